Source: an optimization exercise on an open RTL-to-GDS flow (aim: small area). Production flows keep margins and buffers that such runs may drop.
In this exercise RTL edits were held to simulation tests only and were not proved equivalent to the original.
Runs are listed by start time; runs that overlapped did not see each other's results, and the first one shown may already differ from the original design.
Not every run is shown, and edits may drop behaviour that the tests do not exercise.

### config.mk
export PLATFORM = sky130hd
export DESIGN_NAME = lcd114_test
export DESIGN_NICKNAME = lcd114_test
export VERILOG_FILES = /design/flow/design.v
export SDC_FILE = /design/flow/constraint.sdc
export NUM_CORES = 4
export LEC_CHECK = 0
export CAP_MARGIN = 20
export CORE_MARGIN = 2
export CORE_UTILIZATION = 40
export SLEW_MARGIN = 20
### constraint.sdc
create_clock -name core_clock -period 11.0 [get_ports {clk}]
set_input_delay 2.2000 -clock core_clock [delete_from_list [all_inputs] [get_ports {clk}]]
set_output_delay 2.2000 -clock core_clock [all_outputs]
set_load 0.01 [all_outputs]
### design.v
`timescale 1ps/1ps
module lcd114_test(
	input clk,  
	input resetn,
	output lcd_resetn,
	output lcd_cs,
	output lcd_rs,
	output lcd_data
);
localparam MAX_CMDS = 69;
wire [8:0] init_cmd[MAX_CMDS:0];
assign init_cmd[ 0] = 9'h036;
assign init_cmd[ 1] = 9'h170;
assign init_cmd[ 2] = 9'h03A;
assign init_cmd[ 3] = 9'h105;
assign init_cmd[ 4] = 9'h0B2;
assign init_cmd[ 5] = 9'h10C;
assign init_cmd[ 6] = 9'h10C;
assign init_cmd[ 7] = 9'h100;
assign init_cmd[ 8] = 9'h133;
assign init_cmd[ 9] = 9'h133;
assign init_cmd[10] = 9'h0B7;
assign init_cmd[11] = 9'h135;
assign init_cmd[12] = 9'h0BB;
assign init_cmd[13] = 9'h119;
assign init_cmd[14] = 9'h0C0;
assign init_cmd[15] = 9'h12C;
assign init_cmd[16] = 9'h0C2;
assign init_cmd[17] = 9'h101;
assign init_cmd[18] = 9'h0C3;
assign init_cmd[19] = 9'h112;
assign init_cmd[20] = 9'h0C4;
assign init_cmd[21] = 9'h120;
assign init_cmd[22] = 9'h0C6;
assign init_cmd[23] = 9'h10F;
assign init_cmd[24] = 9'h0D0;
assign init_cmd[25] = 9'h1A4;
assign init_cmd[26] = 9'h1A1;
assign init_cmd[27] = 9'h0E0;
assign init_cmd[28] = 9'h1D0;
assign init_cmd[29] = 9'h104;
assign init_cmd[30] = 9'h10D;
assign init_cmd[31] = 9'h111;
assign init_cmd[32] = 9'h113;
assign init_cmd[33] = 9'h12B;
assign init_cmd[34] = 9'h13F;
assign init_cmd[35] = 9'h154;
assign init_cmd[36] = 9'h14C;
assign init_cmd[37] = 9'h118;
assign init_cmd[38] = 9'h10D;
assign init_cmd[39] = 9'h10B;
assign init_cmd[40] = 9'h11F;
assign init_cmd[41] = 9'h123;
assign init_cmd[42] = 9'h0E1;
assign init_cmd[43] = 9'h1D0;
assign init_cmd[44] = 9'h104;
assign init_cmd[45] = 9'h10C;
assign init_cmd[46] = 9'h111;
assign init_cmd[47] = 9'h113;
assign init_cmd[48] = 9'h12C;
assign init_cmd[49] = 9'h13F;
assign init_cmd[50] = 9'h144;
assign init_cmd[51] = 9'h151;
assign init_cmd[52] = 9'h12F;
assign init_cmd[53] = 9'h11F;
assign init_cmd[54] = 9'h11F;
assign init_cmd[55] = 9'h120;
assign init_cmd[56] = 9'h123;
assign init_cmd[57] = 9'h021;
assign init_cmd[58] = 9'h029;
assign init_cmd[59] = 9'h02A;  
assign init_cmd[60] = 9'h100;
assign init_cmd[61] = 9'h128;
assign init_cmd[62] = 9'h101;
assign init_cmd[63] = 9'h117;
assign init_cmd[64] = 9'h02B;  
assign init_cmd[65] = 9'h100;
assign init_cmd[66] = 9'h135;
assign init_cmd[67] = 9'h100;
assign init_cmd[68] = 9'h1BB;
assign init_cmd[69] = 9'h02C;  
localparam INIT_RESET   = 4'b0000;  
localparam INIT_PREPARE = 4'b0001;  
localparam INIT_WAKEUP  = 4'b0010;  
localparam INIT_SNOOZE  = 4'b0011;  
localparam INIT_WORKING = 4'b0100;  
localparam INIT_DONE    = 4'b0101;  
localparam CNT_100MS = 32'd27;
localparam CNT_120MS = 32'd32;
localparam CNT_200MS = 32'd54;
reg [ 3:0] init_state;
reg [ 6:0] cmd_index;
reg [31:0] clk_cnt;
reg [ 4:0] bit_loop;
reg [15:0] pixel_cnt;
reg lcd_cs_r;
reg lcd_rs_r;
reg lcd_reset_r;
reg [7:0] spi_data;
assign lcd_resetn = lcd_reset_r;
assign lcd_cs     = lcd_cs_r;
assign lcd_rs     = lcd_rs_r;
assign lcd_data   = spi_data[7];  
localparam integer SCALE = 6;
wire [8:0] pixel_x = pixel_cnt % 240;
wire [8:0] pixel_y = pixel_cnt / 240;
localparam ORIGIN_X = 80;
localparam ORIGIN_Y = 80;
wire [9:0] rel_x = pixel_x - ORIGIN_X;
wire [9:0] rel_y = pixel_y - ORIGIN_Y;
wire [2:0] font_col = rel_x / SCALE;
wire [2:0] font_row = rel_y / SCALE;
wire draw_area = (rel_x < 8 * SCALE) && (rel_y < 8 * SCALE);
reg [7:0] font_A_row;
always @(*) begin
    case (font_row)
    3'd0: font_A_row = 8'b00011000;
    3'd1: font_A_row = 8'b00100100;
    3'd2: font_A_row = 8'b01000010;
    3'd3: font_A_row = 8'b01111110;
    3'd4: font_A_row = 8'b01000010;
    3'd5: font_A_row = 8'b01000010;
    3'd6: font_A_row = 8'b01000010;
    default: font_A_row = 8'b00000000;
    endcase
end
wire font_pixel_on = font_A_row[7 - font_col];
wire [15:0] pixel = (draw_area && font_pixel_on) ? 16'h001F : 16'hFFFF;
always@(posedge clk or negedge resetn) begin
	if (~resetn) begin
		clk_cnt <= 0;
		cmd_index <= 0;
		init_state <= INIT_RESET;
		lcd_cs_r <= 1;
		lcd_rs_r <= 1;
		lcd_reset_r <= 0;
		spi_data <= 8'hFF;
		bit_loop <= 0;
		pixel_cnt <= 0;
	end else begin
		case (init_state)
			INIT_RESET : begin
				if (clk_cnt == CNT_100MS) begin
					clk_cnt <= 0;
					init_state <= INIT_PREPARE;
					lcd_reset_r <= 1;
				end else begin
					clk_cnt <= clk_cnt + 1;
				end
			end
			INIT_PREPARE : begin
				if (clk_cnt == CNT_200MS) begin
					clk_cnt <= 0;
					init_state <= INIT_WAKEUP;
				end else begin
					clk_cnt <= clk_cnt + 1;
				end
			end
			INIT_WAKEUP : begin
				if (bit_loop == 0) begin
					lcd_cs_r <= 0;
					lcd_rs_r <= 0;
					spi_data <= 8'h11;  
					bit_loop <= bit_loop + 1;
				end else if (bit_loop == 8) begin
					lcd_cs_r <= 1;
					lcd_rs_r <= 1;
					bit_loop <= 0;
					init_state <= INIT_SNOOZE;
				end else begin
					spi_data <= { spi_data[6:0], 1'b1 };
					bit_loop <= bit_loop + 1;
				end
			end
			INIT_SNOOZE : begin
				if (clk_cnt == CNT_120MS) begin
					clk_cnt <= 0;
					init_state <= INIT_WORKING;
				end else begin
					clk_cnt <= clk_cnt + 1;
				end
			end
			INIT_WORKING : begin
				if (cmd_index == MAX_CMDS + 1) begin
					init_state <= INIT_DONE;
				end else begin
					if (bit_loop == 0) begin
						lcd_cs_r <= 0;
						lcd_rs_r <= init_cmd[cmd_index][8];
						spi_data <= init_cmd[cmd_index][7:0];
						bit_loop <= bit_loop + 1;
					end else if (bit_loop == 8) begin
						lcd_cs_r <= 1;
						lcd_rs_r <= 1;
						bit_loop <= 0;
						cmd_index <= cmd_index + 1;  
					end else begin
						spi_data <= { spi_data[6:0], 1'b1 };
						bit_loop <= bit_loop + 1;
					end
				end
			end
			INIT_DONE : begin
				if (pixel_cnt == 32400) begin
					;  
				end else begin
					if (bit_loop == 0) begin
						lcd_cs_r <= 0;
						lcd_rs_r <= 1;
						spi_data <= pixel[15:8];
						bit_loop <= bit_loop + 1;
					end else if (bit_loop == 8) begin
						spi_data <= pixel[7:0];
						bit_loop <= bit_loop + 1;
					end else if (bit_loop == 16) begin
						lcd_cs_r <= 1;
						lcd_rs_r <= 1;
						bit_loop <= 0;
						pixel_cnt <= pixel_cnt + 1;  
					end else begin
						spi_data <= { spi_data[6:0], 1'b1 };
						bit_loop <= bit_loop + 1;
					end
				end
			end
		endcase
	end
end
endmodule
### run.sh
#!/bin/bash
# synth_recipe.tcl (not shown) runs the flow's synth.tcl, then flattens the netlist and writes it again
# the make line also repeats each setting of config.mk as NAME=value (left out here)
make -C /OpenROAD-flow-scripts/flow DESIGN_CONFIG=/design/flow/config.mk WORK_HOME=/design/flow/orfs CLKGATE_MAP_FILE= SYNTH_SCRIPT=/design/flow/synth_recipe.tcl finish
==> results of run 1 <==
## through the flow
stage          hold slack [ps]  setup WS, ps  instance area [µm²]
2_1_floorplan              447          2470                 8600
3_5_place_dp               451           816                 8750
4_1_cts                    471           716                 9060
3_3_place_gp               453          1020                 8750
5_1_grt                    485          29.1                 9080
6_report                   468           742                 9080
## placed cells by master, fill, tap and decap left out, types with 8 or more instances in the layout
cell type    n
or2_2        8
nor2_1     123
and2_1      12
a21oi_1     70
o21ai_1     13
a211oi_1    14
o22ai_1      9
buf_4       14
nand4_1     26
o21ai_0     57
a31oi_1     20
ha_1        22
o32ai_1      8
dfstp_2     10
inv_1       33
xor2_1      12
o2111ai_1   14
nor3_1      42
nand3_1     56
mux2i_1     12
xnor2_1     52
a21o_1      18
nor2b_1     13
o31ai_1     14
and3_1      22
o21a_1      11
clkbuf_16    9
nand2b_1    16
nor4_1      21
dfrtp_1     63
nand2_1    120
o211ai_1    18
or3_1       16
## timing repair
action	4_1_cts	5_1_grt
resized for setup	0	3
buffers inserted	0	2
endpoints found under the hold margin	0	0
endpoints found under the setup margin	0	8
## cell families (layout without fill, tap and decap cells)
group,after synthesis,after routing
buffers and inverters,110,70
adders and majority gates,22,22
DFF,74,74
muxes,17,17
and+or+nand+nor,514,514
xor gates and xnor gates,65,65
AOI/OAI and AO/OA,364,364
## state kept, by name, summed over array words and instances, names as in the netlist
| register | cells |
|---|---|
| clk_cnt | 32 |
| spi_data | 8 |
| cmd_index | 7 |
| pixel_cnt | 16 |
| lcd_cs_r | 1 |
| bit_loop | 5 |
| lcd_reset_r | 1 |
| init_state | 3 |
| lcd_rs_r | 1 |
## final timing paths
check	end	slack (ps)	cells past startpoint
worst max-delay path	spi_data[5]	740	36
worst min-delay path	lcd_reset_r	470	1
worst max register to register	spi_data[5]	740	36
worst min register to register	lcd_reset_r	470	1
max in group asynchronous	pixel_cnt[14]	8310	1
min in group asynchronous	pixel_cnt[13]	2000	1
## layer usage
layer / routed length [µm] / global-route usage [%] / part of all wire (%) / vias to the layer above
met1: 11700 / 31.6 / 49 / 4101
met2: 10200 / 31.5 / 43 / 329
li1: - / - / - / 4276
met5: 0 / 0 / 0 / -
met3: 1460 / 2.61 / 6.1 / 40
met4: 459 / 6.50 / 1.9 / 0
## area by class of cell
cell class,instances,area (µm²)
clock buffers,11,243
clock inverters,5,63.8
fillers,2170,12000
inverters,36,135
multi-input cells,982,6290
flip-flops and latches,74,1870
well taps,275,344
repair buffers,18,145
==> impl_metrics.yaml, run 1 <==
detailed_routing:
  drtPass1Iterations: 5
  drt-initial-drc-count: 946
  viasPerCell: 6.24
  drc: 0
  drtAntennaViolNets: 0
  wl_per_cell_um: 17.0
  route.vias.total: 8746
  wl_um: 23800
synthesis:
  synth.area.top_cells: "dfrtp_1, nor2_1, xnor2_1, nand2_1, a21oi_1"
  ys_ff_latch: 74
  synth_top_family_by_area: "compound AO/OA/AOI/OAI gates"
  synth-edff-count: 0
  avgSynthCellArea_um2: 7.37
  synthMuxAreaShare_pct: 2.10
  synth_compound_area_share_pct: 30.8
  yosysMostFrequentCell: "nor2_1"
  yosys.area_share.adder_pct: 3.20
  synthCells: 1166
  yosys.area_share.xor_xnor_pct: 6.71
  ys.flop_type: "dfrtp_1"
  synth_cell_types: 102
  yosysWarningCount: 1
  synthArstFlopShare_pct: 100
  synth_top_area_cell: "dfrtp_1"
  synth_nets: 1190
  synthSimpleGateAreaFrac_pct: 30.3
  synthDominantCellAreaShare_pct: 18.6
  syn_area_um2: 8600
  yosysSeqAreaShare_pct: 21.7
  synth_commonest_cells: "nor2_1, nand2_1, a21oi_1"
placement:
  place_congestion: 0.938
  io_buffers: 5
  place_inst: 1383
  dp_hpwl_um: 17300
die:
  dieArea_um2: 22700
  start_util_pct: 40.8
  num_io_pins: 6
  die_h_um: 151
  die_w_um: 151
  rows: 53
  core-area_um2: 21100
critical_path:
  startpoint_type: "register"
  path_class: "reg -> reg"
  crit_top_cell: "nor2_1"
  critPathTopFamily: "compound AO/OA/AOI/OAI gates"
  crit_arrival_ps: 10500
  cp_slowest_cell: "dfrtp_1"
  cp-startpoint: "pixel_cnt[12]"
  path_max_fanout: 20
  endpoint_kind: "register"
  slowest_delay_ps: 680
  cp.required_ps: 11240
  worst-path-buf-inv: 2
  reg2reg_from: "pixel_cnt[12]"
grt:
  grt_overflow: 0
  grt_pass1_vias: 7775
  grt_pass1_wl_um: 39600
  grt_antenna_before_repair: 0
  grt_max_degree: 75
  grt.total_usage_pct: 21.1
timing:
  timing.setup.tns_ps: 0
  finalHoldViolations: 0
  maxSlewHeadroom_pct: 35.5
  final.min_clock_period_ps: 10260
  clock_skew_ps: 7.40
  worst-slew-pin-transition_ps: 958
  setup_viol: 0
  drv_slew: 0
  clock.fmax_ghz: 0.0975
  grt_setup_unrepaired: "false"
  period_share_pct: 93.3
cells_and_area:
  fin_cells: 1401
  areaGrowthSynthToFinish_pct: 5.66
  fin_nets: 1145
  final_core_util_pct: 43.1
  drive_above_1_share_pct: 8.70
  antenna_cells_inserted: 0
flow_run:
  cap_viol_max_count: 0
status:
  status: "timing/DRC/antenna clean"
hold_path:
  min_path_type: "reg -> reg"
  min_from: "lcd_reset_r"
cts:
  cts_max_path_buffers: 2
  cts_tree: "done"
  cts_hold_buf: 0
  cts.htree.levels: 3
  clock_latency_ps: 340
  clock-root-buffer: "clkbuf_16"
  clock_sinks: 74
  cts_buffers: 9
  path_clk_slew_ps: 60
Power of run 1 is not shown: the default activity estimate is doubtful for this run.
==> run 2: changes to the inputs <==
==> design.v (replaced) <==
module lcd114_test(
	input clk,
	input resetn,
	output lcd_resetn,
	output lcd_cs,
	output lcd_rs,
	output lcd_data
);
reg [4:0] b;
reg [2:0] lx;
reg [5:0] gx;
reg [2:0] ly;
reg [4:0] gy;
wire init   = (gx < 6'd18) || (gx == 6'd18 && lx < 3'd4);
wire b8     = (b == 5'd8);
wire b17    = (b == 5'd17);
wire x_last = (gx == 6'd58) && (lx == 3'd3);
wire y_last = (gy == 5'd25) && (ly == 3'd0);
wire stop   = !init && b17 && x_last && y_last;
wire x_inc  = init ? b8 : b17;
wire y_inc  = !init && b17 && x_last;
always @(posedge clk or negedge resetn) begin
	if (~resetn) begin
		b  <= 5'd0;
		lx <= 3'd4;
		gx <= 6'd4;
		ly <= 3'd4;
		gy <= 5'd2;
	end else if (!stop) begin
		if (init)
			b <= b8 ? 5'd0 : b + 5'd1;
		else
			b <= b17 ? 5'd1 : b + 5'd1;
		if (x_inc) begin
			if (x_last) begin
				lx <= 3'd4;
				gx <= 6'd18;
			end else if (lx == 3'd5) begin
				lx <= 3'd0;
				gx <= gx + 6'd1;
			end else
				lx <= lx + 3'd1;
		end
		if (y_inc) begin
			if (ly == 3'd5) begin
				ly <= 3'd0;
				gy <= gy + 5'd1;
			end else
				ly <= ly + 3'd1;
		end
	end
end
reg [8:0] tb;
always @(*) begin
	case ({gx, lx})
		{6'd7,3'd0}: tb = 9'h036;
		{6'd7,3'd1}: tb = 9'h170;
		{6'd7,3'd2}: tb = 9'h03a;
		{6'd7,3'd3}: tb = 9'h105;
		{6'd7,3'd4}: tb = 9'h0b2;
		{6'd7,3'd5}: tb = 9'h10c;
		{6'd8,3'd0}: tb = 9'h10c;
		{6'd8,3'd1}: tb = 9'h100;
		{6'd8,3'd2}: tb = 9'h133;
		{6'd8,3'd3}: tb = 9'h133;
		{6'd8,3'd4}: tb = 9'h0b7;
		{6'd8,3'd5}: tb = 9'h135;
		{6'd9,3'd0}: tb = 9'h0bb;
		{6'd9,3'd1}: tb = 9'h119;
		{6'd9,3'd2}: tb = 9'h0c0;
		{6'd9,3'd3}: tb = 9'h12c;
		{6'd9,3'd4}: tb = 9'h0c2;
		{6'd9,3'd5}: tb = 9'h101;
		{6'd10,3'd0}: tb = 9'h0c3;
		{6'd10,3'd1}: tb = 9'h112;
		{6'd10,3'd2}: tb = 9'h0c4;
		{6'd10,3'd3}: tb = 9'h120;
		{6'd10,3'd4}: tb = 9'h0c6;
		{6'd10,3'd5}: tb = 9'h10f;
		{6'd11,3'd0}: tb = 9'h0d0;
		{6'd11,3'd1}: tb = 9'h1a4;
		{6'd11,3'd2}: tb = 9'h1a1;
		{6'd11,3'd3}: tb = 9'h0e0;
		{6'd11,3'd4}: tb = 9'h1d0;
		{6'd11,3'd5}: tb = 9'h104;
		{6'd12,3'd0}: tb = 9'h10d;
		{6'd12,3'd1}: tb = 9'h111;
		{6'd12,3'd2}: tb = 9'h113;
		{6'd12,3'd3}: tb = 9'h12b;
		{6'd12,3'd4}: tb = 9'h13f;
		{6'd12,3'd5}: tb = 9'h154;
		{6'd13,3'd0}: tb = 9'h14c;
		{6'd13,3'd1}: tb = 9'h118;
		{6'd13,3'd2}: tb = 9'h10d;
		{6'd13,3'd3}: tb = 9'h10b;
		{6'd13,3'd4}: tb = 9'h11f;
		{6'd13,3'd5}: tb = 9'h123;
		{6'd14,3'd0}: tb = 9'h0e1;
		{6'd14,3'd1}: tb = 9'h1d0;
		{6'd14,3'd2}: tb = 9'h104;
		{6'd14,3'd3}: tb = 9'h10c;
		{6'd14,3'd4}: tb = 9'h111;
		{6'd14,3'd5}: tb = 9'h113;
		{6'd15,3'd0}: tb = 9'h12c;
		{6'd15,3'd1}: tb = 9'h13f;
		{6'd15,3'd2}: tb = 9'h144;
		{6'd15,3'd3}: tb = 9'h151;
		{6'd15,3'd4}: tb = 9'h12f;
		{6'd15,3'd5}: tb = 9'h11f;
		{6'd16,3'd0}: tb = 9'h11f;
		{6'd16,3'd1}: tb = 9'h120;
		{6'd16,3'd2}: tb = 9'h123;
		{6'd16,3'd3}: tb = 9'h021;
		{6'd16,3'd4}: tb = 9'h029;
		{6'd16,3'd5}: tb = 9'h02a;
		{6'd17,3'd0}: tb = 9'h100;
		{6'd17,3'd1}: tb = 9'h128;
		{6'd17,3'd2}: tb = 9'h101;
		{6'd17,3'd3}: tb = 9'h117;
		{6'd17,3'd4}: tb = 9'h02b;
		{6'd17,3'd5}: tb = 9'h100;
		{6'd18,3'd0}: tb = 9'h135;
		{6'd18,3'd1}: tb = 9'h100;
		{6'd18,3'd2}: tb = 9'h1bb;
		{6'd18,3'd3}: tb = 9'h02c;
		default: tb = 9'h1ff;
	endcase
end
reg [7:0] font_row;
always @(*) begin
	case (gy[2:0])
	3'd0: font_row = 8'b00011000;
	3'd1: font_row = 8'b00100100;
	3'd2: font_row = 8'b01000010;
	3'd3: font_row = 8'b01111110;
	3'd4: font_row = 8'b01000010;
	3'd5: font_row = 8'b01000010;
	3'd6: font_row = 8'b01000010;
	default: font_row = 8'b00000000;
	endcase
end
wire on = (gx[5:3] == 3'b100) && (gy[4:3] == 2'b10) && font_row[~gx[2:0]];
wire table_slot = (gx >= 6'd7);                            
wire rst_low    = (gx < 6'd5) || (gx == 6'd5 && (lx == 3'd0 || (lx == 3'd1 && b == 5'd0)));
wire wake_a     = (gx == 6'd6) && (lx == 3'd1) && (b >= 5'd3);   
wire wake_b     = (gx == 6'd6) && (lx == 3'd2) && (b <= 5'd1);   
wire [7:0] wake = 8'h11;
wire [2:0] bi   = b[3] ? 3'd0 : ~b[2:0];                    
reg r_rst, r_cs, r_rs, r_data;
always @(*) begin
	r_rst = 1'b1; r_cs = 1'b1; r_rs = 1'b1; r_data = 1'b1;
	if (init) begin
		if (table_slot) begin
			r_cs   = b[3];
			r_rs   = tb[8] | b[3];
			r_data = tb[bi];
		end else if (wake_a) begin
			r_cs = 1'b0; r_rs = 1'b0; r_data = wake[3'd2 - b[2:0]];
		end else if (wake_b) begin
			r_cs = 1'b0; r_rs = 1'b0; r_data = wake[3'd1 - b[2:0]];
		end else
			r_rst = !rst_low;
	end else begin
		r_cs   = b17 || (b == 5'd0);
		r_data = (b != 5'd0) && ((b >= 5'd12) || !on);
	end
end
assign lcd_resetn = r_rst;
assign lcd_cs     = r_cs;
assign lcd_rs     = r_rs;
assign lcd_data   = r_data;
endmodule
--- a/config.mk
+++ b/config.mk
@@ -6,6 +6,8 @@
 export NUM_CORES = 4
 export LEC_CHECK = 0
+export ABC_AREA = 1
 export CAP_MARGIN = 20
 export CORE_MARGIN = 2
-export CORE_UTILIZATION = 40
+export CORE_UTILIZATION = 60
+export CTS_BUF_LIST = sky130_fd_sc_hd__clkbuf_2 sky130_fd_sc_hd__clkbuf_4 sky130_fd_sc_hd__clkbuf_8
 export SLEW_MARGIN = 20
==> run 2 against run 1 <==
Against the previous run:
- wire length is 61% lower
- hold slack better by 30 ps
- still clean on timing, DRC and antenna
- core utilization is 21 points higher
- sequential cell count is 52 lower
- critical path depth is 21 lower
- clock skew is 2.7 ps lower
- synthesized area is 67% lower
- non-clock buffer count is 13 lower
- cell area is 67% lower
- global-route usage is 16 points higher
- sequential share of layout area is 1.8 points lower
==> impl_metrics.yaml, run 2 <==
critical_path:
  regToRegSetupSlack_ps: 7580
  cp.required_ps: 8800
  reg2reg_from: "gx[0]"
  crit_top_cell: "nand2_1"
  r2r.worst_path.cells: 13
  cp_cell_sequence: "inv_1, nor2_1, nand3_1, nand2_1, inv_1, nand2_1, nand2_1, nand2_1, a21oi_1, a21oi_1, nand2_1, nand3_1, nand2_1, nand2_1, clkdlybuf4s50_1"
  cp_slowest_cell: "dfrtp_1"
  slowest_delay_ps: 1030
  startpoint_type: "register"
  path_class: "reg -> out"
  endpoint_kind: "output pin"
  path_max_fanout: 32
  r2r_end: "gx[5]"
  crit_arrival_ps: 3500
cells_and_area:
  mostFrequentLayoutCells: "nand2_1, nor2_1, inv_1, nand3_1, a21oi_1"
  antenna_cells_inserted: 0
  drive_above_1_share_pct: 5.18
  fill_cells: 418
  regMostFlops: "gx"
  fin_nets: 511
  top_regs: "gx (6), b (5), gy (5)"
  fin_cells: 537
  areaGrowthSynthToFinish_pct: 3.27
  final_common_cell: "nand2_1"
  seqCellArea_um2: 556
  multi_input_area_um2: 2020
  largest_reg_flops: 6
grt:
  grt_max_degree: 33
  grt_antenna_before_repair: 0
  grt_pass1_vias: 3153
  grt_overflow: 0
  grt_pass1_wl_um: 15100
  grt.total_usage_pct: 36.7
hold_path:
  holdPathEnd: "ly[2]"
  holdPathStages: 1
  min_path_type: "reg -> reg"
  min_from: "ly[2]"
cts:
  cts_setup_buffers: 0
  clock_latency_ps: 260
  cts_max_path_buffers: 2
  path_clk_slew_ps: 80
  ctsResizeCount: 0
  clock_sinks: 22
  cts_hold_buf: 0
  cts_tree: "done"
  clock-root-buffer: "clkbuf_8"
  cts_buffers: 3
  cts.htree.levels: 1
synthesis:
  avgSynthCellArea_um2: 5.90
  ys_ff_latch: 22
  yosysSeqAreaShare_pct: 19.3
  yosysWarningCount: 1
  ys.flop_type: "dfrtp_1"
  syn_area_um2: 2870
  yosysMostFrequentCell: "nand2_1"
  synth_nets: 514
  synthDominantCellAreaShare_pct: 18.6
  synthCells: 487
  synth_cell_types: 41
  synth-edff-count: 0
  synthArstFlopShare_pct: 100
  synth_commonest_cells: "nand2_1, nor2_1, inv_1, nand3_1, a21oi_1"
  synth.area.top_cells: "nand2_1, dfrtp_1, ha_1, nand3_1, nor2_1"
  synth_top_area_cell: "nand2_1"
timing:
  maxSlewHeadroom_pct: 30.8
  setup_viol: 0
  drv_slew: 0
  finalHoldViolations: 0
  final.min_clock_period_ps: 5700
  clock.fmax_ghz: 0.175
  period_share_pct: 51.8
  worst-slew-pin-transition_ps: 1040
  clock_skew_ps: 4.66
  timing.setup.tns_ps: 0
  grt_setup_unrepaired: "false"
die:
  die_h_um: 73.2
  start_util_pct: 61.6
  rows: 25
  core-area_um2: 4660
  num_io_pins: 6
  die_w_um: 73.2
  dieArea_um2: 5360
flow_run:
  cap_viol_max_count: 0
detailed_routing:
  drt-initial-drc-count: 523
  wl_per_cell_um: 17.1
  drtAntennaViolNets: 0
  drc: 0
  wl_um: 9170
  route.vias.total: 3313
  viasPerCell: 6.17
  drtPass1Iterations: 5
placement:
  io_buffers: 5
  place_inst: 533
  place_congestion: 1.03
  dp_hpwl_um: 7010
status:
  status: "timing/DRC/antenna clean"
## run 2: cell types whose count changed after synthesis, moves of 18 or more
cell,change
and3_1,-22
xnor2_1,-52
a21oi_1,-36
clkbuf_1,-45
nor2_1,-59
dfrtp_1,-46
a21o_1,-18
inv_1,+22
nor4_1,-20
nand2_1,+22
nor3_1,-39
nand4_1,-22
o21ai_0,-28
## run 2: through the flow
step | area, µm² | worst slack, ps | hold WS [ps] | util, %
2_1_floorplan | 2870 | 6940 | 470 | -
3_5_place_dp | 2920 | 5720 | 486 | 62.6
3_3_place_gp | 2920 | 5710 | 480 | 62.6
5_1_grt | 2970 | 4980 | 506 | 63.6
4_1_cts | 2970 | 5430 | 496 | 63.7
6_report | 2970 | 5300 | 498 | 63.6
## run 2: cell families after synthesis
kind of cell             synth area share (%)
multiplexers                            0.349
flip-flops                               19.3
XOR/XNOR                                0.915
AO/OA/AOI/OAI                            16.5
AND/OR/NAND/NOR                          41.7
adder cells (fa/ha/maj)                  10.9
buffers and inverters                    10.4
## run 2: worst max path at each step
stage	depth (start not counted)	startpoint	endpoint	slack, ps
finish	15	gx[1]	lcd_data	5300
global placement	15	gx[1]	lcd_data	5710
floorplan	14	lx[1]	lcd_data	6940
global route	15	gx[1]	lcd_data	4980
detailed placement	15	gx[1]	lcd_data	5720
CTS	15	gx[1]	lcd_data	5430
## run 2: layout make-up
cell class | count | share of cell area [%]
timing repair buffer | 5 | 1.52
sequential | 22 | 18.7
tap | 54 | 2.28
inverter | 59 | 7.55
clock buffer | 4 | 1.86
multi-input combinational | 393 | 68.1
## run 2: worst max-delay path: cells and delay by family (launching register included)
family,cells,cell delay (ps)
buf+inv,3,1110
compound gates,2,190
flops,1,1030
simple gates,10,900
## run 2: routing by layer
metal | GRT usage [%] | routed length (µm)
met5 | 0 | 0
met4 | 24.1 | 630
met3 | 3.45 | 627
met2 | 60.0 | 4320
met1 | 46.0 | 3590
Power of run 2 is not shown: the default activity estimate is doubtful for this run.
==> run 3: changes to the inputs <==
==> design.v (replaced) <==
module lcd114_test(
	input clk,
	input resetn,
	output lcd_resetn,
	output lcd_cs,
	output lcd_rs,
	output lcd_data
);
reg [4:0] b;
reg [2:0] lx;
reg [5:0] gx;
reg [2:0] ly;
reg [4:0] gy;
wire init   = (gy == 5'd2) && ly == 3'b011;          
wire x_last = ({gx, lx} == {6'd58, 3'b011});                
wire x_end  = ({gx, lx} == {6'd14, 3'b010});                 
wire y_last = (gy == 5'd25) && (ly == 3'b000);       
wire wrap_b = init ? (b[3] || x_end) : b[4];          
wire stop   = !init && x_last && y_last;
wire x_inc  = wrap_b && !stop;
always @(posedge clk or negedge resetn) begin
	if (~resetn) begin
		b  <= 5'd0;
		{gx, lx} <= {6'd0, 3'b010};
		gy <= 5'd2;
		ly <= 3'b011;
	end else begin
		if (x_inc)
			b <= 5'd0;
		else if (!wrap_b)
			b <= b + 5'd1;
		if (x_inc) begin
			if (x_last || x_end) begin
				gx <= 6'd18;
				lx <= 3'b100;
				ly <= (ly[2] && ly[0]) ? 3'd0 : ly + 3'd1;
				if (ly[2] && ly[0])
					gy <= gy + 5'd1;
			end else begin
				lx <= (lx[2] && lx[0]) ? 3'd0 : lx + 3'd1;
				if (lx[2] && lx[0])
					gx <= gx + 6'd1;
			end
		end
	end
end
reg [5:0] cls;
reg [8:0] tb;
always @(*) begin
	case ({gx, lx})
		{6'd0, 3'b010}: begin cls = 6'b100000; tb = 9'bx; end
		{6'd0, 3'b011}: begin cls = 6'b100000; tb = 9'bx; end
		{6'd0, 3'b100}: begin cls = 6'b100000; tb = 9'bx; end
		{6'd0, 3'b101}: begin cls = 6'b010000; tb = 9'bx; end
		{6'd1, 3'b000}: begin cls = 6'b000000; tb = 9'bx; end
		{6'd1, 3'b001}: begin cls = 6'b000000; tb = 9'bx; end
		{6'd1, 3'b010}: begin cls = 6'b000000; tb = 9'bx; end
		{6'd1, 3'b011}: begin cls = 6'b000000; tb = 9'bx; end
		{6'd1, 3'b100}: begin cls = 6'b000000; tb = 9'bx; end
		{6'd1, 3'b101}: begin cls = 6'b001000; tb = 9'bx; end
		{6'd2, 3'b000}: begin cls = 6'b000100; tb = 9'bx; end
		{6'd2, 3'b001}: begin cls = 6'b000000; tb = 9'bx; end
		{6'd2, 3'b010}: begin cls = 6'b000000; tb = 9'bx; end
		{6'd2, 3'b011}: begin cls = 6'b000000; tb = 9'bx; end
		{6'd2, 3'b100}: begin cls = 6'b000010; tb = 9'h036; end
		{6'd2, 3'b101}: begin cls = 6'b000010; tb = 9'h170; end
		{6'd3, 3'b000}: begin cls = 6'b000010; tb = 9'h03a; end
		{6'd3, 3'b001}: begin cls = 6'b000010; tb = 9'h105; end
		{6'd3, 3'b010}: begin cls = 6'b000010; tb = 9'h0b2; end
		{6'd3, 3'b011}: begin cls = 6'b000010; tb = 9'h10c; end
		{6'd3, 3'b100}: begin cls = 6'b000010; tb = 9'h10c; end
		{6'd3, 3'b101}: begin cls = 6'b000010; tb = 9'h100; end
		{6'd4, 3'b000}: begin cls = 6'b000010; tb = 9'h133; end
		{6'd4, 3'b001}: begin cls = 6'b000010; tb = 9'h133; end
		{6'd4, 3'b010}: begin cls = 6'b000010; tb = 9'h0b7; end
		{6'd4, 3'b011}: begin cls = 6'b000010; tb = 9'h135; end
		{6'd4, 3'b100}: begin cls = 6'b000010; tb = 9'h0bb; end
		{6'd4, 3'b101}: begin cls = 6'b000010; tb = 9'h119; end
		{6'd5, 3'b000}: begin cls = 6'b000010; tb = 9'h0c0; end
		{6'd5, 3'b001}: begin cls = 6'b000010; tb = 9'h12c; end
		{6'd5, 3'b010}: begin cls = 6'b000010; tb = 9'h0c2; end
		{6'd5, 3'b011}: begin cls = 6'b000010; tb = 9'h101; end
		{6'd5, 3'b100}: begin cls = 6'b000010; tb = 9'h0c3; end
		{6'd5, 3'b101}: begin cls = 6'b000010; tb = 9'h112; end
		{6'd6, 3'b000}: begin cls = 6'b000010; tb = 9'h0c4; end
		{6'd6, 3'b001}: begin cls = 6'b000010; tb = 9'h120; end
		{6'd6, 3'b010}: begin cls = 6'b000010; tb = 9'h0c6; end
		{6'd6, 3'b011}: begin cls = 6'b000010; tb = 9'h10f; end
		{6'd6, 3'b100}: begin cls = 6'b000010; tb = 9'h0d0; end
		{6'd6, 3'b101}: begin cls = 6'b000010; tb = 9'h1a4; end
		{6'd7, 3'b000}: begin cls = 6'b000010; tb = 9'h1a1; end
		{6'd7, 3'b001}: begin cls = 6'b000010; tb = 9'h0e0; end
		{6'd7, 3'b010}: begin cls = 6'b000010; tb = 9'h1d0; end
		{6'd7, 3'b011}: begin cls = 6'b000010; tb = 9'h104; end
		{6'd7, 3'b100}: begin cls = 6'b000010; tb = 9'h10d; end
		{6'd7, 3'b101}: begin cls = 6'b000010; tb = 9'h111; end
		{6'd8, 3'b000}: begin cls = 6'b000010; tb = 9'h113; end
		{6'd8, 3'b001}: begin cls = 6'b000010; tb = 9'h12b; end
		{6'd8, 3'b010}: begin cls = 6'b000010; tb = 9'h13f; end
		{6'd8, 3'b011}: begin cls = 6'b000010; tb = 9'h154; end
		{6'd8, 3'b100}: begin cls = 6'b000010; tb = 9'h14c; end
		{6'd8, 3'b101}: begin cls = 6'b000010; tb = 9'h118; end
		{6'd9, 3'b000}: begin cls = 6'b000010; tb = 9'h10d; end
		{6'd9, 3'b001}: begin cls = 6'b000010; tb = 9'h10b; end
		{6'd9, 3'b010}: begin cls = 6'b000010; tb = 9'h11f; end
		{6'd9, 3'b011}: begin cls = 6'b000010; tb = 9'h123; end
		{6'd9, 3'b100}: begin cls = 6'b000010; tb = 9'h0e1; end
		{6'd9, 3'b101}: begin cls = 6'b000010; tb = 9'h1d0; end
		{6'd10, 3'b000}: begin cls = 6'b000010; tb = 9'h104; end
		{6'd10, 3'b001}: begin cls = 6'b000010; tb = 9'h10c; end
		{6'd10, 3'b010}: begin cls = 6'b000010; tb = 9'h111; end
		{6'd10, 3'b011}: begin cls = 6'b000010; tb = 9'h113; end
		{6'd10, 3'b100}: begin cls = 6'b000010; tb = 9'h12c; end
		{6'd10, 3'b101}: begin cls = 6'b000010; tb = 9'h13f; end
		{6'd11, 3'b000}: begin cls = 6'b000010; tb = 9'h144; end
		{6'd11, 3'b001}: begin cls = 6'b000010; tb = 9'h151; end
		{6'd11, 3'b010}: begin cls = 6'b000010; tb = 9'h12f; end
		{6'd11, 3'b011}: begin cls = 6'b000010; tb = 9'h11f; end
		{6'd11, 3'b100}: begin cls = 6'b000010; tb = 9'h11f; end
		{6'd11, 3'b101}: begin cls = 6'b000010; tb = 9'h120; end
		{6'd12, 3'b000}: begin cls = 6'b000010; tb = 9'h123; end
		{6'd12, 3'b001}: begin cls = 6'b000010; tb = 9'h021; end
		{6'd12, 3'b010}: begin cls = 6'b000010; tb = 9'h029; end
		{6'd12, 3'b011}: begin cls = 6'b000010; tb = 9'h02a; end
		{6'd12, 3'b100}: begin cls = 6'b000010; tb = 9'h100; end
		{6'd12, 3'b101}: begin cls = 6'b000010; tb = 9'h128; end
		{6'd13, 3'b000}: begin cls = 6'b000010; tb = 9'h101; end
		{6'd13, 3'b001}: begin cls = 6'b000010; tb = 9'h117; end
		{6'd13, 3'b010}: begin cls = 6'b000010; tb = 9'h02b; end
		{6'd13, 3'b011}: begin cls = 6'b000010; tb = 9'h100; end
		{6'd13, 3'b100}: begin cls = 6'b000010; tb = 9'h135; end
		{6'd13, 3'b101}: begin cls = 6'b000010; tb = 9'h100; end
		{6'd14, 3'b000}: begin cls = 6'b000010; tb = 9'h1bb; end
		{6'd14, 3'b001}: begin cls = 6'b000010; tb = 9'h02c; end
		{6'd14, 3'b010}: begin cls = 6'b000001; tb = 9'bx; end
		default: begin cls = 6'bxxxxxx; tb = 9'bx; end
	endcase
end
wire rst_a  = cls[5];    
wire rst_b  = cls[4];    
wire wake_a = cls[3];    
wire wake_b = cls[2];    
wire tbl    = cls[1];    
wire last   = cls[0];    
wire [2:0] bi = b[3] ? 3'd0 : ~b[2:0];                
wire [7:0] wake = 8'h11;
reg i_rst, i_cs, i_rs, i_data;
always @(*) begin
	i_rst = 1'b1; i_cs = 1'b1; i_rs = 1'b1; i_data = 1'b1;
	if (tbl) begin
		i_cs   = b[3];
		i_rs   = tb[8] | b[3];
		i_data = tb[bi];
	end else if (last) begin
		i_data = 1'b0;
	end else if (wake_a && b >= 5'd3) begin
		i_cs = 1'b0; i_rs = 1'b0; i_data = wake[3'd2 - b[2:0]];
	end else if (wake_b && b <= 5'd1) begin
		i_cs = 1'b0; i_rs = 1'b0; i_data = wake[3'd1 - b[2:0]];
	end else
		i_rst = !(rst_a || (rst_b && b == 5'd0));
end
reg [7:0] font_row;
always @(*) begin
	case (gy[2:0])
	3'd0: font_row = 8'b00011000;
	3'd1: font_row = 8'b00100100;
	3'd2: font_row = 8'b01000010;
	3'd3: font_row = 8'b01111110;
	3'd4: font_row = 8'b01000010;
	3'd5: font_row = 8'b01000010;
	3'd6: font_row = 8'b01000010;
	default: font_row = 8'b00000000;
	endcase
end
wire on = (gx[5:3] == 3'b100) && (gy[4:3] == 2'b10) && font_row[~gx[2:0]];
wire f_data = b[4] || (b[3] && (b[2] || (b[1] && b[0]))) || !on;
assign lcd_resetn = init ? i_rst  : 1'b1;
assign lcd_cs     = init ? i_cs   : b[4];
assign lcd_rs     = init ? i_rs   : 1'b1;
assign lcd_data   = init ? i_data : f_data;
endmodule
==> flow/run.sh (new file) <==
#!/bin/bash
# Own layout flow: the standard ORFS layout, except that synthesis maps
# the logic with an area-oriented ABC script (flow/area.abc) and leaves out
# Yosys's extract_fa half/full-adder extraction. Everything else (the Yosys
# steps before and after ABC, flattening, renaming, register mapping, and
# all OpenROAD steps) is the standard flow, run through standard.sh.
set -euo pipefail
W=$(pwd)
export MY_ABC_SCRIPT="$W/flow/area.abc"
export MY_NO_FA=1
bash "$W/standard.sh" "SYNTH_SCRIPT=$W/flow/synth.tcl" finish > "$W/flow_make.log" 2>&1
==> flow/area.abc (new file) <==
strash
&get -n
&deepsyn -T 60
&put
dch -f
map -a
topo
==> flow/synth.tcl (new file) <==
# synth_recipe.tcl with two changes: abc runs flow/area.abc instead of the
# ABC script ORFS picks, and extract_fa is skipped.
proc synth {args} { yosys synth -nofsm -noshare {*}$args }
proc abc {args} {
  set i [lsearch -exact $args -script]
  if {$i >= 0} { lset args [expr {$i + 1}] $::env(MY_ABC_SCRIPT) }
  yosys abc {*}$args
}
if {[info exists ::env(MY_NO_FA)] && $::env(MY_NO_FA)} { proc extract_fa {args} {} }
source $::env(SCRIPTS_DIR)/synth.tcl
# left out here: clear keep_hierarchy, flatten, clean up, hide names made inside functions, write 1_2_yosys.v
==> standard.sh (new file) <==
#!/bin/bash
# synth_recipe.tcl (not shown) runs the flow's synth.tcl, then flattens the netlist and writes it again
# the make line also repeats each setting of config.mk as NAME=value (left out here)
make -C /OpenROAD-flow-scripts/flow DESIGN_CONFIG=/design/flow/config.mk WORK_HOME=/design/flow/orfs CLKGATE_MAP_FILE= SYNTH_SCRIPT=/design/flow/synth_recipe.tcl "${@:-finish}"
--- a/config.mk
+++ b/config.mk
@@ -6,8 +6,7 @@
 export NUM_CORES = 4
 export LEC_CHECK = 0
-export ABC_AREA = 1
 export CAP_MARGIN = 20
 export CORE_MARGIN = 2
 export CORE_UTILIZATION = 60
-export CTS_BUF_LIST = sky130_fd_sc_hd__clkbuf_2 sky130_fd_sc_hd__clkbuf_4 sky130_fd_sc_hd__clkbuf_8
+export CTS_BUF_LIST = sky130_fd_sc_hd__clkbuf_8
 export SLEW_MARGIN = 20
removed: run.sh
==> run 3 against run 2 <==
Against the previous run:
- fmax decreased by 2.2%
- hold slack worse by 23 ps
- via count shrank 29%
- synthesized cell count fell by 38%
- final cell count decreased by 36%
- wire length shrank 32%
- synthesized area fell by 35%
- register-to-register slack got worse by 290 ps
- largest cell class unchanged
==> impl_metrics.yaml, run 3 <==
placement:
  place_congestion: 1.11
  io_buffers: 5
  dp_hpwl_um: 4650
status:
  status: "timing/DRC/antenna clean"
timing:
  clock_skew_ps: 7.85
  period_share_pct: 53.0
  clock.fmax_ghz: 0.172
  finalHoldViolations: 0
  grt_setup_unrepaired: "false"
  final.min_clock_period_ps: 5830
  timing.setup.tns_ps: 0
  setup_viol: 0
  drv_slew: 0
  maxSlewHeadroom_pct: 48.6
  worst-slew-pin-transition_ps: 768
detailed_routing:
  routed.top_layer: "met4"
  drtPass1Iterations: 5
  wl_met1_um: 2320
  viasPerCell: 6.85
  drc: 0
  drtAntennaViolNets: 0
  drt-initial-drc-count: 276
  wl_um: 6240
  wl_met2_um: 2880
  wl_met3_um: 690
  wl_per_cell_um: 18.2
  route.vias.total: 2344
cells_and_area:
  final_common_cell: "nor2_1"
  regMostFlops: "gx"
  mostFrequentLayoutCells: "nor2_1, clkinv_1, nand2_1, o21ai_0, a21oi_1"
  final_core_util_pct: 67.0
  areaGrowthSynthToFinish_pct: 7.56
  top_regs: "gx (6), b (5), gy (5)"
  fin_nets: 312
  antenna_cells_inserted: 0
  drive_above_1_share_pct: 3.88
  largest_reg_flops: 6
die:
  dieArea_um2: 3580
  rows: 20
  die_w_um: 59.8
  start_util_pct: 62.3
  num_io_pins: 6
  core-area_um2: 3000
  die_h_um: 59.8
critical_path:
  path_max_fanout: 12
  r2r_end: "gx[5]"
  cp_slowest_cell: "dfrtp_1"
  cp.required_ps: 8800
  startpoint_type: "register"
  crit_arrival_ps: 3630
  path_class: "reg -> out"
  cp_cell_sequence: "clkinv_1, nor2_1, clkinv_1, o22ai_1, o21ai_0, nand2_1, o311ai_0, nand4_1, a31oi_1, o22ai_1, a41oi_1, clkdlybuf4s50_1"
  reg2reg_from: "gx[0]"
  slowest_delay_ps: 560
  endpoint_kind: "output pin"
  regToRegSetupSlack_ps: 7290
  r2r.worst_path.cells: 15
flow_run:
  cap_viol_max_count: 0
hold_path:
  holdPathStages: 2
  min_path_type: "reg -> reg"
  min_from: "ly[1]"
  holdPathEnd: "ly[1]"
cts:
  cts.htree.levels: 1
  ctsResizeCount: 0
  path_clk_slew_ps: 70
  cts_buffers: 3
  cts_max_path_buffers: 2
  cts_tree: "done"
  clock_sinks: 22
  clock_latency_ps: 270
  clock-root-buffer: "clkbuf_8"
  cts_hold_buf: 0
  cts_setup_buffers: 0
synthesis:
  avgSynthCellArea_um2: 6.23
  synth_cell_types: 28
  yosysMostFrequentCell: "nor2_1"
  ys.flop_type: "dfrtp_1"
  yosysSeqAreaShare_pct: 29.7
  synthArstFlopShare_pct: 100
  synth.area.top_cells: "dfrtp_1, nor2_1, clkinv_1, nand2_1, dfstp_2"
  synth_commonest_cells: "nor2_1, clkinv_1, nand2_1"
  yosysWarningCount: 1
  synthDominantCellAreaShare_pct: 24.1
  synth-edff-count: 0
  synth_top_area_cell: "dfrtp_1"
  synthCells: 300
  syn_area_um2: 1870
  synth_nets: 302
  ys_ff_latch: 22
grt:
  grt_max_degree: 23
  grt_pass1_vias: 2135
  grt_pass1_wl_um: 10100
  grt_overflow: 0
  grt.total_usage_pct: 37.5
  grt_antenna_before_repair: 0
==> run 3: cell types whose count changed in the layout (fill, tap and decap cells not counted), moves of 6 or more <==
cell,before,now
nand4_1,4,10
inv_1,55,0
clkinv_1,0,48
o21ai_0,29,20
nand3_1,55,17
ha_1,25,0
a21oi_1,34,20
nand2_1,142,46
==> run 3: cell type report <==
cell class,instances,area [µm²]
multi-input cells,230,1130
fillers,269,992
flip-flops and latches,22,556
inverters,48,180
clock buffers,4,55.1
repair buffers,5,45.0
well taps,33,41.3
==> run 3: worst max-delay path, delay by kind of cell (launching register included) <==
family,cells,cell delay (ps)
flip-flops,1,560
buffers and inverters,3,1230
AND/OR/NAND/NOR,3,540
AO/OA/AOI/OAI,6,1020
==> run 3: kinds of logic after synthesis <==
| group | after synthesis | synth area share, % |
|---|---|---|
| flip-flops | 22 | 29.7 |
| AO/OA/AOI/OAI | 74 | 24.6 |
| XOR/XNOR | 3 | 1.41 |
| buffers and inverters | 48 | 9.64 |
| AND/OR/NAND/NOR | 153 | 34.6 |
==> run 3: worst max path at each step <==
| stage | start | end | slack, ps | cells past startpoint |
|---|---|---|---|---|
| after floorplan | lx[1] | lcd_data | 6660 | 11 |
| after global placement | gx[1] | lcd_data | 5560 | 12 |
| after detailed placement | lx[1] | lcd_data | 5620 | 12 |
| after CTS | lx[1] | lcd_data | 5350 | 12 |
| after global routing | lx[1] | lcd_data | 5000 | 12 |
| final | gx[1] | lcd_data | 5170 | 12 |
==> run 3: per-stage QoR <==
stage | cells | setup WS, ps | area, µm² | hold slack [ps]
after global routing | 342 | 5000 | 2010 | 505
after detailed placement | 338 | 5620 | 1960 | 469
after floorplan | 300 | 6660 | 1870 | 449
final | 342 | 5170 | 2010 | 476
after global placement | 338 | 5560 | 1960 | 463
after CTS | 342 | 5350 | 2020 | 480
==> run 3: per-layer routing <==
layer | up-vias | GRT usage, %
met5 | - | 0
met4 | 0 | 18.1
met3 | 43 | 4.55
met2 | 191 | 60.2
met1 | 1035 | 50.1
li1 | 1075 | -
Power of run 3 is not shown: the default activity estimate is doubtful for this run.
==> run 4: changes to the inputs <==
==> flow/run.sh (replaced) <==
#!/bin/bash
# Own layout flow: the standard ORFS layout (standard.sh) with three changes:
#  - synthesis maps the logic with an area-oriented ABC script (flow/area.abc)
#    and skips Yosys's extract_fa half/full-adder extraction (flow/synth.tcl);
#    all other synthesis steps, register mapping, flattening and renaming are
#    the standard ones;
#  - the port buffers that buffer_ports inserts on every input and output are
#    sky130_fd_sc_hd__buf_1;
#  - clock tree synthesis uses sky130_fd_sc_hd__clkbuf_8 buffers, one sink
#    cluster for up to 32 flip-flops, and no dummy loads.
# Each tool's full output is in the ORFS logs under orfs/logs/; make's own
# output is in flow_make.log.
set -euo pipefail
W=$(pwd)
export MY_ABC_SCRIPT="$W/flow/area.abc"
export MY_NO_FA=1
bash "$W/standard.sh" \
  "SYNTH_SCRIPT=$W/flow/synth.tcl" \
  "BUFFER_PORTS_ARGS=-buffer_cell sky130_fd_sc_hd__buf_1" \
  "CTS_ARGS=-sink_clustering_enable -repair_clock_nets -sink_clustering_size 32 -buf_list sky130_fd_sc_hd__clkbuf_8 -root_buf sky130_fd_sc_hd__clkbuf_8 -dont_use_dummy_load" \
  finish > "$W/flow_make.log" 2>&1
--- a/config.mk
+++ b/config.mk
@@ -9,4 +9,3 @@
 export CORE_MARGIN = 2
 export CORE_UTILIZATION = 60
-export CTS_BUF_LIST = sky130_fd_sc_hd__clkbuf_8
 export SLEW_MARGIN = 20
==> run 4 against run 3 <==
Against the previous run:
- wire length increased by 5.1%
- worst setup slack improved by 440 ps
- highest routed layer unchanged
- global-route usage up 3.1 points
- cell area is 1.4% lower
- clock-buffer cell count decreased by 1
- core utilization decreased by 0.96 points
- sequential cell count is the same
- non-clock buffer count up 1
- clock skew up 2.7 ps
- critical path depth unchanged
- via count is 2.0% higher
==> impl_metrics.yaml, run 4 <==
status:
  status: "timing/DRC/antenna clean"
critical_path:
  regToRegSetupSlack_ps: 7070
  cp-startpoint: "lx[1]"
  endpoint_kind: "output pin"
  path_max_fanout: 8
  cp_cell_sequence: "clkinv_1, nor2_1, clkinv_1, nor2_1, clkinv_1, nand3_1, nand3_1, o21ai_0, o221ai_1, o22ai_1, a41oi_1, buf_1"
  worstSetupEndpoint: "lcd_data"
  crit_top_cell: "clkinv_1"
  path_class: "reg -> out"
  crit_arrival_ps: 3190
  startpoint_type: "register"
  r2r_end: "gx[5]"
  reg2reg_from: "gx[2]"
  slowest_delay_ps: 620
  r2r.worst_path.cells: 15
  cp_slowest_cell: "dfstp_2"
  cp.required_ps: 8800
timing:
  grt_setup_unrepaired: "false"
  drv_slew: 0
  maxSlewHeadroom_pct: 51.9
  final.min_clock_period_ps: 5390
  timing.setup.tns_ps: 0
  worst-slew-pin-transition_ps: 719
  clock_skew_ps: 10.6
  worst_hold_slack_ps: 493
  period_share_pct: 49.0
  clock.fmax_ghz: 0.186
  setup_viol: 0
  finalHoldViolations: 0
placement:
  dp_hpwl_um: 4830
  placed_cell_area_um2: 1940
  io_buffers: 5
  place_congestion: 1.14
synthesis:
  synthCells: 300
  synth-edff-count: 0
  syn_area_um2: 1870
  yosysMostFrequentCell: "nor2_1"
  synth_nets: 302
  synth_cell_types: 28
  synth_commonest_cells: "nor2_1, clkinv_1, nand2_1"
  synth.area.top_cells: "dfrtp_1, nor2_1, clkinv_1, nand2_1, dfstp_2"
  ys.flop_type: "dfrtp_1"
  avgSynthCellArea_um2: 6.23
  ys_ff_latch: 22
  synth_top_area_cell: "dfrtp_1"
  yosysSeqAreaShare_pct: 29.7
  synthArstFlopShare_pct: 100
  yosysWarningCount: 1
  synthDominantCellAreaShare_pct: 24.1
cts:
  ctsResizeCount: 0
  clock_sinks: 22
  cts_hold_buf: 0
  cts_tree: "done"
  cts.htree.levels: 1
  clock-root-buffer: "clkbuf_8"
  cts_max_path_buffers: 2
  cts_setup_buffers: 0
  cts_buffers: 3
  clock_latency_ps: 270
  path_clk_slew_ps: 80
grt:
  grt_pass1_wl_um: 10700
  grt_pass1_vias: 2335
  grt_overflow: 0
  grt_antenna_before_repair: 0
  grt.total_usage_pct: 40.6
  grt_max_degree: 15
cells_and_area:
  fin_area_um2: 1980
  areaGrowthSynthToFinish_pct: 6.02
  top_regs: "gx (6), b (5), gy (5)"
  largest_reg_flops: 6
  final_core_util_pct: 66.0
  final_common_cell: "nor2_1"
  drive_above_1_share_pct: 3.56
  antenna_cells_inserted: 0
  regMostFlops: "gx"
  fin_nets: 313
  mostFrequentLayoutCells: "nor2_1, clkinv_1, nand2_1, o21ai_0, a21oi_1"
die:
  num_io_pins: 6
  dieArea_um2: 3580
  core-area_um2: 3000
  die_h_um: 59.8
  die_w_um: 59.8
  rows: 20
  start_util_pct: 62.3
hold_path:
  min_path_type: "reg -> reg"
  holdPathStages: 2
flow_run:
  cap_viol_max_count: 0
detailed_routing:
  drtPass1Iterations: 7
  viasPerCell: 6.99
  wl_per_cell_um: 19.2
  drtAntennaViolNets: 0
  drt-initial-drc-count: 285
  wl_um: 6550
  route.vias.total: 2392
  drc: 0
## run 4: cell count changes in the layout (fill, tap and decap cells not counted)
cell             before  now
buf_6                 0    1
clkbuf_8              4    3
buf_1                 0    5
buf_2                 1    0
clkdlybuf4s50_1       4    0
## run 4: how the worst min path moves through the flow
stage,startpoint,endpoint,slack [ps]
after global routing,ly[1],ly[1],520
after detailed placement,ly[1],ly[1],490
final,ly[1],ly[1],490
after CTS,ly[1],ly[1],490
after global placement,ly[1],ly[1],460
after floorplan,ly[1],ly[1],450
## run 4: critical path: cells and delay by family, from the launching register on
family / cells / cell delay [ps]
and+or+nand+nor: 4 / 1030
buffers and inverters: 4 / 710
AOI/OAI and AO/OA: 4 / 570
DFF: 1 / 620
## run 4: final cells by class
cell class / count / area, µm²
Fill cell: 229 / 1020
Sequential cell: 22 / 556
Inverter: 48 / 180
Multi-Input combinational cell: 230 / 1130
Timing Repair Buffer: 6 / 30.0
Tap cell: 33 / 41.3
Clock buffer: 3 / 41.3
## run 4: cell families after synthesis
kind of cell,count (synthesis),share of synthesized area (%)
and+or+nand+nor,153,34.6
AOI/OAI and AO/OA,74,24.6
buffers and inverters,48,9.64
DFF,22,29.7
xor gates and xnor gates,3,1.41
## run 4: stage by stage
stage                     cells  setup WS, ps
after detailed placement    339          6050
after global placement      338          5880
final                       342          5610
after global routing        342          5420
after floorplan             300          6660
after CTS                   342          5750
## run 4: routing by layer
| layer | GRT usage (%) | up-vias | share of wire (%) |
|---|---|---|---|
| met5 | 0 | - | 0 |
| met1 | 49.5 | 1031 | 34 |
| met2 | 65.5 | 236 | 47 |
| met4 | 27.0 | 0 | 6.3 |
| li1 | - | 1067 | - |
| met3 | 6.71 | 58 | 13 |
Power of run 4 is not shown: the default activity estimate is doubtful for this run.
==> run 5: changes to the inputs <==
==> design.v (replaced) <==
module lcd114_test(
	input clk,
	input resetn,
	output lcd_resetn,
	output lcd_cs,
	output lcd_rs,
	output lcd_data
);
reg [4:0] b;
reg [2:0] lx;
reg [5:0] gx;
reg [2:0] ly;
reg [4:0] gy;
wire init   = (gy == 5'd2) && ly == 3'b011;          
wire x_last = ({gx, lx} == {6'd58, 3'b011});                
wire x_end  = ({gx, lx} == {6'd15, 3'b101});                 
wire y_last = (gy == 5'd25) && (ly == 3'b000);       
wire wrap_b = init ? (b[3] || x_end) : b[4];          
wire stop   = !init && x_last && y_last;
wire x_inc  = wrap_b && !stop;
always @(posedge clk or negedge resetn) begin
	if (~resetn) begin
		b  <= 5'd0;
		{gx, lx} <= {6'd1, 3'b101};
		gy <= 5'd2;
		ly <= 3'b011;
	end else begin
		if (x_inc)
			b <= 5'd0;
		else if (!wrap_b)
			b <= b + 5'd1;
		if (x_inc) begin
			if (x_last || x_end) begin
				gx <= 6'd18;
				lx <= 3'b100;
				ly <= (ly[2] && ly[0]) ? 3'd0 : ly + 3'd1;
				if (ly[2] && ly[0])
					gy <= gy + 5'd1;
			end else begin
				lx <= (lx[2] && lx[0]) ? 3'd0 : lx + 3'd1;
				if (lx[2] && lx[0])
					gx <= gx + 6'd1;
			end
		end
	end
end
reg [5:0] cls;
reg [8:0] tb;
always @(*) begin
	case ({gx, lx})
		{6'd1, 3'b101}: begin cls = 6'b100000; tb = 9'bx; end
		{6'd2, 3'b000}: begin cls = 6'b100000; tb = 9'bx; end
		{6'd2, 3'b001}: begin cls = 6'b100000; tb = 9'bx; end
		{6'd2, 3'b010}: begin cls = 6'b010000; tb = 9'bx; end
		{6'd2, 3'b011}: begin cls = 6'b000000; tb = 9'bx; end
		{6'd2, 3'b100}: begin cls = 6'b000000; tb = 9'bx; end
		{6'd2, 3'b101}: begin cls = 6'b000000; tb = 9'bx; end
		{6'd3, 3'b000}: begin cls = 6'b000000; tb = 9'bx; end
		{6'd3, 3'b001}: begin cls = 6'b000000; tb = 9'bx; end
		{6'd3, 3'b010}: begin cls = 6'b001000; tb = 9'bx; end
		{6'd3, 3'b011}: begin cls = 6'b000100; tb = 9'bx; end
		{6'd3, 3'b100}: begin cls = 6'b000000; tb = 9'bx; end
		{6'd3, 3'b101}: begin cls = 6'b000000; tb = 9'bx; end
		{6'd4, 3'b000}: begin cls = 6'b000000; tb = 9'bx; end
		{6'd4, 3'b001}: begin cls = 6'b000010; tb = 9'h036; end
		{6'd4, 3'b010}: begin cls = 6'b000010; tb = 9'h170; end
		{6'd4, 3'b011}: begin cls = 6'b000010; tb = 9'h03a; end
		{6'd4, 3'b100}: begin cls = 6'b000010; tb = 9'h105; end
		{6'd4, 3'b101}: begin cls = 6'b000010; tb = 9'h0b2; end
		{6'd5, 3'b000}: begin cls = 6'b000010; tb = 9'h10c; end
		{6'd5, 3'b001}: begin cls = 6'b000010; tb = 9'h10c; end
		{6'd5, 3'b010}: begin cls = 6'b000010; tb = 9'h100; end
		{6'd5, 3'b011}: begin cls = 6'b000010; tb = 9'h133; end
		{6'd5, 3'b100}: begin cls = 6'b000010; tb = 9'h133; end
		{6'd5, 3'b101}: begin cls = 6'b000010; tb = 9'h0b7; end
		{6'd6, 3'b000}: begin cls = 6'b000010; tb = 9'h135; end
		{6'd6, 3'b001}: begin cls = 6'b000010; tb = 9'h0bb; end
		{6'd6, 3'b010}: begin cls = 6'b000010; tb = 9'h119; end
		{6'd6, 3'b011}: begin cls = 6'b000010; tb = 9'h0c0; end
		{6'd6, 3'b100}: begin cls = 6'b000010; tb = 9'h12c; end
		{6'd6, 3'b101}: begin cls = 6'b000010; tb = 9'h0c2; end
		{6'd7, 3'b000}: begin cls = 6'b000010; tb = 9'h101; end
		{6'd7, 3'b001}: begin cls = 6'b000010; tb = 9'h0c3; end
		{6'd7, 3'b010}: begin cls = 6'b000010; tb = 9'h112; end
		{6'd7, 3'b011}: begin cls = 6'b000010; tb = 9'h0c4; end
		{6'd7, 3'b100}: begin cls = 6'b000010; tb = 9'h120; end
		{6'd7, 3'b101}: begin cls = 6'b000010; tb = 9'h0c6; end
		{6'd8, 3'b000}: begin cls = 6'b000010; tb = 9'h10f; end
		{6'd8, 3'b001}: begin cls = 6'b000010; tb = 9'h0d0; end
		{6'd8, 3'b010}: begin cls = 6'b000010; tb = 9'h1a4; end
		{6'd8, 3'b011}: begin cls = 6'b000010; tb = 9'h1a1; end
		{6'd8, 3'b100}: begin cls = 6'b000010; tb = 9'h0e0; end
		{6'd8, 3'b101}: begin cls = 6'b000010; tb = 9'h1d0; end
		{6'd9, 3'b000}: begin cls = 6'b000010; tb = 9'h104; end
		{6'd9, 3'b001}: begin cls = 6'b000010; tb = 9'h10d; end
		{6'd9, 3'b010}: begin cls = 6'b000010; tb = 9'h111; end
		{6'd9, 3'b011}: begin cls = 6'b000010; tb = 9'h113; end
		{6'd9, 3'b100}: begin cls = 6'b000010; tb = 9'h12b; end
		{6'd9, 3'b101}: begin cls = 6'b000010; tb = 9'h13f; end
		{6'd10, 3'b000}: begin cls = 6'b000010; tb = 9'h154; end
		{6'd10, 3'b001}: begin cls = 6'b000010; tb = 9'h14c; end
		{6'd10, 3'b010}: begin cls = 6'b000010; tb = 9'h118; end
		{6'd10, 3'b011}: begin cls = 6'b000010; tb = 9'h10d; end
		{6'd10, 3'b100}: begin cls = 6'b000010; tb = 9'h10b; end
		{6'd10, 3'b101}: begin cls = 6'b000010; tb = 9'h11f; end
		{6'd11, 3'b000}: begin cls = 6'b000010; tb = 9'h123; end
		{6'd11, 3'b001}: begin cls = 6'b000010; tb = 9'h0e1; end
		{6'd11, 3'b010}: begin cls = 6'b000010; tb = 9'h1d0; end
		{6'd11, 3'b011}: begin cls = 6'b000010; tb = 9'h104; end
		{6'd11, 3'b100}: begin cls = 6'b000010; tb = 9'h10c; end
		{6'd11, 3'b101}: begin cls = 6'b000010; tb = 9'h111; end
		{6'd12, 3'b000}: begin cls = 6'b000010; tb = 9'h113; end
		{6'd12, 3'b001}: begin cls = 6'b000010; tb = 9'h12c; end
		{6'd12, 3'b010}: begin cls = 6'b000010; tb = 9'h13f; end
		{6'd12, 3'b011}: begin cls = 6'b000010; tb = 9'h144; end
		{6'd12, 3'b100}: begin cls = 6'b000010; tb = 9'h151; end
		{6'd12, 3'b101}: begin cls = 6'b000010; tb = 9'h12f; end
		{6'd13, 3'b000}: begin cls = 6'b000010; tb = 9'h11f; end
		{6'd13, 3'b001}: begin cls = 6'b000010; tb = 9'h11f; end
		{6'd13, 3'b010}: begin cls = 6'b000010; tb = 9'h120; end
		{6'd13, 3'b011}: begin cls = 6'b000010; tb = 9'h123; end
		{6'd13, 3'b100}: begin cls = 6'b000010; tb = 9'h021; end
		{6'd13, 3'b101}: begin cls = 6'b000010; tb = 9'h029; end
		{6'd14, 3'b000}: begin cls = 6'b000010; tb = 9'h02a; end
		{6'd14, 3'b001}: begin cls = 6'b000010; tb = 9'h100; end
		{6'd14, 3'b010}: begin cls = 6'b000010; tb = 9'h128; end
		{6'd14, 3'b011}: begin cls = 6'b000010; tb = 9'h101; end
		{6'd14, 3'b100}: begin cls = 6'b000010; tb = 9'h117; end
		{6'd14, 3'b101}: begin cls = 6'b000010; tb = 9'h02b; end
		{6'd15, 3'b000}: begin cls = 6'b000010; tb = 9'h100; end
		{6'd15, 3'b001}: begin cls = 6'b000010; tb = 9'h135; end
		{6'd15, 3'b010}: begin cls = 6'b000010; tb = 9'h100; end
		{6'd15, 3'b011}: begin cls = 6'b000010; tb = 9'h1bb; end
		{6'd15, 3'b100}: begin cls = 6'b000010; tb = 9'h02c; end
		{6'd15, 3'b101}: begin cls = 6'b000001; tb = 9'bx; end
		default: begin cls = 6'bxxxxxx; tb = 9'bx; end
	endcase
end
wire rst_a  = cls[5];    
wire rst_b  = cls[4];    
wire wake_a = cls[3];    
wire wake_b = cls[2];    
wire tbl    = cls[1];    
wire last   = cls[0];    
wire [2:0] bi = b[3] ? 3'd0 : ~b[2:0];                
wire [7:0] wake = 8'h11;
reg i_rst, i_cs, i_rs, i_data;
always @(*) begin
	i_rst = 1'b1; i_cs = 1'b1; i_rs = 1'b1; i_data = 1'b1;
	if (tbl) begin
		i_cs   = b[3];
		i_rs   = tb[8] | b[3];
		i_data = tb[bi];
	end else if (last) begin
		i_data = 1'b0;
	end else if (wake_a && b >= 5'd3) begin
		i_cs = 1'b0; i_rs = 1'b0; i_data = wake[3'd2 - b[2:0]];
	end else if (wake_b && b <= 5'd1) begin
		i_cs = 1'b0; i_rs = 1'b0; i_data = wake[3'd1 - b[2:0]];
	end else
		i_rst = !(rst_a || (rst_b && b == 5'd0));
end
reg [7:0] font_row;
always @(*) begin
	case (gy[2:0])
	3'd0: font_row = 8'b00011000;
	3'd1: font_row = 8'b00100100;
	3'd2: font_row = 8'b01000010;
	3'd3: font_row = 8'b01111110;
	3'd4: font_row = 8'b01000010;
	3'd5: font_row = 8'b01000010;
	3'd6: font_row = 8'b01000010;
	default: font_row = 8'b00000000;
	endcase
end
wire on = (gx[5:3] == 3'b100) && (gy[4:3] == 2'b10) && font_row[~gx[2:0]];
wire f_data = b[4] || (b[3] && (b[2] || (b[1] && b[0]))) || !on;
assign lcd_resetn = init ? i_rst  : 1'b1;
assign lcd_cs     = init ? i_cs   : b[4];
assign lcd_rs     = init ? i_rs   : 1'b1;
assign lcd_data   = init ? i_data : f_data;
endmodule
==> flow/area.abc (replaced) <==
strash
&get -n
&deepsyn -T 600
&put
dch -f
amap
strash
dch -f
amap
topo
--- a/config.mk
+++ b/config.mk
@@ -8,4 +8,4 @@
 export CAP_MARGIN = 20
 export CORE_MARGIN = 2
-export CORE_UTILIZATION = 60
+export CORE_UTILIZATION = 45
 export SLEW_MARGIN = 20
==> run 5 against run 4 <==
Against the previous run:
- first-iteration DRC count up 54%
- cell area down 5.6%
- global-route usage down 13 points
- largest cell class unchanged
- sequential cell count unchanged
- core utilization down 15 points
- critical path depth up 7
==> impl_metrics.yaml, run 5 <==
timing:
  clock.fmax_ghz: 0.170
  clock_skew_ps: 19.2
  grt_setup_unrepaired: "false"
  period_share_pct: 53.4
  final.min_clock_period_ps: 5880
  timing.setup.tns_ps: 0
  drv_slew: 0
  maxSlewHeadroom_pct: 48.2
  finalHoldViolations: 0
  setup_viol: 0
  worst-slew-pin-transition_ps: 770
  setup_ws_ps: 5120
synthesis:
  syn_area_um2: 1740
  synthArstFlopShare_pct: 100
  ys.flop_type: "dfrtp_1"
  synthDominantCellAreaShare_pct: 23.0
  synth_commonest_cells: "nor2_1, clkinv_1, a21oi_1"
  synth_cell_types: 34
  avgSynthCellArea_um2: 6.41
  ys_ff_latch: 22
  synthCells: 272
  synth_top_area_cell: "dfrtp_1"
  yosysWarningCount: 1
  yosysSeqAreaShare_pct: 32.0
  yosysMostFrequentCell: "nor2_1"
  synth.area.top_cells: "dfrtp_1, nor2_1, dfstp_2, clkinv_1, a21oi_1"
  synth_nets: 274
  synth-edff-count: 0
die:
  num_io_pins: 6
  die_w_um: 66.3
  rows: 22
  core-area_um2: 3690
  dieArea_um2: 4390
  die_h_um: 66.3
  start_util_pct: 47.3
critical_path:
  startpoint_type: "register"
  crit_arrival_ps: 3680
  path_class: "reg -> out"
  cp_cell_sequence: "clkinv_1, nor2_1, clkinv_1, nor2_1, clkinv_1, o21ai_0, o21a_1, a31oi_1, a21boi_0, o21ai_0, o211ai_1, nor2_1, nor4_1, o21ai_0, o31ai_1, nand2b_1, nand3_1, o41a_1, buf_1"
  cp.required_ps: 8800
  worst-path-buf-inv: 4
  slowest_delay_ps: 590
  r2r.worst_path.cells: 21
  cp.depth: 19
  cp_slowest_cell: "dfstp_2"
  endpoint_kind: "output pin"
  path_max_fanout: 7
  critPathTopFamily: "compound AO/OA/AOI/OAI gates"
cts:
  clock-root-buffer: "clkbuf_8"
  cts_setup_buffers: 0
  cts_max_path_buffers: 2
  cts.htree.levels: 1
  path_clk_slew_ps: 90
  cts_hold_buf: 0
  ctsResizeCount: 0
  clock_latency_ps: 270
  cts_tree: "done"
  cts_buffers: 3
  clock_sinks: 22
grt:
  top_usage_layer: "met2"
  grt_antenna_before_repair: 0
  met1_usage_pct: 38.3
  grt_pass1_wl_um: 9270
  grt_use_met2_pct: 41.4
  grt.total_usage_pct: 27.4
  grt_pass1_vias: 1914
  grtUsageMet3_pct: 4.94
  grt_overflow: 0
  grt_max_degree: 23
detailed_routing:
  drt-initial-drc-count: 439
  viasPerCell: 6.21
  drtPass1Iterations: 6
  drc: 0
  wl_um: 5380
  route.vias.total: 2042
  drtAntennaViolNets: 0
  wl_per_cell_um: 16.3
hold_path:
  holdPathStages: 2
  min_path_type: "reg -> reg"
cells_and_area:
  antenna_cells_inserted: 0
  final_common_cell: "nor2_1"
  fin_cells: 329
  drive_above_1_share_pct: 3.56
  fin_nets: 285
  areaGrowthSynthToFinish_pct: 7.32
  regMostFlops: "gx"
  largest_reg_flops: 6
  mostFrequentLayoutCells: "nor2_1, clkinv_1, a21oi_1, nand2_1, o21ai_0"
  top_regs: "gx (6), b (5), gy (5)"
status:
  status: "timing/DRC/antenna clean"
placement:
  place_inst: 326
  place_congestion: 1.01
  pre_cts_ws_ps: 5510
  io_buffers: 5
  dp_hpwl_um: 4150
flow_run:
  cap_viol_max_count: 0
==> run 5: worst reg2reg max path: cells and delay by family (launching register included) <==
| family | cells | cell delay (ps) |
|---|---|---|
| compound gates | 3 | 550 |
| buf+inv | 6 | 1070 |
| flops | 1 | 640 |
| simple gates | 12 | 2470 |
==> run 5: worst paths after layout <==
kind	from	end	slack [ps]
worst max-delay path	lx[2]	lcd_data	5120
worst min-delay path	ly[0]	ly[0]	490
worst max register to register	gx[0]	gy[4]	6190
worst min register to register	ly[0]	ly[0]	490
max in group asynchronous	resetn	gx[0]	8830
min in group asynchronous	resetn	ly[2]	1880
==> run 5: per-layer routing <==
metal / part of all wire [%] / wire length, µm / vias up
met5: 0 / 0 / -
met3: 10 / 538 / 35
met1: 41 / 2200 / 899
li1: - / - / 967
met4: 5.1 / 273 / 0
met2: 44 / 2360 / 141
==> run 5: area by class of cell <==
class / count / area (µm²)
multi-input cells: 213 / 1050
fillers: 379 / 1820
clock buffers: 3 / 41.3
well taps: 48 / 60.1
flip-flops and latches: 22 / 558
repair buffers: 6 / 26.3
inverters: 37 / 139
==> run 5: through the flow <==
stage	cell area, µm²	utilization (%)	hold WS, ps
2_1_floorplan	1740	-	456
3_3_place_gp	1830	49.6	479
3_5_place_dp	1830	49.6	480
4_1_cts	1870	50.7	495
5_1_grt	1870	50.7	522
6_report	1870	50.7	489
==> run 5: kinds of logic after synthesis <==
kind of cell	synth area share, %
and+or+nand+nor	32.4
AOI/OAI and AO/OA	27.6
buffers and inverters	7.96
DFF	32.0
Power of run 5 is not shown: the default activity estimate is doubtful for this run.
==> run 6: changes to the inputs <==
--- a/flow/run.sh
+++ b/flow/run.sh
@@ -1,8 +1,8 @@
 #!/bin/bash
 # Own layout flow: the standard ORFS layout (standard.sh) with three changes:
-#  - synthesis maps the logic with an area-oriented ABC script (flow/area.abc)
-#    and skips Yosys's extract_fa half/full-adder extraction (flow/synth.tcl);
-#    all other synthesis steps, register mapping, flattening and renaming are
-#    the standard ones;
+#  - synthesis (flow/synth.tcl) maps the logic with an area search in ABC
+#    (&deepsyn with three seeds, two mappings each, smallest kept) and skips
+#    Yosys's extract_fa half/full-adder extraction; all other synthesis steps,
+#    register mapping, flattening and renaming are the standard ones;
 #  - the port buffers that buffer_ports inserts on every input and output are
 #    sky130_fd_sc_hd__buf_1;
@@ -13,6 +13,9 @@
 set -euo pipefail
 W=$(pwd)
-export MY_ABC_SCRIPT="$W/flow/area.abc"
 export MY_NO_FA=1
+export MY_SEEDS="1 2 3"
+export MY_DS_T=${MY_DS_T:-240}
+export MY_TMP="$W/orfs/abc_search"
+export MY_LIB=/OpenROAD-flow-scripts/flow/platforms/sky130hd/lib/sky130_fd_sc_hd__tt_025C_1v80.lib
 bash "$W/standard.sh" \
   "SYNTH_SCRIPT=$W/flow/synth.tcl" \
==> flow/synth.tcl (replaced) <==
# synth_recipe.tcl with two changes to the logic mapping:
#  - abc runs a search of its own instead of the ABC script ORFS picks: for each
#    seed in MY_SEEDS it optimises the logic with ABC's &deepsyn (MY_DS_T seconds),
#    then maps the result onto the library in each of two ways; the mapping with
#    the smallest cell area is kept;
#  - extract_fa is skipped.
# The steps before and after abc (register mapping, flattening, renaming) are
# the standard ones.
proc synth {args} { yosys synth -nofsm -noshare {*}$args }
proc abc_area_of {} {
  set st [tee -q -s result.string stat -liberty $::env(MY_LIB)]
  if {[regexp {Chip area for module [^:]*: ([0-9.eE+]+)} $st -> a]} { return $a }
  return 1e18
}
proc abc {args} {
  set i [lsearch -exact $args -script]
  set tmp $::env(MY_TMP)
  file mkdir $tmp
  set best 1e18
  set n 0
  yosys design -save pre_abc
  foreach seed $::env(MY_SEEDS) {
    foreach map {nfam am3} {
      yosys design -load pre_abc
      set scr "$tmp/s${seed}_$map.abc"
      set f [open $scr w]
      if {$map eq "nfam"} {
        puts $f "strash\n&get -n\n&deepsyn -T $::env(MY_DS_T) -S $seed\n&put\nwrite_blif $tmp/ds$seed.blif"
        puts $f "strash\n&get -n\n&st\n&dch -f\n&nf -a -R 1000\n&put\nstrash\ndch -f\namap\ntopo"
      } else {
        puts $f "read_blif $tmp/ds$seed.blif\nstrash\ndch -f\namap\nstrash\ndch -f\namap\nstrash\ndch -f\namap\ntopo"
      }
      close $f
      lset args [expr {$i + 1}] $scr
      yosys abc {*}$args
      set a [abc_area_of]
      puts "abc search: seed $seed map $map area $a"
      if {$a < $best} {
        set best $a
        yosys design -save best_abc
      }
      incr n
    }
  }
  puts "abc search: kept area $best"
  yosys design -load best_abc
}
if {[info exists ::env(MY_NO_FA)] && $::env(MY_NO_FA)} { proc extract_fa {args} {} }
source $::env(SCRIPTS_DIR)/synth.tcl
# left out here: clear keep_hierarchy, flatten, clean up, hide names made inside functions, write 1_2_yosys.v
removed: flow/area.abc
==> run 6 against run 5 <==
Against the previous run:
- still clean
- sequential share of layout area is 0.060 points higher
- synthesized area is 0.22% lower
- cell area is 0.20% lower
- clock skew is 12 ps lower
- worst setup slack worse by 1000 ps
- fmax is 14% lower
- synthesized cell count is 5.5% lower
- non-clock buffer count stayed put
- global-route usage is 0.48 points higher
==> impl_metrics.yaml, run 6 <==
timing:
  clock_skew_ps: 7.24
  drv_slew: 0
  grt_setup_unrepaired: "false"
  finalHoldViolations: 0
  timing.setup.tns_ps: 0
  clock.fmax_ghz: 0.145
  final.min_clock_period_ps: 6870
  worst-slew-pin-transition_ps: 742
  maxSlewHeadroom_pct: 50.1
  setup_viol: 0
  period_share_pct: 62.5
detailed_routing:
  wl_per_cell_um: 17.4
  drtAntennaViolNets: 0
  viasPerCell: 6.41
  route.vias.total: 2013
  drtPass1Iterations: 5
  wl_um: 5450
  drt-initial-drc-count: 433
  drc: 0
status:
  status: "timing/DRC/antenna clean"
synthesis:
  synthDominantCellAreaShare_pct: 23.0
  synth_commonest_cells: "nor2_1, clkinv_1, a21oi_1"
  ys_ff_latch: 22
  synth_nets: 259
  synth.area.top_cells: "dfrtp_1, nor2_1, dfstp_2, clkinv_1, a21oi_1"
  ys.flop_type: "dfrtp_1"
  syn_area_um2: 1740
  yosysSeqAreaShare_pct: 32.1
  synth-edff-count: 0
  synthArstFlopShare_pct: 100
  yosysWarningCount: 1
  yosysMostFrequentCell: "nor2_1"
  synthCells: 257
  synth_cell_types: 32
  avgSynthCellArea_um2: 6.77
  synth_top_area_cell: "dfrtp_1"
critical_path:
  slowest_delay_ps: 670
  path_max_fanout: 11
  regToRegSetupSlack_ps: 5650
  crit_arrival_ps: 4670
  cp-startpoint: "gx[1]"
  path_class: "reg -> out"
  cp_cell_sequence: "clkinv_1, nor2_1, clkinv_1, nor2_1, o21ai_0, o21ai_0, a31o_1, a21oi_1, o21a_1, a31oi_1, o21ai_0, a2111oi_0, clkinv_1, o31ai_1, o21ai_0, buf_1"
  crit_top_cell: "o21ai_0"
  endpoint_kind: "output pin"
  reg2reg_from: "gx[1]"
  cp.required_ps: 8800
  cp_slowest_cell: "a2111oi_0"
  startpoint_type: "register"
die:
  die_h_um: 66.2
  dieArea_um2: 4380
  die_w_um: 66.2
  rows: 22
  core-area_um2: 3690
  start_util_pct: 47.2
  num_io_pins: 6
cts:
  cts_setup_buffers: 0
  path_clk_slew_ps: 80
  cts_max_path_buffers: 2
  cts_buffers: 3
  clock_latency_ps: 270
  cts_hold_buf: 0
  clock_sinks: 22
  cts.htree.levels: 1
  ctsResizeCount: 0
  clock-root-buffer: "clkbuf_8"
  cts_tree: "done"
placement:
  dp_hpwl_um: 4130
  placed_cell_area_um2: 1830
  place_congestion: 1.05
  io_buffers: 5
grt:
  grt_antenna_before_repair: 0
  met1_usage_pct: 37.0
  grt_max_degree: 23
  grtUsageMet3_pct: 3.75
  grt_overflow: 0
  grt_pass1_vias: 1895
  grt_pass1_wl_um: 9310
  grt_use_met2_pct: 45.4
  top_usage_layer: "met2"
  grt.total_usage_pct: 27.9
cells_and_area:
  final_common_cell: "nor2_1"
  areaGrowthSynthToFinish_pct: 7.33
  drive_above_1_share_pct: 3.76
  fill_cells: 428
  fin_nets: 270
  antenna_cells_inserted: 0
  largest_reg_flops: 6
  regMostFlops: "gx"
  fin_area_um2: 1870
  mostFrequentLayoutCells: "nor2_1, clkinv_1, a21oi_1, nand2_1"
  top_regs: "gx (6), b (5), gy (5)"
hold_path:
  min_path_type: "reg -> reg"
  min_from: "ly[0]"
flow_run:
  cap_viol_max_count: 0
-- run 6: final timing paths --
kind	cells past startpoint	end
min in group asynchronous	2	gx[5]
worst min-delay path	2	ly[0]
worst max-delay path	16	lcd_data
max in group asynchronous	2	ly[1]
worst min register to register	2	ly[0]
worst max register to register	23	gy[4]
-- run 6: per-stage QoR --
stage          instances  hold WS, ps  utilization, %  setup WS [ps]
2_1_floorplan        257          463               -           5540
3_3_place_gp         311          477            49.5           4490
3_5_place_dp         311          481            49.5           4630
4_1_cts              314          492            50.6           4300
5_1_grt              314          523            50.6           3830
6_report             314          485            50.6           4130
-- run 6: metal layers --
layer / vias up / routed length, µm
met4: 0 / 232
met1: 900 / 2310
li1: 962 / -
met5: - / 0
met3: 26 / 413
met2: 125 / 2500
-- run 6: cell families after synthesis --
kind of cell           Yosys count  synth area share, %
buffers and inverters           32                 6.90
and+or+nand+nor                125                 31.4
AOI/OAI and AO/OA               78                 29.6
DFF                             22                 32.1
-- run 6: final cells by class --
class	instances	area, µm²	share of cell area, %
inverter	32	120	6.43
tap	48	60.1	3.22
timing repair buffer	6	26.3	1.41
sequential	22	558	29.9
clock buffer	3	41.3	2.21
multi-input combinational	203	1060	56.9
-- run 6: critical path, delay by kind of cell, from the launching register on --
family          cells  cell delay (ps)
compound gates     10             2160
simple gates        2              730
buf+inv             4              970
flops               1              540
Power of run 6 is not shown: the default activity estimate is doubtful for this run.
==> run 7: changes to the inputs <==
--- a/flow/run.sh
+++ b/flow/run.sh
@@ -2,5 +2,5 @@
 # Own layout flow: the standard ORFS layout (standard.sh) with three changes:
 #  - synthesis (flow/synth.tcl) maps the logic with an area search in ABC
-#    (&deepsyn with three seeds, two mappings each, smallest kept) and skips
+#    (&deepsyn with six seeds, two mappings each, smallest kept) and skips
 #    Yosys's extract_fa half/full-adder extraction; all other synthesis steps,
 #    register mapping, flattening and renaming are the standard ones;
@@ -14,6 +14,6 @@
 W=$(pwd)
 export MY_NO_FA=1
-export MY_SEEDS="1 2 3"
-export MY_DS_T=${MY_DS_T:-240}
+export MY_SEEDS="1 2 3 4 5 6"
+export MY_DS_T=${MY_DS_T:-200}
 export MY_TMP="$W/orfs/abc_search"
 export MY_LIB=/OpenROAD-flow-scripts/flow/platforms/sky130hd/lib/sky130_fd_sc_hd__tt_025C_1v80.lib
==> run 7 against run 6 <==
Against the previous run:
- cell area is 1.7% lower
- global-route usage shrank 0.70 points
- wire length fell by 2.3%
- critical path type unchanged
==> impl_metrics.yaml, run 7 <==
grt:
  grt_antenna_before_repair: 0
  grt_pass1_vias: 1849
  grt_max_degree: 23
  grt_overflow: 0
  grt_pass1_wl_um: 9050
  grt.total_usage_pct: 27.2
synthesis:
  yosysSeqAreaShare_pct: 32.7
  syn_area_um2: 1710
  synth-edff-count: 0
  synth_commonest_cells: "nor2_1, clkinv_1, nand2_1"
  avgSynthCellArea_um2: 6.84
  synth.area.top_cells: "dfrtp_1, nor2_1, dfstp_2, clkinv_1, nand2_1"
  ys.flop_type: "dfrtp_1"
  synth_top_area_cell: "dfrtp_1"
  synthDominantCellAreaShare_pct: 23.4
  synthArstFlopShare_pct: 100
  synth_cell_types: 36
  ys_ff_latch: 22
  synth_nets: 252
  yosysWarningCount: 1
  synthCells: 250
  yosysMostFrequentCell: "nor2_1"
cts:
  cts_setup_buffers: 0
  cts_hold_buf: 0
  cts_tree: "done"
  cts_buffers: 3
  cts.htree.levels: 1
  cts_max_path_buffers: 2
  ctsResizeCount: 0
  path_clk_slew_ps: 70
  clock-root-buffer: "clkbuf_8"
  clock_sinks: 22
  clock_latency_ps: 260
critical_path:
  startpoint_type: "register"
  regToRegSetupSlack_ps: 6610
  r2r_end: "gx[5]"
  worstSetupEndpoint: "lcd_data"
  cp-startpoint: "lx[0]"
  cp.required_ps: 8800
  endpoint_kind: "output pin"
  reg2reg_from: "gx[3]"
  path_class: "reg -> out"
  crit_arrival_ps: 3620
  path_max_fanout: 14
  r2r.worst_path.cells: 17
die:
  num_io_pins: 6
  start_util_pct: 46.7
  die_w_um: 65.6
  rows: 22
  core-area_um2: 3660
  die_h_um: 65.6
  dieArea_um2: 4310
cells_and_area:
  largest_reg_flops: 6
  antenna_cells_inserted: 0
  areaGrowthSynthToFinish_pct: 7.47
  regMostFlops: "gx"
  mostFrequentLayoutCells: "nor2_1, clkinv_1, nand2_1, o21ai_0, dfrtp_1"
  fill_cells: 393
  fin_cells: 307
  top_regs: "gx (6), b (5), gy (5)"
  fin_nets: 263
  final_common_cell: "nor2_1"
  drive_above_1_share_pct: 3.86
timing:
  finalHoldViolations: 0
  worst-slew-pin-transition_ps: 649
  period_share_pct: 52.9
  setup_viol: 0
  clock.fmax_ghz: 0.172
  clock_skew_ps: 9.30
  grt_setup_unrepaired: "false"
  final.min_clock_period_ps: 5820
  drv_slew: 0
  timing.setup.tns_ps: 0
  maxSlewHeadroom_pct: 56.3
detailed_routing:
  drt-initial-drc-count: 397
  viasPerCell: 6.48
  drtPass1Iterations: 6
  drc: 0
  route.vias.total: 1989
  drtAntennaViolNets: 0
  wl_um: 5330
  wl_per_cell_um: 17.4
placement:
  place_congestion: 1.09
  dp_hpwl_um: 4110
  place_inst: 304
  io_buffers: 5
flow_run:
  cap_viol_max_count: 0
hold_path:
  min_path_type: "reg -> reg"
status:
  status: "timing/DRC/antenna clean"
run 7: changes by cell type after synthesis, moves of 5 or more:
cell     before  now
a21oi_1      20   12
a31oi_1       3    9
nand2_1      18   28
nor2_1       69   56
nor2b_1       5    0
nor4_1        9    3
o21ai_0      16   21
run 7: worst max-delay path: stages, from the launching register on:
cell and delay [ps]:
dfstp_2 710, clkinv_1 410, nor2_1 280, clkinv_1 140
nor2_1 240, o21ai_0 150, o21ai_0 110, a32oi_1 130
a31oi_1 240, o21ai_0 140, nand2_1 90, o41ai_1 70
a221o_1 330, a31oi_1 160, buf_1 170
run 7: cell families after synthesis:
group / count (synthesis) / synth area share [%]
AO/OA/AOI/OAI: 84 / 32.7
flip-flops: 22 / 32.6
buffers and inverters: 36 / 7.91
AND/OR/NAND/NOR: 108 / 26.7
run 7: area by class of cell:
cell class | count | area [µm²] | share of cell area, %
sequential | 22 | 558 | 30.4
timing repair buffer | 6 | 26.3 | 1.43
multi-input combinational | 192 | 1020 | 55.3
clock buffer | 3 | 41.3 | 2.25
inverter | 36 | 135 | 7.36
tap | 48 | 60.1 | 3.27
run 7: worst min-delay path by stage:
stage / start / to / slack, ps / depth (start not counted)
global placement: ly[0] / ly[0] / 480 / 2
global route: ly[0] / ly[0] / 530 / 2
CTS: ly[0] / ly[0] / 500 / 2
floorplan: ly[0] / ly[0] / 460 / 2
finish: ly[0] / ly[0] / 500 / 2
detailed placement: ly[0] / ly[0] / 490 / 2
run 7: per-stage QoR:
step                hold slack, ps  worst slack [ps]  utilization, %  cell area [µm²]
floorplan                      462              6380               -             1710
global placement               480              5430            49.0             1800
detailed placement             486              5660            49.0             1800
CTS                            503              5370            50.2             1840
global route                   527              5100            50.2             1840
finish                         498              5180            50.2             1840
run 7: per-layer routing:
metal	global-route usage, %	routed length [µm]	vias to the layer above	share of wire (%)
met5	0	0	-	0
met4	13.3	325	0	6.1
met3	4.28	429	46	8.1
met2	42.2	2370	133	45
met1	36.7	2200	885	41
li1	-	-	925	-
Power of run 7 is not shown: the default activity estimate is doubtful for this run.
==> run 8: changes to the inputs <==
==> design.v (replaced) <==
module lcd114_test(
	input clk,
	input resetn,
	output lcd_resetn,
	output lcd_cs,
	output lcd_rs,
	output lcd_data
);
reg [4:0] b;
reg [2:0] lx;
reg [5:0] gx;
reg [2:0] ly;
reg [4:0] gy;
wire init   = (gy == 5'd2) && ly == 3'b011;          
wire x_last = ({gx, lx} == {6'd58, 3'b011});                
wire x_end  = ({gx, lx} == {6'd15, 3'b100});                 
wire y_last = (gy == 5'd25) && (ly == 3'b000);       
wire wrap_b = init ? (b[3] || x_end) : b[4];          
wire stop   = !init && x_last && y_last;
wire x_inc  = wrap_b && !stop;
always @(posedge clk or negedge resetn) begin
	if (~resetn) begin
		b  <= 5'd0;
		{gx, lx} <= {6'd1, 3'b100};
		gy <= 5'd2;
		ly <= 3'b011;
	end else begin
		if (x_inc)
			b <= 5'd0;
		else if (!wrap_b)
			b <= b + 5'd1;
		if (x_inc) begin
			if (x_last || x_end) begin
				gx <= 6'd18;
				lx <= 3'b100;
				ly <= (ly[2] && ly[0]) ? 3'd0 : ly + 3'd1;
				if (ly[2] && ly[0])
					gy <= gy + 5'd1;
			end else begin
				lx <= (lx[2] && lx[0]) ? 3'd0 : lx + 3'd1;
				if (lx[2] && lx[0])
					gx <= gx + 6'd1;
			end
		end
	end
end
reg [5:0] cls;
reg [8:0] tb;
always @(*) begin
	case ({gx, lx})
		{6'd1, 3'b100}: begin cls = 6'b100000; tb = 9'bx; end
		{6'd1, 3'b101}: begin cls = 6'b100000; tb = 9'bx; end
		{6'd2, 3'b000}: begin cls = 6'b100000; tb = 9'bx; end
		{6'd2, 3'b001}: begin cls = 6'b010000; tb = 9'bx; end
		{6'd2, 3'b010}: begin cls = 6'b000000; tb = 9'bx; end
		{6'd2, 3'b011}: begin cls = 6'b000000; tb = 9'bx; end
		{6'd2, 3'b100}: begin cls = 6'b000000; tb = 9'bx; end
		{6'd2, 3'b101}: begin cls = 6'b000000; tb = 9'bx; end
		{6'd3, 3'b000}: begin cls = 6'b000000; tb = 9'bx; end
		{6'd3, 3'b001}: begin cls = 6'b001000; tb = 9'bx; end
		{6'd3, 3'b010}: begin cls = 6'b000100; tb = 9'bx; end
		{6'd3, 3'b011}: begin cls = 6'b000000; tb = 9'bx; end
		{6'd3, 3'b100}: begin cls = 6'b000000; tb = 9'bx; end
		{6'd3, 3'b101}: begin cls = 6'b000000; tb = 9'bx; end
		{6'd4, 3'b000}: begin cls = 6'b000010; tb = 9'h036; end
		{6'd4, 3'b001}: begin cls = 6'b000010; tb = 9'h170; end
		{6'd4, 3'b010}: begin cls = 6'b000010; tb = 9'h03a; end
		{6'd4, 3'b011}: begin cls = 6'b000010; tb = 9'h105; end
		{6'd4, 3'b100}: begin cls = 6'b000010; tb = 9'h0b2; end
		{6'd4, 3'b101}: begin cls = 6'b000010; tb = 9'h10c; end
		{6'd5, 3'b000}: begin cls = 6'b000010; tb = 9'h10c; end
		{6'd5, 3'b001}: begin cls = 6'b000010; tb = 9'h100; end
		{6'd5, 3'b010}: begin cls = 6'b000010; tb = 9'h133; end
		{6'd5, 3'b011}: begin cls = 6'b000010; tb = 9'h133; end
		{6'd5, 3'b100}: begin cls = 6'b000010; tb = 9'h0b7; end
		{6'd5, 3'b101}: begin cls = 6'b000010; tb = 9'h135; end
		{6'd6, 3'b000}: begin cls = 6'b000010; tb = 9'h0bb; end
		{6'd6, 3'b001}: begin cls = 6'b000010; tb = 9'h119; end
		{6'd6, 3'b010}: begin cls = 6'b000010; tb = 9'h0c0; end
		{6'd6, 3'b011}: begin cls = 6'b000010; tb = 9'h12c; end
		{6'd6, 3'b100}: begin cls = 6'b000010; tb = 9'h0c2; end
		{6'd6, 3'b101}: begin cls = 6'b000010; tb = 9'h101; end
		{6'd7, 3'b000}: begin cls = 6'b000010; tb = 9'h0c3; end
		{6'd7, 3'b001}: begin cls = 6'b000010; tb = 9'h112; end
		{6'd7, 3'b010}: begin cls = 6'b000010; tb = 9'h0c4; end
		{6'd7, 3'b011}: begin cls = 6'b000010; tb = 9'h120; end
		{6'd7, 3'b100}: begin cls = 6'b000010; tb = 9'h0c6; end
		{6'd7, 3'b101}: begin cls = 6'b000010; tb = 9'h10f; end
		{6'd8, 3'b000}: begin cls = 6'b000010; tb = 9'h0d0; end
		{6'd8, 3'b001}: begin cls = 6'b000010; tb = 9'h1a4; end
		{6'd8, 3'b010}: begin cls = 6'b000010; tb = 9'h1a1; end
		{6'd8, 3'b011}: begin cls = 6'b000010; tb = 9'h0e0; end
		{6'd8, 3'b100}: begin cls = 6'b000010; tb = 9'h1d0; end
		{6'd8, 3'b101}: begin cls = 6'b000010; tb = 9'h104; end
		{6'd9, 3'b000}: begin cls = 6'b000010; tb = 9'h10d; end
		{6'd9, 3'b001}: begin cls = 6'b000010; tb = 9'h111; end
		{6'd9, 3'b010}: begin cls = 6'b000010; tb = 9'h113; end
		{6'd9, 3'b011}: begin cls = 6'b000010; tb = 9'h12b; end
		{6'd9, 3'b100}: begin cls = 6'b000010; tb = 9'h13f; end
		{6'd9, 3'b101}: begin cls = 6'b000010; tb = 9'h154; end
		{6'd10, 3'b000}: begin cls = 6'b000010; tb = 9'h14c; end
		{6'd10, 3'b001}: begin cls = 6'b000010; tb = 9'h118; end
		{6'd10, 3'b010}: begin cls = 6'b000010; tb = 9'h10d; end
		{6'd10, 3'b011}: begin cls = 6'b000010; tb = 9'h10b; end
		{6'd10, 3'b100}: begin cls = 6'b000010; tb = 9'h11f; end
		{6'd10, 3'b101}: begin cls = 6'b000010; tb = 9'h123; end
		{6'd11, 3'b000}: begin cls = 6'b000010; tb = 9'h0e1; end
		{6'd11, 3'b001}: begin cls = 6'b000010; tb = 9'h1d0; end
		{6'd11, 3'b010}: begin cls = 6'b000010; tb = 9'h104; end
		{6'd11, 3'b011}: begin cls = 6'b000010; tb = 9'h10c; end
		{6'd11, 3'b100}: begin cls = 6'b000010; tb = 9'h111; end
		{6'd11, 3'b101}: begin cls = 6'b000010; tb = 9'h113; end
		{6'd12, 3'b000}: begin cls = 6'b000010; tb = 9'h12c; end
		{6'd12, 3'b001}: begin cls = 6'b000010; tb = 9'h13f; end
		{6'd12, 3'b010}: begin cls = 6'b000010; tb = 9'h144; end
		{6'd12, 3'b011}: begin cls = 6'b000010; tb = 9'h151; end
		{6'd12, 3'b100}: begin cls = 6'b000010; tb = 9'h12f; end
		{6'd12, 3'b101}: begin cls = 6'b000010; tb = 9'h11f; end
		{6'd13, 3'b000}: begin cls = 6'b000010; tb = 9'h11f; end
		{6'd13, 3'b001}: begin cls = 6'b000010; tb = 9'h120; end
		{6'd13, 3'b010}: begin cls = 6'b000010; tb = 9'h123; end
		{6'd13, 3'b011}: begin cls = 6'b000010; tb = 9'h021; end
		{6'd13, 3'b100}: begin cls = 6'b000010; tb = 9'h029; end
		{6'd13, 3'b101}: begin cls = 6'b000010; tb = 9'h02a; end
		{6'd14, 3'b000}: begin cls = 6'b000010; tb = 9'h100; end
		{6'd14, 3'b001}: begin cls = 6'b000010; tb = 9'h128; end
		{6'd14, 3'b010}: begin cls = 6'b000010; tb = 9'h101; end
		{6'd14, 3'b011}: begin cls = 6'b000010; tb = 9'h117; end
		{6'd14, 3'b100}: begin cls = 6'b000010; tb = 9'h02b; end
		{6'd14, 3'b101}: begin cls = 6'b000010; tb = 9'h100; end
		{6'd15, 3'b000}: begin cls = 6'b000010; tb = 9'h135; end
		{6'd15, 3'b001}: begin cls = 6'b000010; tb = 9'h100; end
		{6'd15, 3'b010}: begin cls = 6'b000010; tb = 9'h1bb; end
		{6'd15, 3'b011}: begin cls = 6'b000010; tb = 9'h02c; end
		{6'd15, 3'b100}: begin cls = 6'b000001; tb = 9'bx; end
		default: begin cls = 6'bxxxxxx; tb = 9'bx; end
	endcase
end
wire rst_a  = cls[5];    
wire rst_b  = cls[4];    
wire wake_a = cls[3];    
wire wake_b = cls[2];    
wire tbl    = cls[1];    
wire last   = cls[0];    
wire [2:0] bi = b[3] ? 3'd0 : ~b[2:0];                
wire [7:0] wake = 8'h11;
reg i_rst, i_cs, i_rs, i_data;
always @(*) begin
	i_rst = 1'b1; i_cs = 1'b1; i_rs = 1'b1; i_data = 1'b1;
	if (tbl) begin
		i_cs   = b[3];
		i_rs   = tb[8] | b[3];
		i_data = tb[bi];
	end else if (last) begin
		i_data = 1'b0;
	end else if (wake_a && b >= 5'd3) begin
		i_cs = 1'b0; i_rs = 1'b0; i_data = wake[3'd2 - b[2:0]];
	end else if (wake_b && b <= 5'd1) begin
		i_cs = 1'b0; i_rs = 1'b0; i_data = wake[3'd1 - b[2:0]];
	end else
		i_rst = !(rst_a || (rst_b && b == 5'd0));
end
reg [7:0] font_row;
always @(*) begin
	case (gy[2:0])
	3'd0: font_row = 8'b00011000;
	3'd1: font_row = 8'b00100100;
	3'd2: font_row = 8'b01000010;
	3'd3: font_row = 8'b01111110;
	3'd4: font_row = 8'b01000010;
	3'd5: font_row = 8'b01000010;
	3'd6: font_row = 8'b01000010;
	default: font_row = 8'b00000000;
	endcase
end
wire on = (gx[5:3] == 3'b100) && (gy[4:3] == 2'b10) && font_row[~gx[2:0]];
wire f_data = b[4] || (b[3] && (b[2] || (b[1] && b[0]))) || !on;
assign lcd_resetn = init ? i_rst  : 1'b1;
assign lcd_cs     = init ? i_cs   : b[4];
assign lcd_rs     = init ? i_rs   : 1'b1;
assign lcd_data   = init ? i_data : f_data;
endmodule
==> run 8 against run 7 <==
Against the previous run:
- synthesized area increased by 0.73%
- die area rose by 0.69%
- critical endpoint unchanged
- largest cell class unchanged
- still clean
- clock-buffer cell count is the same
- critical path depth up 8
- non-clock buffer count is the same
- via count grew 0.80%
- cell area increased by 0.68%
- final cell count is 3.9% higher
==> impl_metrics.yaml, run 8 <==
hold_path:
  holdPathEnd: "gx[5]"
  min_from: "gx[5]"
  min_path_type: "reg -> reg"
  holdPathStages: 1
grt:
  grt_pass1_wl_um: 9230
  grt_overflow: 0
  grt_antenna_before_repair: 0
  grt_max_degree: 23
  grt.total_usage_pct: 27.9
  grt_pass1_vias: 1910
critical_path:
  r2r.worst_path.cells: 25
  crit_arrival_ps: 4530
  regToRegSetupSlack_ps: 5580
  path_max_fanout: 10
  startpoint_type: "register"
  cp-startpoint: "gx[0]"
  path_class: "reg -> out"
  endpoint_kind: "output pin"
  reg2reg_from: "gx[0]"
  r2r_end: "gy[4]"
  cp.required_ps: 8800
timing:
  grt_setup_unrepaired: "false"
  period_share_pct: 61.2
  maxSlewHeadroom_pct: 56.4
  final.min_clock_period_ps: 6730
  worst-slew-pin-transition_ps: 648
  drv_slew: 0
  setup_viol: 0
  clock.fmax_ghz: 0.149
  clock_skew_ps: 16.5
  timing.setup.tns_ps: 0
  finalHoldViolations: 0
die:
  rows: 22
  start_util_pct: 47.0
  die_w_um: 65.9
  dieArea_um2: 4340
  core-area_um2: 3660
  num_io_pins: 6
  die_h_um: 65.9
cts:
  clock_latency_ps: 260
  cts_tree: "done"
  ctsResizeCount: 0
  cts_hold_buf: 0
  clock-root-buffer: "clkbuf_8"
  clock_sinks: 22
  cts_max_path_buffers: 2
  path_clk_slew_ps: 80
  cts.htree.levels: 1
  cts_setup_buffers: 0
  cts_buffers: 3
synthesis:
  ys_ff_latch: 22
  yosysMostFrequentCell: "nor2_1"
  ys.flop_type: "dfrtp_1"
  syn_area_um2: 1720
  synthArstFlopShare_pct: 100
  yosysSeqAreaShare_pct: 32.3
  synth-edff-count: 0
  yosysWarningCount: 1
  synthCells: 262
  avgSynthCellArea_um2: 6.57
  synth_nets: 264
  synth_top_area_cell: "dfrtp_1"
  synth_commonest_cells: "nor2_1, clkinv_1, nand2_1"
  synth.area.top_cells: "dfrtp_1, nor2_1, clkinv_1, dfstp_2, nand2_1"
  synth_cell_types: 33
  synthDominantCellAreaShare_pct: 24.7
placement:
  place_congestion: 1.07
  dp_hpwl_um: 4240
  place_inst: 316
  io_buffers: 5
  placed_cell_area_um2: 1810
cells_and_area:
  largest_reg_flops: 6
  fin_cells: 319
  top_regs: "gx (6), b (5), gy (5)"
  antenna_cells_inserted: 0
  final_core_util_pct: 50.5
  regMostFlops: "gx"
  final_common_cell: "nor2_1"
  fin_nets: 275
  fill_cells: 381
  drive_above_1_share_pct: 3.32
  mostFrequentLayoutCells: "nor2_1, clkinv_1, nand2_1, dfrtp_1, a21oi_1"
  areaGrowthSynthToFinish_pct: 7.41
  fin_area_um2: 1850
status:
  status: "timing/DRC/antenna clean"
detailed_routing:
  drtAntennaViolNets: 0
  viasPerCell: 6.29
  wl_um: 5370
  drtPass1Iterations: 6
  wl_per_cell_um: 16.8
  route.vias.total: 2005
  drt-initial-drc-count: 403
  drc: 0
flow_run:
  cap_viol_max_count: 0
[run 8: cells by family after synthesis]
kind of cell           synth area share (%)
buffers and inverters                  8.29
AOI/OAI and AO/OA                      26.9
DFF                                    32.3
and+or+nand+nor                        32.5
[run 8: worst max-delay path by stage]
stage,endpoint,slack (ps),cells past startpoint
3_3_place_gp,lcd_data,4740,22
3_5_place_dp,lcd_data,4730,22
6_report,lcd_data,4270,22
5_1_grt,lcd_data,3870,22
4_1_cts,lcd_data,4420,22
2_1_floorplan,lcd_data,5610,21
[run 8: stage by stage]
| step | setup WS [ps] | hold WS, ps |
|---|---|---|
| 2_1_floorplan | 5610 | 462 |
| 3_3_place_gp | 4740 | 489 |
| 3_5_place_dp | 4730 | 496 |
| 4_1_cts | 4420 | 509 |
| 5_1_grt | 3870 | 532 |
| 6_report | 4270 | 504 |
[run 8: cell type report]
| class | count | area [µm²] | area share [%] |
|---|---|---|---|
| Timing Repair Buffer | 6 | 26.3 | 1.42 |
| Clock buffer | 3 | 41.3 | 2.23 |
| Sequential cell | 22 | 557 | 30.1 |
| Inverter | 38 | 143 | 7.71 |
| Multi-Input combinational cell | 202 | 1020 | 55.3 |
| Tap cell | 48 | 60.1 | 3.25 |
[run 8: critical path, stage by stage (launching register included)]
cell      delay (ps)
dfstp_2          640
clkinv_1         310
nor2_1           570
nor2_1           250
clkinv_1         140
a22oi_1          110
a31o_1           270
o22ai_1          220
clkinv_1         140
a21oi_1          200
or2_0            170
nand2_1          100
o31ai_1          100
o221ai_1         190
nand2_1           80
o21ai_0           70
nand2_1           80
a21o_1           100
nand2_1           40
o21ai_0           70
nor2_1            60
a41oi_1          190
buf_1            170
[run 8: layer usage]
layer,track usage (%),part of all wire (%),wire [µm]
met1,36.6,41,2210
met2,43.1,45,2420
met3,3.92,7.7,414
met4,17.7,5.9,319
met5,0,0,0
Power of run 8 is not shown: the default activity estimate is doubtful for this run.

static timing again, ports no longer ideal:
The flow's constraints put no driver on any port. The routed layouts listed below were extracted and timed again, unchanged, in two steps.
Step 1 sets driving cells, clkbuf_16 on the clock port and buf_2 on the other inputs (assumed; they add their load-dependent delay and slew).
Step 2 moves the port delays by t, midway between the first and last clock arrival at a register: inputs arrive t later, outputs are due t later. That takes back most of the time a late clock gives input paths.
Three values: ideal ports, drivers, drivers and shift; two values: the first two.
| run | t, ns | setup WS [ns] | worst setup path after step 2 | latest minus earliest clock arrival (ns) | worst register clock-pin slew, ns |
|---|---|---|---|---|---|
| run 1 | 0.380 | 0.742 / 0.742 / 0.742 | register to register | 0.007 / 0.007 | 0.06 / 0.06 |
| run 2 | 0.280 | 5.299 / 5.276 / 5.556 | register to output | 0.004 / 0.004 | 0.08 / 0.08 |
| run 3 | 0.284 | 5.173 / 5.150 / 5.434 | register to output | 0.007 / 0.008 | 0.08 / 0.08 |
| run 4 | 0.284 | 5.612 / 5.589 / 5.873 | register to output | 0.011 / 0.011 | 0.08 / 0.08 |
| run 5 | 0.286 | 5.121 / 5.093 / 5.380 | register to output | 0.019 / 0.019 | 0.09 / 0.09 |
| run 6 | 0.287 | 4.125 / 4.100 / 4.387 | register to output | 0.008 / 0.007 | 0.08 / 0.08 |
| run 7 | 0.277 | 5.182 / 5.156 / 5.433 | register to output | 0.009 / 0.009 | 0.08 / 0.08 |
| run 8 | 0.282 | 4.269 / 4.242 / 4.524 | register to output | 0.017 / 0.016 | 0.08 / 0.08 |
After both steps every run listed still meets setup and hold.
